Background: an optimization exercise with open tools, aiming at a short achievable clock period. Do not read the settings as production practice.
Where RTL was checked, it was by simulation tests only, not by an equivalence proof against the original.
Runs are listed by start time; runs that overlapped did not see each other's results, and the first one shown may already differ from the original design.
The series may have gaps, and a smaller design here may also do less where the tests do not look.
For run 1, only the layout was checked, not whether the RTL still works.
Power and IR drop assume default switching activity.

### design/flow/config.mk
export PLATFORM = sky130hd
export DESIGN_NAME = R_triadic
export DESIGN_NICKNAME = R_triadic
export VERILOG_FILES = /design/flow/design.v
export SDC_FILE = /design/flow/constraint.sdc
export NUM_CORES = 4
export LEC_CHECK = 0
export CAP_MARGIN = 20
export CORE_MARGIN = 2
export CORE_UTILIZATION = 40
export SLEW_MARGIN = 20
### design/flow/constraint.sdc
create_clock -name core_clock -period 9.0 [get_ports {clk}]
set_input_delay 1.8000 -clock core_clock [delete_from_list [all_inputs] [get_ports {clk}]]
set_output_delay 1.8000 -clock core_clock [all_outputs]
set_load 0.01 [all_outputs]
### design/flow/design.v
`timescale 1ns / 1ps
module ALU(A, B, ALU_ctrl, Y);
input [31:0]A, B;
input [5:0]ALU_ctrl;
output reg [31:0]Y;
reg signed [31:0] AA, BB;
always@* begin
    AA = A; BB = B;
    case(ALU_ctrl)
        1:  Y = A + B;               
        2:  Y = A - B;               
        3:  Y = A & B;               
        4:  Y = A | B;               
        5:  Y = A ^ B;               
        6:  Y = A << B;      
        7:  Y = A >> B;     
        8:  Y = A >>> B;    
        9:  Y = {A[30:0],A[31]};     
        10: Y = {A[0], A[31:1]};     
        11: Y = (A[31])? ( (B[31])? (A>B): 1) : ( (B[31])? 0: (A>B) );           
        12: Y = (AA>BB)? 1:0;                                                    
        13: Y = (AA<=BB)? 1:0;                                                   
        14: Y = ~( (A[31])? ( (B[31])? (A>B): 1) : ( (B[31])? 0: (A>B) ) );      
        15:  Y = (A>B)? 1:0;         
        16:  Y = (A<B)? 1:0;         
        17:  Y = (A>=B)? 1:0;        
        18:  Y = (A<=B)? 1:0;        
        default: Y = 32'd0;
    endcase
end
endmodule
`timescale 1ns / 1ps
module Reg_File(WE, RD, RS1, RS2, Din, Dout_1, Dout_2, clk, rst);
input WE;
input clk;
input rst;
input[4:0] RD, RS1, RS2;
input [31:0]Din;
output [31:0] Dout_1, Dout_2;
reg [31:0] RFile[31:0];
integer i;
    assign Dout_1 = RFile[RS1];
    assign Dout_2 = RFile[RS2];
    always@(posedge clk)
    begin
        if(rst == 1'b1)
            begin
                for (i = 0; i < 32; i = i + 1)
                    RFile[i] <= i;
            end
        else if(WE == 1'b1)
            begin
                RFile[RD] <= Din;
            end
    end
endmodule
`timescale 1ns / 1ps
module R_triadic(P, OUT, temp, clk, rst, p5);
input clk,rst,p5;
input[3:0]P;
reg [31:0] IR;
output reg [15:0] OUT;
 wire [31:0]Y;
input [7:0]temp;
wire [31:0] dout1, dout2;
always @(posedge clk)
    begin
    if (rst) begin
        IR <= 32'd0;
    end
    else if (P[0]) begin
        IR[7:0] <= temp;
    end
    else if (P[1]) begin
        IR[15:8] <= temp;
    end
    else if (P[2]) begin
        IR[23:16] <= temp;
    end
    else if (P[3]) begin
        IR[31:24] <= temp;
    end
    end
always @*
    begin
    if (p5) begin
      OUT = Y[15:0];
      end
    else begin
      OUT = Y[31:16];
    end
    end
Reg_File reg_32_32( .WE(1'b1),.RD(IR[15:11]), .RS1(IR[25:21]), .RS2(IR[20:16]), .Dout_1(dout1), .Dout_2(dout2), .clk(clk), .rst(rst), .Din(Y) );
ALU Alu(.A(dout1),  .B(dout2), .ALU_ctrl(IR[5:0]), .Y(Y) );
endmodule
### design/flow/run.sh
#!/bin/bash
# synth_recipe.tcl (not shown) runs the flow's synth.tcl, then flattens the netlist and writes it again
# the make line also repeats each setting of config.mk as NAME=value (left out here)
make -C /OpenROAD-flow-scripts/flow DESIGN_CONFIG=/design/flow/config.mk WORK_HOME=/design/flow/orfs CLKGATE_MAP_FILE= SYNTH_SCRIPT=/design/flow/synth_recipe.tcl finish
==> results of run 1 <==
[how the worst max path moves through the flow]
stage                     cells after the start      end      start  slack (ns)
after floorplan                              25   OUT[0]  flip-flop        1.58
after global placement                       21  OUT[13]  flip-flop        0.19
after detailed placement                     21  OUT[13]  flip-flop        0.26
after CTS                                    19   OUT[0]     IR[22]      0.0003
after global routing                         23   OUT[0]  flip-flop       0.007
final                                        24   OUT[0]  flip-flop        0.10
[cell type report]
cell class	instances	area, sq um
fillers	14100	84900
clock inverters	60	652
diodes	5	12.5
repair buffers	419	3690
multi-input cells	3767	29400
flip-flops and latches	1050	31300
clock buffers	150	3000
well taps	2058	2570
inverters	94	353
[report_power, final]
group          total (mW)  internal [mW]  switching [mW]
sequential           5.71           5.58           0.137
clock                4.67           2.59            2.09
combinational        5.03           1.51            3.52
[worst max-delay path, stage by stage, from the launching register on]
cell             delay [ns]
dfxtp_4                0.45
buf_16                 0.21
buf_4                  0.21
nor2_1                 0.51
buf_4                  0.27
nand3_1                0.10
nand4_1                0.12
buf_4                  0.21
ha_1                   0.20
inv_1                  0.06
fa_1                   0.46
nor3b_1                0.18
o31ai_2                0.31
a31oi_1                0.18
nor3_1                 0.21
o21ai_1                0.15
buf_4                  0.18
a21oi_1                0.23
o21a_1                 0.21
mux2_2                 0.35
a211o_1                0.30
a2111oi_4              0.31
buf_4                  0.20
mux2i_1                0.14
clkdlybuf4s50_1        0.54
[kinds of logic after synthesis]
| family | after synthesis | share of synthesized area |
|---|---|---|
| compound gates | 903 | 0.104 |
| xor+xnor | 8 | 0.00112 |
| fa+ha+maj | 100 | 0.0202 |
| buf+inv | 608 | 0.0428 |
| flops | 1050 | 0.500 |
| mux | 973 | 0.208 |
| simple gates | 1783 | 0.124 |
[state kept, by name, summed over array words and instances (netlist names), named ones only]
name	count
Alu.ALU_ctrl	6
IR	15
reg_32_32.RFile	1024
[cells in the mapped netlist, types with 10 or more instances]
cell type     n  area share
a211oi_1     22      0.0026
a21o_1       36      0.0043
a21oi_1     121      0.0097
a221o_1      36      0.0058
a221oi_1     45      0.0063
a22oi_1     324       0.039
a31oi_1      17      0.0017
and2_1       13      0.0013
and3_1       14      0.0014
buf_1        27      0.0016
buf_2       193       0.015
buf_4        21      0.0025
buf_6        10      0.0018
clkbuf_1    263       0.016
dfxtp_1      26      0.0083
edfxtp_1   1024        0.49
ha_1         98       0.020
inv_1        89      0.0053
mux2_2       38      0.0068
mux2i_1     676        0.11
mux4_2      259       0.093
nand2_1     235       0.014
nand2b_1     27      0.0027
nand3_1     107      0.0086
nand4_1      67      0.0067
nor2_1     1134       0.068
nor2b_1      30      0.0030
nor3_1       45      0.0036
nor3b_1      15      0.0018
nor4_1       16      0.0016
o211ai_1     26      0.0031
o21ai_0      86      0.0069
o21bai_1     23      0.0028
o221ai_1     17      0.0024
o22ai_1      34      0.0034
o31ai_1      14      0.0017
or3_1        16      0.0016
[stage by stage]
stage	hold slack [ns]	power (mW)	util	std cells	instance area (sq um)
4_1_cts	0.515	15.2	0.452	7565	70500
3_3_place_gp	0.481	10.6	0.427	7340	66600
6_report	0.518	15.4	0.455	7603	71000
3_5_place_dp	0.502	10.6	0.427	7340	66600
2_1_floorplan	0.463	8.47	-	5425	62600
5_1_grt	0.547	15.8	0.455	7598	70900
[routing by layer]
metal  up-vias  GRT usage
met2      4669      0.511
met3      1021      0.118
met5         -          0
met4        16      0.202
li1      20700          -
met1     26100      0.467
[cells in the final DEF (no fill, tap or decap), drive strengths merged, types with 26 or more instances in the layout]
cell,netlist,layout
dfxtp,26,26
nor2b,30,30
nor3,45,45
mux2i,676,676
nand4,67,67
a221oi,46,46
clkdlybuf4s50,0,28
a22oi,324,324
mux4,259,259
nand3,107,107
clkbuf,263,152
mux2,38,38
nand2b,27,27
a21o,36,36
a221o,36,36
o21ai,90,90
a21oi,121,121
o22ai,34,34
buf,251,389
o211ai,26,26
inv,90,93
clkinv,4,47
nand2,235,235
ha,98,98
nor2,1135,1135
edfxtp,1024,1024
[what timing repair did]
action / CTS / global route
gates resized for setup: 17 / 38
pin swaps: 4 / 7
buffers inserted: 15 / 31
setup endpoints to repair: 13 / 11
cloned: 0 / 2
==> results_dict.tcl, run 1 <==
set metrics [dict create \
    finalCritPeriodShare 0.988 \
    antenna_found_initial 12 \
    numCtsBuffers 114 \
    dieWidth_um 400 \
    fin_tns_setup_ns 0 \
    syn2layout_area_growth_pct 13.3 \
    clock_skew_ns 0.0785 \
    async_reset_ff_frac 0 \
    avgSynthCellArea_sq_um 11.5 \
    syn_inst 5425 \
    port_buffers 30 \
    core_sq_um 156000 \
    pwr_density_cell_nw_per_um2 217 \
    drcViolationCount 0 \
    wl_met1_um 106000 \
    hold_buffers 0 \
    via_per_inst 6.90 \
    maxCapViolations 0 \
    tightest_slew_ns 1.15 \
    wl_per_cell_um 38.1 \
    insertion_delay_ns 0.81 \
    hold_start "IR[19]" \
    cts_max_level 3 \
    clock_sinks 1050 \
    required_ns 7.20 \
    grt_max_degree 67 \
    gp_congestion 0.979 \
    final_antenna_net_count 0 \
    met2_wirelength_um 121000 \
    yosys_warnings 3 \
    std_cell_rows 145 \
    yosysSeqAreaShare 0.500 \
    fp.dieH_um 400 \
    final_nets 5561 \
    first_pass_iters 9 \
    cts.path.max_buffers 3 \
    vias 52400 \
    setup_viol 0 \
    relSlewSlack 0.234 \
    synth_cell_types 88 \
    cts_tree "yes" \
    clk_pin_slew_worst_paths_ns 0.06 \
    status "finished clean" \
    timing.fmax_mhz 112 \
    endpoint_kind "output port" \
    critPathMaxFanout 12 \
    critPathArrivalTime_ns 7.10 \
    grt_pass1_wl_um 396000 \
    wl_met3_um 42500 \
    synth_seq_cells 1050 \
    grt.total_usage 0.355 \
    critical_path.startpoint_type "flip-flop" \
    fin_ws_ns 0.105 \
    holdPathStages 2 \
    drtIter0Drc 9371 \
    post-place-ws_ns 0.257 \
    hold_path_class "flip-flop to flip-flop" \
    wl_um 290000 \
    root_buffer "clkbuf_16" \
    drive_above_1_share 0.185 \
    maxUsedRoutingLayer "met5" \
    period_needed_ns 8.90 \
    reg2reg_depth 24 \
    vdd_drop_max_v 0.000187 \
    syn_area_sq_um 62600 \
    p_leak_nw 23.5 \
    crit_type "flip-flop to output port" \
    hold_viol_final 0 \
    regToRegEndpoint "reg_32_32.RFile[3][0]" \
    synth_edf_count 1024 \
    start_util 0.402 \
    rsz0062_at_grt "no" \
    ys_dominant_reg_cell "edfxtp_1" \
    overflow 0 \
    ios 31 \
    hold_path_end "IR[19]" \
    rrSetupSlack_ns 2.46 \
    slew_viol_final 0 \
    grt_pass1_vias 49900 \
    floorplan.die_area_sq_um 160000 \
    place_hpwl_um 187000 \
]
==> run 2, diff against run 1 <==
==> design/flow/design.v (replaced) <==
`timescale 1ns / 1ps
module KSAdd(a, b, cin, s, co);
parameter N = 16;
input [N-1:0] a, b;
input cin;
output [N-1:0] s;
output co;
localparam L = (N < 2) ? 1 : (N < 4) ? 2 : (N < 8) ? 3 : (N < 16) ? 4 : (N < 32) ? 5 : 6;
wire [N-1:0] p = a ^ b;
wire [N:0] g [0:L];
wire [N:0] q [0:L];
assign g[0] = {a & b, cin};
assign q[0] = {p, 1'b0};
genvar k, i;
generate
    for (k = 0; k < L; k = k + 1) begin : g_lvl
        for (i = 0; i <= N; i = i + 1) begin : g_pos
            if (i >= (1 << k)) begin : g_cmb
                assign g[k+1][i] = g[k][i] | (q[k][i] & g[k][i - (1 << k)]);
                assign q[k+1][i] = q[k][i] & q[k][i - (1 << k)];
            end else begin : g_cpy
                assign g[k+1][i] = g[k][i];
                assign q[k+1][i] = q[k][i];
            end
        end
    end
endgenerate
assign s = p ^ g[L][N-1:0];
assign co = g[L][N];
endmodule
module ALU(A, B, ALU_ctrl, kill, yc, al, sl, ah0, ah1, sh0, sh1,
           s_al, s_sl, s_ah0, s_ah1, s_sh0, s_sh1,
           shl, shr, sl0, sl1, sr0, sr1, cs, ch0, ch1, kc, x1, x0);
input [31:0] A, B;
input [5:0] ALU_ctrl;
input kill;
output [31:0] yc;
output [15:0] al, sl, ah0, ah1, sh0, sh1;
output s_al, s_sl, s_ah0, s_ah1, s_sh0, s_sh1;
output [31:0] shl, shr;
output sl0, sl1, sr0, sr1;
output cs, ch0, ch1, kc, x1, x0;
wire [18:0] o;
genvar n;
generate
    for (n = 0; n < 19; n = n + 1) begin : g_dec
        assign o[n] = ~kill & (ALU_ctrl == n);
    end
endgenerate
wire [31:0] nB = ~B;
wire add_c, add_c0, add_c1, sub_c1;
KSAdd #(16) u_al(.a(A[15:0]), .b(B[15:0]), .cin(1'b0), .s(al), .co(add_c));
KSAdd #(16) u_sl(.a(A[15:0]), .b(nB[15:0]), .cin(1'b1), .s(sl), .co(cs));
KSAdd #(16) u_ah0(.a(A[31:16]), .b(B[31:16]), .cin(1'b0), .s(ah0), .co(add_c0));
KSAdd #(16) u_ah1(.a(A[31:16]), .b(B[31:16]), .cin(1'b1), .s(ah1), .co(add_c1));
KSAdd #(16) u_sh0(.a(A[31:16]), .b(nB[31:16]), .cin(1'b0), .s(sh0), .co(ch0));
KSAdd #(16) u_sh1(.a(A[31:16]), .b(nB[31:16]), .cin(1'b1), .s(sh1), .co(ch1));
assign s_al = o[1];
assign s_sl = o[2];
assign s_ah0 = o[1] & ~add_c;
assign s_ah1 = o[1] & add_c;
assign s_sh0 = o[2] & ~cs;
assign s_sh1 = o[2] & cs;
assign yc = {32{o[3]}} & (A & B)
          | {32{o[4]}} & (A | B)
          | {32{o[5]}} & (A ^ B)
          | {32{o[9]}} & {A[30:0], A[31]}
          | {32{o[10]}} & {A[0], A[31:1]}
          | {32{o[14]}} & 32'hFFFFFFFE;
wire eq = (A == B);
wire sd = A[31] ^ B[31];
wire s_ugt = o[11] | o[15] | (o[12] & ~sd);
wire s_nugt = o[14] | o[18] | (o[13] & ~sd);
assign kc = (o[12] & sd & B[31]) | (o[13] & sd & ~B[31]) | (s_nugt & eq);
assign x1 = (s_ugt & ~eq) | o[17];
assign x0 = s_nugt | o[16];
wire big = |B[31:5];
assign shl = A << B[3:0];
assign shr = A >> B[3:0];
assign sl0 = o[6] & ~big & ~B[4];
assign sl1 = o[6] & ~big & B[4];
assign sr0 = (o[7] | o[8]) & ~big & ~B[4];
assign sr1 = (o[7] | o[8]) & ~big & B[4];
endmodule
module ALU_fin(yc, al, sl, ah0, ah1, sh0, sh1, s_al, s_sl, s_ah0, s_ah1, s_sh0, s_sh1,
               shl, shr, sl0, sl1, sr0, sr1, cs, ch0, ch1, kc, x1, x0, Y);
input [31:0] yc;
input [15:0] al, sl, ah0, ah1, sh0, sh1;
input s_al, s_sl, s_ah0, s_ah1, s_sh0, s_sh1;
input [31:0] shl, shr;
input sl0, sl1, sr0, sr1;
input cs, ch0, ch1, kc, x1, x0;
output [31:0] Y;
wire ge = cs ? ch1 : ch0;
wire cmp = kc | (ge ? x1 : x0);
wire [31:0] ysh = {32{sl0}} & shl | {32{sl1}} & {shl[15:0], 16'd0}
                | {32{sr0}} & shr | {32{sr1}} & {16'd0, shr[31:16]};
wire [15:0] yadd_l = {16{s_al}} & al | {16{s_sl}} & sl;
wire [15:0] yadd_h = {16{s_ah0}} & ah0 | {16{s_ah1}} & ah1
                   | {16{s_sh0}} & sh0 | {16{s_sh1}} & sh1;
assign Y = yc | ysh | {yadd_h, yadd_l[15:1], yadd_l[0] | cmp};
endmodule
`timescale 1ns / 1ps
module Reg_File(sel, data, dout);
parameter N = 32;
parameter W = 32;
input [N-1:0] sel;
input [N*W-1:0] data;
output [W-1:0] dout;
genvar b, j;
generate
    for (b = 0; b < W; b = b + 1) begin : g_bit
        wire [N-1:0] t;
        for (j = 0; j < N; j = j + 1) begin : g_term
            assign t[j] = sel[j] & data[W*j + b];
        end
        assign dout[b] = |t;
    end
endgenerate
endmodule
`timescale 1ns / 1ps
module R_triadic(P, OUT, temp, clk, rst, p5);
input clk, rst, p5;
input [3:0] P;
input [7:0] temp;
output [15:0] OUT;
reg [31:0] IR;
reg [31:0] rd_oh, nrd, rs1_nf, rs2_nf, m2, m3;
reg f_a, f_b, e_a2, e_a3;
reg [31:0] RFile [31:0];
reg [31:0] yc;
reg [15:0] al, sl, ah0, ah1, sh0, sh1;
reg s_al, s_sl, s_ah0, s_ah1, s_sh0, s_sh1;
reg [31:0] shl, shr;
reg sl0, sl1, sr0, sr1;
reg cs, ch0, ch1, kc, x1, x0;
wire [31:0] Y, Yo;
ALU_fin fin_y(.yc(yc), .al(al), .sl(sl), .ah0(ah0), .ah1(ah1), .sh0(sh0), .sh1(sh1),
              .s_al(s_al), .s_sl(s_sl), .s_ah0(s_ah0), .s_ah1(s_ah1), .s_sh0(s_sh0), .s_sh1(s_sh1),
              .shl(shl), .shr(shr), .sl0(sl0), .sl1(sl1), .sr0(sr0), .sr1(sr1),
              .cs(cs), .ch0(ch0), .ch1(ch1), .kc(kc), .x1(x1), .x0(x0), .Y(Y));
ALU_fin fin_o(.yc(yc), .al(al), .sl(sl), .ah0(ah0), .ah1(ah1), .sh0(sh0), .sh1(sh1),
              .s_al(s_al), .s_sl(s_sl), .s_ah0(s_ah0), .s_ah1(s_ah1), .s_sh0(s_sh0), .s_sh1(s_sh1),
              .shl(shl), .shr(shr), .sl0(sl0), .sl1(sl1), .sr0(sr0), .sr1(sr1),
              .cs(cs), .ch0(ch0), .ch1(ch1), .kc(kc), .x1(x1), .x0(x0), .Y(Yo));
assign OUT = p5 ? Yo[15:0] : Yo[31:16];
reg [31:0] IR_n;
always @* begin
    IR_n = IR;
    if (rst)
        IR_n = 32'd0;
    else if (P[0])
        IR_n[7:0] = temp;
    else if (P[1])
        IR_n[15:8] = temp;
    else if (P[2])
        IR_n[23:16] = temp;
    else if (P[3])
        IR_n[31:24] = temp;
end
wire [1023:0] Rc;
genvar j;
generate
    for (j = 0; j < 32; j = j + 1) begin : g_rf
        assign Rc[32*j +: 32] = RFile[j];
        always @(posedge clk) begin
            if (rst)
                RFile[j] <= j;
            else if (rd_oh[j])
                RFile[j] <= Y;
        end
    end
endgenerate
wire ld2 = ~P[0] & ~P[1] & P[2];
wire ld3 = ~P[0] & ~P[1] & ~P[2] & P[3];
wire ldn = ~ld2 & ~ld3;
wire [31:0] g32 = {32{ld2}} & (32'd1 << temp[4:0]);
wire [7:0] g8 = {8{ld2}} & (8'd1 << temp[7:5]);
wire [3:0] g4 = {4{ld3}} & (4'd1 << temp[1:0]);
wire fwd_a = ldn & f_a | ld2 & e_a2 & (temp[7:5] == IR[13:11])
           | ld3 & e_a3 & (temp[1:0] == IR[15:14]);
wire fwd_b = ~ld2 & f_b | ld2 & (temp[4:0] == IR[15:11]);
wire [31:0] sel_a, sel_b;
generate
    for (j = 0; j < 32; j = j + 1) begin : g_sel
        assign sel_a[j] = (ldn & rs1_nf[j]) | (g8[j % 8] & m2[j]) | (g4[j / 8] & m3[j]);
        assign sel_b[j] = (~ld2 & rs2_nf[j]) | (g32[j] & nrd[j]);
    end
endgenerate
wire [31:0] A_n, B_n;
Reg_File #(33, 32) rd_a(.sel({fwd_a, sel_a}), .data({Y, Rc}), .dout(A_n));
Reg_File #(33, 32) rd_b(.sel({fwd_b, sel_b}), .data({Y, Rc}), .dout(B_n));
wire [5:0] op_n = P[0] ? temp[5:0] : IR[5:0];
wire [31:0] yc_n, shl_n, shr_n;
wire [15:0] al_n, sl_n, ah0_n, ah1_n, sh0_n, sh1_n;
wire s_al_n, s_sl_n, s_ah0_n, s_ah1_n, s_sh0_n, s_sh1_n;
wire sl0_n, sl1_n, sr0_n, sr1_n, cs_n, ch0_n, ch1_n, kc_n, x1_n, x0_n;
ALU Alu(.A(A_n), .B(B_n), .ALU_ctrl(op_n), .kill(rst),
        .yc(yc_n), .al(al_n), .sl(sl_n), .ah0(ah0_n), .ah1(ah1_n), .sh0(sh0_n), .sh1(sh1_n),
        .s_al(s_al_n), .s_sl(s_sl_n), .s_ah0(s_ah0_n), .s_ah1(s_ah1_n),
        .s_sh0(s_sh0_n), .s_sh1(s_sh1_n),
        .shl(shl_n), .shr(shr_n), .sl0(sl0_n), .sl1(sl1_n), .sr0(sr0_n), .sr1(sr1_n),
        .cs(cs_n), .ch0(ch0_n), .ch1(ch1_n), .kc(kc_n), .x1(x1_n), .x0(x0_n));
generate
    for (j = 0; j < 32; j = j + 1) begin : g_oh
        always @(posedge clk) begin
            rd_oh[j] <= (IR_n[15:11] == j);
            nrd[j] <= (IR_n[15:11] != j);
            rs1_nf[j] <= (IR_n[25:21] == j) & (IR_n[15:11] != j);
            rs2_nf[j] <= (IR_n[20:16] == j) & (IR_n[15:11] != j);
            m2[j] <= (IR_n[25:24] == j / 8) & (IR_n[15:11] != j);
            m3[j] <= (IR_n[23:21] == j % 8) & (IR_n[15:11] != j);
        end
    end
endgenerate
always @(posedge clk) begin
    IR <= IR_n;
    f_a <= (IR_n[25:21] == IR_n[15:11]);
    f_b <= (IR_n[20:16] == IR_n[15:11]);
    e_a2 <= (IR_n[25:24] == IR_n[15:14]);
    e_a3 <= (IR_n[23:21] == IR_n[13:11]);
    yc <= yc_n;
    al <= al_n;
    sl <= sl_n;
    ah0 <= ah0_n;
    ah1 <= ah1_n;
    sh0 <= sh0_n;
    sh1 <= sh1_n;
    s_al <= s_al_n;
    s_sl <= s_sl_n;
    s_ah0 <= s_ah0_n;
    s_ah1 <= s_ah1_n;
    s_sh0 <= s_sh0_n;
    s_sh1 <= s_sh1_n;
    shl <= shl_n;
    shr <= shr_n;
    sl0 <= sl0_n;
    sl1 <= sl1_n;
    sr0 <= sr0_n;
    sr1 <= sr1_n;
    cs <= cs_n;
    ch0 <= ch0_n;
    ch1 <= ch1_n;
    kc <= kc_n;
    x1 <= x1_n;
    x0 <= x0_n;
end
endmodule
--- a/design/flow/config.mk
+++ b/design/flow/config.mk
@@ -7,5 +7,9 @@
 export LEC_CHECK = 0
+export ABC_CLOCK_PERIOD_IN_PS = 100
 export CAP_MARGIN = 20
 export CORE_MARGIN = 2
-export CORE_UTILIZATION = 40
+export CORE_UTILIZATION = 30
+export PLACE_DENSITY = 0.45
+export SETUP_SLACK_MARGIN = 5
 export SLEW_MARGIN = 20
+export SYNTH_HIERARCHICAL = 1
==> run 2 against run 1 <==
Sequential cell count increased by 399. Highest routed layer unchanged. Critical endpoint is now x1. Combinational power decreased by 39%. Die area increased by 53%. Via count increased by 39%. Worst hold slack got worse by 0.013 ns. Critical path depth increased by 3. Clock skew decreased by 0.0082 ns. Non-clock buffer count increased by 600. First-iteration DRC count increased by 16%. Utilization decreased by 5.0 points.
==> results_dict.tcl, run 2 <==
set metrics [dict create \
    r2r-start "sl1" \
    relSlewSlack 0.121 \
    insertion_delay_ns 0.89 \
    grt_pass1_wl_um 577000 \
    seqCellArea_sq_um 29100 \
    wl_um 432000 \
    critPathLaunch "P[0]" \
    clock_skew_ns 0.0703 \
    endpoint_kind "flip-flop" \
    placed_cell_area_sq_um 77500 \
    avgSynthCellArea_sq_um 9.31 \
    start_util 0.302 \
    overflow 0 \
    dieWidth_um 494 \
    rrSetupSlack_ns 3.95 \
    wl_per_cell_um 37.3 \
    grt_max_degree 226 \
    core_sq_um 238000 \
    critPathMaxFanout 7 \
    hold_path_class "flip-flop to flip-flop" \
    critical_path.startpoint_type "primary input" \
    antenna_found_initial 28 \
    drive_above_1_share 0.284 \
    path_depth 27 \
    critPathArrivalTime_ns 6.77 \
    status "finished clean" \
    rsz0062_at_grt "yes" \
    first_pass_iters 10 \
    finalCritPeriodShare 0.668 \
    vias 72900 \
    dp_cells 10500 \
    post-place-ws_ns 0.480 \
    reg2reg_depth 16 \
    tightest_slew_ns 1.32 \
    hold_viol_final 0 \
    timing.fmax_mhz 166 \
    cp_slowest_cell "nand4_1" \
    clk_pin_slew_worst_paths_ns 0.06 \
    maxCapViolations 0 \
    path_buf_inv 15 \
    drtIter0Drc 10900 \
    grt_pass1_vias 67100 \
    endpoint "x1" \
    crit_family "buffers and inverters" \
    stdcell_area_sq_um 96400 \
    required_ns 9.75 \
    setup_viol 0 \
    fp.dieH_um 494 \
    cts.path.max_buffers 3 \
    crit_path_frequent_cell "buf_6" \
    via_per_inst 6.30 \
    slew_viol_final 0 \
    drcViolationCount 0 \
    port_buffers 30 \
    fin_ws_ns 2.99 \
    holdPathStages 2 \
    final_antenna_net_count 0 \
    gp_congestion 0.921 \
    fin_util 0.405 \
    cts_tree "yes" \
    vdd_drop_max_v 0.000194 \
    syn2layout_area_growth_pct 34.1 \
    fin_tns_setup_ns 0 \
    largest_reg_flops 1024 \
    final_nets 8417 \
    cts_max_level 4 \
    std_cell_rows 179 \
    numCtsBuffers 167 \
    yosys_warnings 9 \
    crit_type "primary input to flip-flop" \
    ios 31 \
    place_hpwl_um 242000 \
    slowest_delay_ns 0.43 \
    syn_inst 7726 \
    hold_ws_ns 0.505 \
    period_needed_ns 6.01 \
    multiInputGateArea_sq_um 45700 \
    clock_sinks 1449 \
    regToRegEndpoint "ah1[12]" \
    final_cell_mix "dfxtp_1, nor2_1, mux2i_1" \
    floorplan.die_area_sq_um 244000 \
    instances_no_fill 11600 \
    syn_area_sq_um 71900 \
    power_mw 17.4 \
    pwr_density_cell_nw_per_um2 181 \
    fillers 23000 \
    regMostFlops "RFile" \
    root_buffer "clkbuf_16" \
    grt.total_usage 0.340 \
    p_leak_nw 34.2 \
    final_common_cell "dfxtp_1" \
]
run 2: cell count changes in the layout (fill, tap and decap cells not counted), moves of 145 or more:
cell,before,now
nand4_1,67,212
mux2i_1,676,1074
buf_6,4,200
dfxtp_1,18,1412
buf_4,350,589
a22oi_2,0,165
mux4_2,259,12
edfxtp_1,1024,0
a22oi_1,324,970
run 2: worst min path at each step:
stage / startpoint / to
2_1_floorplan: RFile[20][2] / RFile[20][2]
3_3_place_gp: RFile[29][3] / RFile[29][3]
3_5_place_dp: RFile[31][3] / RFile[31][3]
4_1_cts: RFile[31][3] / RFile[31][3]
5_1_grt: RFile[15][0] / RFile[15][0]
6_report: RFile[31][3] / RFile[31][3]
run 2: area by class of cell:
cell class,instances,share of cell area
clock inverter,73,0.00928
clock buffer,241,0.0508
sequential,1449,0.302
antenna,17,0.000441
inverter,117,0.00649
timing repair inverter,1,0.000208
tap,3167,0.0411
multi-input combinational,5480,0.474
timing repair buffer,1019,0.116
run 2: power breakdown:
group | switching, mW | internal, mW | total, mW
registers | 0.351 | 6.66 | 7.01
clock network | 3.11 | 4.24 | 7.35
logic | 1.79 | 1.25 | 3.05
total | 5.26 | 12.2 | 17.4
run 2: worst register-to-register path, cell delays in order, from the launching register on:
cell	delay [ns]
dfxtp_1	0.30
buf_6	0.18
a22o_1	0.31
a221oi_2	0.20
nand3_2	0.58
a22oi_1	0.40
nand4_1	0.19
nor4_4	0.74
nand2_1	0.20
buf_8	0.20
ha_4	0.29
a21oi_4	0.13
nand2_1	0.07
or3_4	0.38
o21a_1	0.23
or4_1	0.42
nand4_1	0.15
run 2: routing by layer:
metal  share of wire  GRT usage  vias up
met1            0.37      0.406    36200
met4           0.095      0.260       14
li1                -          -    29800
met2            0.42      0.503     5186
met3            0.11      0.111     1637
met5         0.00022          0        -
run 2: what timing repair did:
action	CTS	global route
gates resized for setup	1040	348
setup endpoints to repair	379	443
pin swaps	355	253
hold buffers	0	0
buffers inserted	515	140
cloned	43	2
==> run 3, diff against run 2 <==
==> design/flow/design.v (replaced) <==
`timescale 1ns / 1ps
module KSPre(a, b, cin, p, G, P);
parameter N = 32;
parameter LV = 3;
input [N-1:0] a, b;
input cin;
output [N-1:0] p;
output [N:0] G, P;
assign p = a ^ b;
wire [N:0] g [0:LV];
wire [N:0] q [0:LV];
assign g[0] = {a & b, cin};
assign q[0] = {p, 1'b0};
genvar k, i;
generate
    for (k = 0; k < LV; k = k + 1) begin : g_lvl
        for (i = 0; i <= N; i = i + 1) begin : g_pos
            if (i >= (1 << k)) begin : g_cmb
                assign g[k+1][i] = g[k][i] | (q[k][i] & g[k][i - (1 << k)]);
                assign q[k+1][i] = q[k][i] & q[k][i - (1 << k)];
            end else begin : g_cpy
                assign g[k+1][i] = g[k][i];
                assign q[k+1][i] = q[k][i];
            end
        end
    end
endgenerate
assign G = g[LV];
assign P = q[LV];
endmodule
module KSPost(p, G, P, s, co);
parameter N = 32;
parameter LV = 3;    
parameter L = 6;     
input [N-1:0] p;
input [N:0] G, P;
output [N-1:0] s;
output co;
wire [N:0] g [LV:L];
wire [N:0] q [LV:L];
assign g[LV] = G;
assign q[LV] = P;
genvar k, i;
generate
    for (k = LV; k < L; k = k + 1) begin : g_lvl
        for (i = 0; i <= N; i = i + 1) begin : g_pos
            if (i >= (1 << k)) begin : g_cmb
                assign g[k+1][i] = g[k][i] | (q[k][i] & g[k][i - (1 << k)]);
                assign q[k+1][i] = q[k][i] & q[k][i - (1 << k)];
            end else begin : g_cpy
                assign g[k+1][i] = g[k][i];
                assign q[k+1][i] = q[k][i];
            end
        end
    end
endgenerate
assign s = p ^ g[L][N-1:0];
assign co = g[L][N];
endmodule
module OpSel(sa, sb, Yf, a_cur, na_l2, na_l3, b_cur, b_l2, A, B);
input [3:0] sa;      
input [2:0] sb;      
input [31:0] Yf, a_cur, na_l2, na_l3, b_cur, b_l2;
output [31:0] A, B;
wire [31:0] ta0, ta1, ta2, ta3, tb0, tb1, tb2;
GND2 #(32) u_ta0(.a({32{sa[0]}}), .b(Yf), .y(ta0));
GND2 #(32) u_ta1(.a({32{sa[1]}}), .b(a_cur), .y(ta1));
GORNB #(32) u_ta2(.a(na_l2), .b({32{sa[2]}}), .y(ta2));
GORNB #(32) u_ta3(.a(na_l3), .b({32{sa[3]}}), .y(ta3));
GND4 #(32) u_a(.a(ta0), .b(ta1), .c(ta2), .d(ta3), .y(A));
GND2 #(32) u_tb0(.a({32{sb[0]}}), .b(Yf), .y(tb0));
GND2 #(32) u_tb1(.a({32{sb[1]}}), .b(b_cur), .y(tb1));
GND2 #(32) u_tb2(.a({32{sb[2]}}), .b(b_l2), .y(tb2));
GND3 #(32) u_b(.a(tb0), .b(tb1), .c(tb2), .y(B));
endmodule
module ALU(a_cur, na_l2, na_l3, b_cur, b_l2, Yf, sa, sb, ALU_ctrl, kill,
           yc, pa, Ga, Pa, ps, Gs, Ps, s_add, s_sub,
           shl, shr, sl0, sl1, sr0, sr1, kc, x1, x0);
input [31:0] a_cur, na_l2, na_l3, b_cur, b_l2, Yf;    
input [3:0] sa;      
input [2:0] sb;      
input [5:0] ALU_ctrl;
input kill;
output [31:0] yc;
output [31:0] pa, ps;
output [32:0] Ga, Pa, Gs, Ps;
output s_add, s_sub;
output [31:0] shl, shr;
output sl0, sl1, sr0, sr1;
output kc, x1, x0;
wire [31:0] A, B, Ax, Bx;
OpSel u_opa(.sa(sa), .sb(sb), .Yf(Yf), .a_cur(a_cur), .na_l2(na_l2), .na_l3(na_l3),
            .b_cur(b_cur), .b_l2(b_l2), .A(Ax), .B(Bx));
OpSel u_opb(.sa(sa), .sb(sb), .Yf(Yf), .a_cur(a_cur), .na_l2(na_l2), .na_l3(na_l3),
            .b_cur(b_cur), .b_l2(b_l2), .A(A), .B(B));
wire [18:0] o;
genvar n;
generate
    for (n = 0; n < 19; n = n + 1) begin : g_dec
        assign o[n] = ~kill & (ALU_ctrl == n);
    end
endgenerate
KSPre #(32, 3) u_add(.a(Ax), .b(Bx), .cin(1'b0), .p(pa), .G(Ga), .P(Pa));
KSPre #(32, 3) u_sub(.a(Ax), .b(~Bx), .cin(1'b1), .p(ps), .G(Gs), .P(Ps));
assign s_add = o[1];
assign s_sub = o[2];
assign yc = {32{o[3]}} & (A & B)
          | {32{o[4]}} & (A | B)
          | {32{o[5]}} & (A ^ B)
          | {32{o[9]}} & {A[30:0], A[31]}
          | {32{o[10]}} & {A[0], A[31:1]}
          | {32{o[14]}} & 32'hFFFFFFFE;
wire eq = (A == B);
wire sd = A[31] ^ B[31];
wire s_ugt = o[11] | o[15] | (o[12] & ~sd);
wire s_nugt = o[14] | o[18] | (o[13] & ~sd);
assign kc = (o[12] & sd & B[31]) | (o[13] & sd & ~B[31]) | (s_nugt & eq);
assign x1 = (s_ugt & ~eq) | o[17];
assign x0 = s_nugt | o[16];
wire [2:0] bigc = {|b_l2[31:5], |b_cur[31:5], |Yf[31:5]};
wire big = |(sb & bigc);
assign shl = A << B[3:0];
assign shr = A >> B[3:0];
assign sl0 = o[6] & ~big & ~B[4];
assign sl1 = o[6] & ~big & B[4];
assign sr0 = (o[7] | o[8]) & ~big & ~B[4];
assign sr1 = (o[7] | o[8]) & ~big & B[4];
endmodule
module ALU_fin(yc, pa, Ga, Pa, ps, Gs, Ps, s_add, s_sub,
               shl, shr, sl0, sl1, sr0, sr1, kc, x1, x0, Y);
input [31:0] yc;
input [31:0] pa, ps;
input [32:0] Ga, Pa, Gs, Ps;
input s_add, s_sub;
input [31:0] shl, shr;
input sl0, sl1, sr0, sr1;
input kc, x1, x0;
output [31:0] Y;
wire [31:0] sum, dif;
wire co_add, ge;
KSPost #(32, 3, 6) u_add(.p(pa), .G(Ga), .P(Pa), .s(sum), .co(co_add));
KSPost #(32, 3, 6) u_sub(.p(ps), .G(Gs), .P(Ps), .s(dif), .co(ge));
wire cmp = kc | (ge ? x1 : x0);
wire [31:0] ysh = {32{sl0}} & shl | {32{sl1}} & {shl[15:0], 16'd0}
                | {32{sr0}} & shr | {32{sr1}} & {16'd0, shr[31:16]};
assign Y = yc | ysh | {32{s_add}} & sum | {32{s_sub}} & dif | {31'd0, cmp};
endmodule
`timescale 1ns / 1ps
module Reg_File(sel, data, dout);
parameter N = 32;
parameter W = 32;
parameter INV = 0;
input [N-1:0] sel;
input [N*W-1:0] data;
output [W-1:0] dout;
wire [W*N/2-1:0] t1;
genvar i;
generate
    for (i = 0; i < N / 2; i = i + 1) begin : g_t1
        GA22OI #(W) u(.a({W{sel[2*i]}}), .b(data[W*(2*i) +: W]),
                      .c({W{sel[2*i+1]}}), .d(data[W*(2*i+1) +: W]), .y(t1[W*i +: W]));
    end
    if (N == 32) begin : g_n32
        wire [4*W-1:0] t2;
        for (i = 0; i < 4; i = i + 1) begin : g_t2
            GND4 #(W) u(.a(t1[W*(4*i) +: W]), .b(t1[W*(4*i+1) +: W]),
                        .c(t1[W*(4*i+2) +: W]), .d(t1[W*(4*i+3) +: W]), .y(t2[W*i +: W]));
        end
        if (INV) begin : g_inv
            GNR4 #(W) u(.a(t2[0 +: W]), .b(t2[W +: W]), .c(t2[2*W +: W]), .d(t2[3*W +: W]), .y(dout));
        end else begin : g_true
            wire [2*W-1:0] t3;
            GNR2 #(W) u0(.a(t2[0 +: W]), .b(t2[W +: W]), .y(t3[0 +: W]));
            GNR2 #(W) u1(.a(t2[2*W +: W]), .b(t2[3*W +: W]), .y(t3[W +: W]));
            GND2 #(W) u2(.a(t3[0 +: W]), .b(t3[W +: W]), .y(dout));
        end
    end else if (N == 8) begin : g_n8
        if (INV) begin : g_inv
            wire [2*W-1:0] t2;
            GND2 #(W) u0(.a(t1[0 +: W]), .b(t1[W +: W]), .y(t2[0 +: W]));
            GND2 #(W) u1(.a(t1[2*W +: W]), .b(t1[3*W +: W]), .y(t2[W +: W]));
            GNR2 #(W) u2(.a(t2[0 +: W]), .b(t2[W +: W]), .y(dout));
        end else begin : g_true
            GND4 #(W) u(.a(t1[0 +: W]), .b(t1[W +: W]), .c(t1[2*W +: W]), .d(t1[3*W +: W]), .y(dout));
        end
    end else begin : g_n4
        if (INV) begin : g_inv
            GAN2 #(W) u(.a(t1[0 +: W]), .b(t1[W +: W]), .y(dout));
        end else begin : g_true
            GND2 #(W) u(.a(t1[0 +: W]), .b(t1[W +: W]), .y(dout));
        end
    end
endgenerate
endmodule
module GA22OI(a, b, c, d, y);
parameter W = 32;
input [W-1:0] a, b, c, d;
output [W-1:0] y;
assign y = ~((a & b) | (c & d));
endmodule
module GND2(a, b, y);
parameter W = 32;
input [W-1:0] a, b;
output [W-1:0] y;
assign y = ~(a & b);
endmodule
module GND3(a, b, c, y);
parameter W = 32;
input [W-1:0] a, b, c;
output [W-1:0] y;
assign y = ~(a & b & c);
endmodule
module GND4(a, b, c, d, y);
parameter W = 32;
input [W-1:0] a, b, c, d;
output [W-1:0] y;
assign y = ~(a & b & c & d);
endmodule
module GNR2(a, b, y);
parameter W = 32;
input [W-1:0] a, b;
output [W-1:0] y;
assign y = ~(a | b);
endmodule
module GNR4(a, b, c, d, y);
parameter W = 32;
input [W-1:0] a, b, c, d;
output [W-1:0] y;
assign y = ~(a | b | c | d);
endmodule
module GAN2(a, b, y);
parameter W = 32;
input [W-1:0] a, b;
output [W-1:0] y;
assign y = a & b;
endmodule
module GORNB(a, b, y);
parameter W = 32;
input [W-1:0] a, b;
output [W-1:0] y;
assign y = a | ~b;
endmodule
`timescale 1ns / 1ps
module R_triadic(P, OUT, temp, clk, rst, p5);
input clk, rst, p5;
input [3:0] P;
input [7:0] temp;
output [15:0] OUT;
reg [31:0] IR;
reg [31:0] rs1_oh, rs2_oh, rd_oh;
reg [3:0] rs1_hi;    
reg [7:0] rs1_lo;    
reg f_a, f_b, e_a2, e_a3;
reg [31:0] RFile [31:0];
reg [31:0] yc;
reg [31:0] pa, ps;
reg [32:0] Ga, Pa, Gs, Ps;
reg s_add, s_sub;
reg [31:0] shl, shr;
reg sl0, sl1, sr0, sr1;
reg kc, x1, x0;
wire [31:0] Y, Yo;
ALU_fin fin_y(.yc(yc), .pa(pa), .Ga(Ga), .Pa(Pa), .ps(ps), .Gs(Gs), .Ps(Ps),
              .s_add(s_add), .s_sub(s_sub),
              .shl(shl), .shr(shr), .sl0(sl0), .sl1(sl1), .sr0(sr0), .sr1(sr1),
              .kc(kc), .x1(x1), .x0(x0), .Y(Y));
ALU_fin fin_o(.yc(yc), .pa(pa), .Ga(Ga), .Pa(Pa), .ps(ps), .Gs(Gs), .Ps(Ps),
              .s_add(s_add), .s_sub(s_sub),
              .shl(shl), .shr(shr), .sl0(sl0), .sl1(sl1), .sr0(sr0), .sr1(sr1),
              .kc(kc), .x1(x1), .x0(x0), .Y(Yo));
wire [15:0] o_lo, o_hi;
GND2 #(16) u_olo(.a({16{p5}}), .b(Yo[15:0]), .y(o_lo));      
GORNB #(16) u_ohi(.a({16{p5}}), .b(Yo[31:16]), .y(o_hi));    
GND2 #(16) u_out(.a(o_lo), .b(o_hi), .y(OUT));
reg [31:0] IR_n;
always @* begin
    IR_n = IR;
    if (rst)
        IR_n = 32'd0;
    else if (P[0])
        IR_n[7:0] = temp;
    else if (P[1])
        IR_n[15:8] = temp;
    else if (P[2])
        IR_n[23:16] = temp;
    else if (P[3])
        IR_n[31:24] = temp;
end
wire [1023:0] Rc;
genvar j;
generate
    for (j = 0; j < 32; j = j + 1) begin : g_rf
        assign Rc[32*j +: 32] = RFile[j];
        always @(posedge clk) begin
            if (rst)
                RFile[j] <= j;
            else if (rd_oh[j])
                RFile[j] <= Y;
        end
    end
endgenerate
wire ld2 = ~P[0] & ~P[1] & P[2];
wire ld3 = ~P[0] & ~P[1] & ~P[2] & P[3];
wire ldn = ~ld2 & ~ld3;
wire [31:0] t32 = 32'd1 << temp[4:0];
wire [7:0] t8 = 8'd1 << temp[7:5];
wire [3:0] t4 = 4'd1 << temp[1:0];
wire [31:0] a_cur, b_cur, b_l2, na_l2, na_l3;
Reg_File #(32, 32, 0) rd_a(.sel(rs1_oh), .data(Rc), .dout(a_cur));
Reg_File #(32, 32, 0) rd_b(.sel(rs2_oh), .data(Rc), .dout(b_cur));
Reg_File #(32, 32, 0) rd_bl(.sel(t32), .data(Rc), .dout(b_l2));
wire [255:0] a8;
wire [127:0] a4;
genvar k;
generate
    for (k = 0; k < 8; k = k + 1) begin : g_a8
        Reg_File #(4, 32, 0) rd(.sel(rs1_hi),
            .data({Rc[32*(24+k) +: 32], Rc[32*(16+k) +: 32], Rc[32*(8+k) +: 32], Rc[32*k +: 32]}),
            .dout(a8[32*k +: 32]));
    end
    for (k = 0; k < 4; k = k + 1) begin : g_a4
        Reg_File #(8, 32, 0) rd(.sel(rs1_lo), .data(Rc[256*k +: 256]), .dout(a4[32*k +: 32]));
    end
endgenerate
Reg_File #(8, 32, 1) rd_al2(.sel(t8), .data(a8), .dout(na_l2));
Reg_File #(4, 32, 1) rd_al3(.sel(t4), .data(a4), .dout(na_l3));
wire fwd_a = ldn & f_a | ld2 & e_a2 & (temp[7:5] == IR[13:11])
           | ld3 & e_a3 & (temp[1:0] == IR[15:14]);
wire fwd_b = ~ld2 & f_b | ld2 & (temp[4:0] == IR[15:11]);
wire [5:0] op_n = P[0] ? temp[5:0] : IR[5:0];
wire [31:0] yc_n, shl_n, shr_n, pa_n, ps_n;
wire [32:0] Ga_n, Pa_n, Gs_n, Ps_n;
wire s_add_n, s_sub_n, sl0_n, sl1_n, sr0_n, sr1_n, kc_n, x1_n, x0_n;
ALU Alu(.a_cur(a_cur), .na_l2(na_l2), .na_l3(na_l3), .b_cur(b_cur), .b_l2(b_l2), .Yf(Y),
        .sa({ld3 & ~fwd_a, ld2 & ~fwd_a, ldn & ~fwd_a, fwd_a}),
        .sb({ld2 & ~fwd_b, ~ld2 & ~fwd_b, fwd_b}), .ALU_ctrl(op_n), .kill(rst),
        .yc(yc_n), .pa(pa_n), .Ga(Ga_n), .Pa(Pa_n), .ps(ps_n), .Gs(Gs_n), .Ps(Ps_n),
        .s_add(s_add_n), .s_sub(s_sub_n),
        .shl(shl_n), .shr(shr_n), .sl0(sl0_n), .sl1(sl1_n), .sr0(sr0_n), .sr1(sr1_n),
        .kc(kc_n), .x1(x1_n), .x0(x0_n));
generate
    for (j = 0; j < 32; j = j + 1) begin : g_oh
        always @(posedge clk) begin
            rd_oh[j] <= (IR_n[15:11] == j);
            rs1_oh[j] <= (IR_n[25:21] == j);
            rs2_oh[j] <= (IR_n[20:16] == j);
        end
    end
endgenerate
always @(posedge clk) begin
    IR <= IR_n;
    rs1_hi <= 4'd1 << IR_n[25:24];
    rs1_lo <= 8'd1 << IR_n[23:21];
    f_a <= (IR_n[25:21] == IR_n[15:11]);
    f_b <= (IR_n[20:16] == IR_n[15:11]);
    e_a2 <= (IR_n[25:24] == IR_n[15:14]);
    e_a3 <= (IR_n[23:21] == IR_n[13:11]);
    yc <= yc_n;
    pa <= pa_n;
    Ga <= Ga_n;
    Pa <= Pa_n;
    ps <= ps_n;
    Gs <= Gs_n;
    Ps <= Ps_n;
    s_add <= s_add_n;
    s_sub <= s_sub_n;
    shl <= shl_n;
    shr <= shr_n;
    sl0 <= sl0_n;
    sl1 <= sl1_n;
    sr0 <= sr0_n;
    sr1 <= sr1_n;
    kc <= kc_n;
    x1 <= x1_n;
    x0 <= x0_n;
end
endmodule
--- a/design/flow/config.mk
+++ b/design/flow/config.mk
@@ -7,4 +7,6 @@
 export LEC_CHECK = 0
-export ABC_CLOCK_PERIOD_IN_PS = 100
+export ABC_CLOCK_PERIOD_IN_PS = 4000
 export CAP_MARGIN = 20
+export CELL_PAD_IN_SITES_DETAIL_PLACEMENT = 1
+export CELL_PAD_IN_SITES_GLOBAL_PLACEMENT = 1
 export CORE_MARGIN = 2
==> run 3 against run 2 <==
Still clean on timing, DRC and antenna. Clock-buffer cell count up 29. Sequential cell count shrank 9. Register-to-register slack gained 0.27 ns. Sequential power about the same. Total power is 11% higher. Clock skew shrank 0.0077 ns. Worst setup slack better by 1.2 ns.
==> results_dict.tcl, run 3 <==
set metrics [dict create \
    critPathArrivalTime_ns 5.62 \
    finalCritPeriodShare 0.532 \
    clk_pin_slew_worst_paths_ns 0.06 \
    tightest_slew_ns 1.34 \
    slew_viol_final 0 \
    place_hpwl_um 499000 \
    final_common_cell "a22oi_2" \
    setup_viol 0 \
    core_sq_um 337000 \
    vdd_drop_max_v 0.000148 \
    syn_area_sq_um 102000 \
    endpoint_kind "flip-flop" \
    fp.dieH_um 586 \
    drive_above_1_share 0.451 \
    floorplan.die_area_sq_um 343000 \
    fin_util 0.384 \
    grt.total_usage 0.443 \
    placed_cell_area_sq_um 111000 \
    port_buffers 30 \
    maxCapViolations 0 \
    final_cell_mix "a22oi_2, dfxtp_1, nor2_1" \
    via_per_inst 6.90 \
    crit_type "flip-flop to flip-flop" \
    clock_sinks 1440 \
    dieWidth_um 586 \
    wl_per_cell_um 50.1 \
    grt_max_degree 168 \
    stdcell_area_sq_um 129000 \
    drtIter0Drc 13900 \
    gp_congestion 0.968 \
    grt_pass1_vias 105000 \
    wl_um 789000 \
    critPathMaxFanout 72 \
    start_util 0.302 \
    regMostFlops "RFile" \
    relSlewSlack 0.106 \
    hold_path_class "flip-flop to flip-flop" \
    rsz0062_at_grt "yes" \
    vias 109000 \
    avgSynthCellArea_sq_um 9.79 \
    numCtsBuffers 191 \
    critical_path.startpoint_type "flip-flop" \
    first_pass_iters 9 \
    root_buffer "clkbuf_16" \
    final_antenna_net_count 0 \
    grt_pass1_wl_um 1030000 \
    clock_skew_ns 0.0626 \
    timing.fmax_mhz 209 \
    largest_reg_flops 1024 \
    status "finished clean" \
    yosys_warnings 10 \
    std_cell_rows 213 \
    pwr_density_cell_nw_per_um2 150 \
    overflow 0 \
    fin_tns_setup_ns 0 \
    final_nets 11200 \
    insertion_delay_ns 0.97 \
    hold_ws_ns 0.595 \
    syn_inst 10400 \
    required_ns 9.84 \
    cts_max_level 4 \
    ios 31 \
    period_needed_ns 4.78 \
    syn2layout_area_growth_pct 27.3 \
    hold_viol_final 0 \
    antenna_found_initial 43 \
    power_mw 19.4 \
    cts.path.max_buffers 4 \
    p_leak_nw 40.8 \
    drcViolationCount 0 \
    cts_tree "yes" \
]
-- run 3: through the flow --
step                cells  setup slack, ns
finish              15800             4.22
global route        15700             4.43
CTS                 15600             4.44
detailed placement  14800            0.481
global placement    14800            0.598
floorplan           10400             3.29
-- run 3: path summary, 6_finish.rpt --
path	startpoint	endpoint	slack (ns)	depth (start not counted)
worst min-delay path	IR[17]	IR[17]	0.59	2
worst max register to register	rs1_lo[2]	x1	4.22	14
worst max-delay path	rs1_lo[2]	x1	4.22	14
worst min register to register	IR[17]	IR[17]	0.59	2
-- run 3: cell type report --
type                            count  area [sq um]
Fill cell                       36900        207000
Multi-Input combinational cell   8326         75400
Sequential cell                  1440         29400
Timing Repair Buffer              965         11600
Tap cell                         4515          5650
Clock buffer                      270          5490
Clock inverter                     80          1140
Inverter                          132           538
Antenna cell                       39          97.6
Timing Repair inverter              2          17.5
-- run 3: report_power, final --
part           total [mW]  internal, mW  switching [mW]
registers            6.98          6.56           0.419
logic                3.96          1.32            2.64
clock network        8.44          4.90            3.54
-- run 3: per-layer routing --
layer / track usage / routed length (um)
met5: 0.00364 / 359
met4: 0.339 / 72200
met3: 0.175 / 94300
met2: 0.616 / 314000
met1: 0.541 / 309000
-- run 3: repair_timing --
action                                  CTS  global route
buffers inserted                        366           173
cloned                                   32             7
resized for setup                       888           446
endpoints found under the setup margin  297           225
pin swaps                               314           418
hold buffers                              0             0
-- run 3: critical path, stage by stage, from the launching register on --
cell and delay [ns]:
dfxtp_4 0.52, buf_12 0.26, a22oi_2 0.42, nand4_1 0.13, a22oi_2 0.27, and2_1 0.25, nand2b_1 0.14, nand4_1 0.28
buf_12 0.24, inv_1 0.09, ha_4 0.25, nor4_4 0.56, nand4_1 0.36, nor2_4 0.32, o32ai_2 0.13
==> run 4, diff against run 3 <==
--- a/design/flow/design.v
+++ b/design/flow/design.v
@@ -59,6 +59,6 @@
 endmodule
-module OpSel(sa, sb, Yf, a_cur, na_l2, na_l3, b_cur, b_l2, A, B);
+module OpSel(sa, sb, Yf, na_cur, na_l2, na_l3, nb_cur, nb_l2, A, B);
 input [3:0] sa;      
 input [2:0] sb;      
-input [31:0] Yf, a_cur, na_l2, na_l3, b_cur, b_l2;
+input [31:0] Yf, na_cur, na_l2, na_l3, nb_cur, nb_l2;
 output [31:0] A, B;
@@ -66,3 +66,3 @@
 GND2 #(32) u_ta0(.a({32{sa[0]}}), .b(Yf), .y(ta0));
-GND2 #(32) u_ta1(.a({32{sa[1]}}), .b(a_cur), .y(ta1));
+GORNB #(32) u_ta1(.a(na_cur), .b({32{sa[1]}}), .y(ta1));
 GORNB #(32) u_ta2(.a(na_l2), .b({32{sa[2]}}), .y(ta2));
@@ -71,10 +71,10 @@
 GND2 #(32) u_tb0(.a({32{sb[0]}}), .b(Yf), .y(tb0));
-GND2 #(32) u_tb1(.a({32{sb[1]}}), .b(b_cur), .y(tb1));
-GND2 #(32) u_tb2(.a({32{sb[2]}}), .b(b_l2), .y(tb2));
+GORNB #(32) u_tb1(.a(nb_cur), .b({32{sb[1]}}), .y(tb1));
+GORNB #(32) u_tb2(.a(nb_l2), .b({32{sb[2]}}), .y(tb2));
 GND3 #(32) u_b(.a(tb0), .b(tb1), .c(tb2), .y(B));
 endmodule
-module ALU(a_cur, na_l2, na_l3, b_cur, b_l2, Yf, sa, sb, ALU_ctrl, kill,
+module ALU(na_cur, na_l2, na_l3, nb_cur, nb_l2, Yf, sa, sb, ALU_ctrl, kill,
            yc, pa, Ga, Pa, ps, Gs, Ps, s_add, s_sub,
            shl, shr, sl0, sl1, sr0, sr1, kc, x1, x0);
-input [31:0] a_cur, na_l2, na_l3, b_cur, b_l2, Yf;    
+input [31:0] na_cur, na_l2, na_l3, nb_cur, nb_l2, Yf;    
 input [3:0] sa;      
@@ -91,6 +91,6 @@
 wire [31:0] A, B, Ax, Bx;
-OpSel u_opa(.sa(sa), .sb(sb), .Yf(Yf), .a_cur(a_cur), .na_l2(na_l2), .na_l3(na_l3),
-            .b_cur(b_cur), .b_l2(b_l2), .A(Ax), .B(Bx));
-OpSel u_opb(.sa(sa), .sb(sb), .Yf(Yf), .a_cur(a_cur), .na_l2(na_l2), .na_l3(na_l3),
-            .b_cur(b_cur), .b_l2(b_l2), .A(A), .B(B));
+OpSel u_opa(.sa(sa), .sb(sb), .Yf(Yf), .na_cur(na_cur), .na_l2(na_l2), .na_l3(na_l3),
+            .nb_cur(nb_cur), .nb_l2(nb_l2), .A(Ax), .B(Bx));
+OpSel u_opb(.sa(sa), .sb(sb), .Yf(Yf), .na_cur(na_cur), .na_l2(na_l2), .na_l3(na_l3),
+            .nb_cur(nb_cur), .nb_l2(nb_l2), .A(A), .B(B));
 wire [18:0] o;
@@ -119,3 +119,3 @@
 assign x0 = s_nugt | o[16];
-wire [2:0] bigc = {|b_l2[31:5], |b_cur[31:5], |Yf[31:5]};
+wire [2:0] bigc = {~&nb_l2[31:5], ~&nb_cur[31:5], |Yf[31:5]};
 wire big = |(sb & bigc);
@@ -171,6 +171,3 @@
         end else begin : g_true
-            wire [2*W-1:0] t3;
-            GNR2 #(W) u0(.a(t2[0 +: W]), .b(t2[W +: W]), .y(t3[0 +: W]));
-            GNR2 #(W) u1(.a(t2[2*W +: W]), .b(t2[3*W +: W]), .y(t3[W +: W]));
-            GND2 #(W) u2(.a(t3[0 +: W]), .b(t3[W +: W]), .y(dout));
+            GOR4 #(W) u(.a(t2[0 +: W]), .b(t2[W +: W]), .c(t2[2*W +: W]), .d(t2[3*W +: W]), .y(dout));
         end
@@ -230,2 +227,8 @@
 endmodule
+module GOR4(a, b, c, d, y);
+parameter W = 32;
+input [W-1:0] a, b, c, d;
+output [W-1:0] y;
+assign y = a | b | c | d;
+endmodule
 module GAN2(a, b, y);
@@ -270,6 +273,3 @@
               .kc(kc), .x1(x1), .x0(x0), .Y(Yo));
-wire [15:0] o_lo, o_hi;
-GND2 #(16) u_olo(.a({16{p5}}), .b(Yo[15:0]), .y(o_lo));      
-GORNB #(16) u_ohi(.a({16{p5}}), .b(Yo[31:16]), .y(o_hi));    
-GND2 #(16) u_out(.a(o_lo), .b(o_hi), .y(OUT));
+assign OUT = p5 ? Yo[15:0] : Yo[31:16];
 reg [31:0] IR_n;
@@ -307,6 +307,6 @@
 wire [3:0] t4 = 4'd1 << temp[1:0];
-wire [31:0] a_cur, b_cur, b_l2, na_l2, na_l3;
-Reg_File #(32, 32, 0) rd_a(.sel(rs1_oh), .data(Rc), .dout(a_cur));
-Reg_File #(32, 32, 0) rd_b(.sel(rs2_oh), .data(Rc), .dout(b_cur));
-Reg_File #(32, 32, 0) rd_bl(.sel(t32), .data(Rc), .dout(b_l2));
+wire [31:0] na_cur, nb_cur, nb_l2, na_l2, na_l3;
+Reg_File #(32, 32, 1) rd_a(.sel(rs1_oh), .data(Rc), .dout(na_cur));
+Reg_File #(32, 32, 1) rd_b(.sel(rs2_oh), .data(Rc), .dout(nb_cur));
+Reg_File #(32, 32, 1) rd_bl(.sel(t32), .data(Rc), .dout(nb_l2));
 wire [255:0] a8;
@@ -333,3 +333,3 @@
 wire s_add_n, s_sub_n, sl0_n, sl1_n, sr0_n, sr1_n, kc_n, x1_n, x0_n;
-ALU Alu(.a_cur(a_cur), .na_l2(na_l2), .na_l3(na_l3), .b_cur(b_cur), .b_l2(b_l2), .Yf(Y),
+ALU Alu(.na_cur(na_cur), .na_l2(na_l2), .na_l3(na_l3), .nb_cur(nb_cur), .nb_l2(nb_l2), .Yf(Y),
         .sa({ld3 & ~fwd_a, ld2 & ~fwd_a, ldn & ~fwd_a, fwd_a}),
--- a/design/flow/config.mk
+++ b/design/flow/config.mk
@@ -8,3 +8,3 @@
 export ABC_CLOCK_PERIOD_IN_PS = 4000
-export CAP_MARGIN = 20
+export CAP_MARGIN = 40
 export CELL_PAD_IN_SITES_DETAIL_PLACEMENT = 1
@@ -15,3 +15,3 @@
 export SETUP_SLACK_MARGIN = 5
-export SLEW_MARGIN = 20
+export SLEW_MARGIN = 40
 export SYNTH_HIERARCHICAL = 1
==> run 4 against run 3 <==
Still clean on timing, DRC and antenna. Sequential share of layout area decreased by 0.27 points. Maximum frequency up 2.4%. Worst hold slack better by 0.054 ns. Worst setup slack better by 0.11 ns. Utilization rose by 0.15 points. Die area increased by 0.56%. Global-route usage down 0.51 points. Highest routed layer unchanged.
==> results_dict.tcl, run 4 <==
set metrics [dict create \
    place_hpwl_um 512000 \
    first_pass_iters 9 \
    stdcell_area_sq_um 131000 \
    endpoint_kind "flip-flop" \
    timing.fmax_mhz 214 \
    ios 31 \
    numCtsBuffers 190 \
    final_common_cell "a22oi_2" \
    hold_ws_ns 0.649 \
    floorplan.die_area_sq_um 345000 \
    cts.path.max_buffers 4 \
    p_leak_nw 41.1 \
    via_per_inst 6.98 \
    maxCapViolations 0 \
    fin_ws_ns 4.33 \
    clock_skew_ns 0.0630 \
    critPathMaxFanout 28 \
    syn_inst 10200 \
    syn2layout_area_growth_pct 28.1 \
    final_nets 11000 \
    fp.dieH_um 587 \
    r2r-start "rs1_lo[0]" \
    placed_cell_area_sq_um 113000 \
    final_cell_mix "a22oi_2, dfxtp_1, nor2_1" \
    grt_pass1_wl_um 1030000 \
    overflow 0 \
    post-place-ws_ns 1.39 \
    hold_start "RFile[27][31]" \
    largest_reg_flops 1024 \
    grt.total_usage 0.437 \
    start_util 0.301 \
    port_buffers 30 \
    setup_viol 0 \
    grt_pass1_vias 105000 \
    yosys_warnings 10 \
    hold_viol_final 0 \
    period_needed_ns 4.67 \
    critical_path.startpoint_type "flip-flop" \
    critPathArrivalTime_ns 5.38 \
    drive_above_1_share 0.468 \
    finalCritPeriodShare 0.519 \
    required_ns 9.70 \
    fillers 36900 \
    cts_max_level 4 \
    crit_type "flip-flop to flip-flop" \
    regMostFlops "RFile" \
    std_cell_rows 214 \
    wl_per_cell_um 50.7 \
    final_antenna_net_count 0 \
    slew_viol_final 0 \
    status "finished clean" \
    root_buffer "clkbuf_16" \
    fin_tns_setup_ns 0 \
    vias 109000 \
    pwr_density_cell_nw_per_um2 146 \
    syn_area_sq_um 102000 \
    instances_no_fill 15600 \
    tightest_slew_ns 1.02 \
    antenna_found_initial 35 \
    insertion_delay_ns 1.00 \
    hold_path_class "flip-flop to flip-flop" \
    critPathLaunch "rs1_lo[0]" \
    avgSynthCellArea_sq_um 10.1 \
    vdd_drop_max_v 0.000150 \
    dieWidth_um 587 \
    dp_cells 14600 \
    wl_um 791000 \
    grt_max_degree 173 \
    drcViolationCount 0 \
    clock_sinks 1440 \
    core_sq_um 339000 \
    relSlewSlack 0.317 \
    rsz0062_at_grt "yes" \
    cts_tree "yes" \
    clk_pin_slew_worst_paths_ns 0.06 \
    gp_congestion 0.980 \
    drtIter0Drc 14600 \
]
[run 4: timing repair]
action	in CTS	in global routing
cloned	40	5
endpoints found under the setup margin	403	561
hold buffers	0	0
setup buffers	380	147
pin swaps	430	303
gates resized for setup	981	243
[run 4: cell type report]
class | instances | area, sq um | share of cell area
Multi-Input combinational cell | 8099 | 75900 | 0.581
Sequential cell | 1440 | 29300 | 0.224
Clock inverter | 96 | 1480 | 0.0113
Timing Repair Buffer | 1017 | 12300 | 0.0944
Clock buffer | 253 | 5340 | 0.0409
Tap cell | 4536 | 5680 | 0.0434
Inverter | 132 | 558 | 0.00427
Antenna cell | 32 | 80.1 | 0.000612
Timing Repair inverter | 2 | 17.5 | 0.000134
[run 4: routing by layer]
metal | wire length (um) | track usage | share of wire | up-vias
met3 | 91900 | 0.168 | 0.12 | 2677
met2 | 318000 | 0.618 | 0.40 | 8124
met4 | 66400 | 0.304 | 0.084 | 29
li1 | - | - | - | 41600
met1 | 314000 | 0.543 | 0.40 | 56500
met5 | 923 | 0.00274 | 0.0012 | -
[run 4: final timing paths]
path | slack, ns | cells after the start | end
setup / recovery | 4.33 | 13 | yc[12]
hold / removal | 0.65 | 2 | RFile[27][31]
setup reg to reg | 4.33 | 13 | yc[12]
hold reg to reg | 0.65 | 2 | RFile[27][31]
[run 4: report_power, final]
| part | leakage, nW | switching [mW] | total [mW] | internal [mW] |
|---|---|---|---|---|
| clock network | 3.32 | 3.54 | 8.66 | 5.12 |
| registers | 11.7 | 0.397 | 6.95 | 6.55 |
| logic | 26.0 | 2.26 | 3.48 | 1.23 |
[run 4: critical path: stages, from the launching register on]
cell       delay, ns
dfxtp_4         0.80
buf_6           0.44
buf_8           0.48
a22oi_2         0.16
nand4_1         0.33
a22oi_2         0.19
and2_1          0.23
nand2b_1        0.15
nand4_1         0.10
buf_4           0.28
inv_1           0.12
ha_4            0.26
a222oi_1        0.32
o2111ai_2       0.39
[run 4: metrics by stage]
stage | total power [mW] | util
after floorplan | 8.43 | -
after CTS | 18.9 | 0.378
final | 19.1 | 0.385
after detailed placement | 9.72 | 0.332
after global placement | 9.68 | 0.329
after global routing | 19.5 | 0.385
==> run 5, diff against run 4 <==
--- a/design/flow/design.v
+++ b/design/flow/design.v
@@ -59,6 +59,32 @@
 endmodule
-module OpSel(sa, sb, Yf, na_cur, na_l2, na_l3, nb_cur, nb_l2, A, B);
+module KSCo(G, P, co);
+parameter N = 32;
+parameter LV = 3;
+parameter L = 6;
+input [N:0] G, P;
+output co;
+wire [N:0] g [LV:L];
+wire [N:0] q [LV:L];
+assign g[LV] = G;
+assign q[LV] = P;
+genvar k, i;
+generate
+    for (k = LV; k < L; k = k + 1) begin : g_lvl
+        for (i = 0; i <= N; i = i + 1) begin : g_pos
+            if (i >= (1 << k)) begin : g_cmb
+                assign g[k+1][i] = g[k][i] | (q[k][i] & g[k][i - (1 << k)]);
+                assign q[k+1][i] = q[k][i] & q[k][i - (1 << k)];
+            end else begin : g_cpy
+                assign g[k+1][i] = g[k][i];
+                assign q[k+1][i] = q[k][i];
+            end
+        end
+    end
+endgenerate
+assign co = g[L][N];
+endmodule
+module OpSel(sa, sb, Yf, a_cur, na_l2, na_l3, b_cur, b_l2, A, B);
 input [3:0] sa;      
 input [2:0] sb;      
-input [31:0] Yf, na_cur, na_l2, na_l3, nb_cur, nb_l2;
+input [31:0] Yf, a_cur, na_l2, na_l3, b_cur, b_l2;
 output [31:0] A, B;
@@ -66,3 +92,3 @@
 GND2 #(32) u_ta0(.a({32{sa[0]}}), .b(Yf), .y(ta0));
-GORNB #(32) u_ta1(.a(na_cur), .b({32{sa[1]}}), .y(ta1));
+GND2 #(32) u_ta1(.a({32{sa[1]}}), .b(a_cur), .y(ta1));
 GORNB #(32) u_ta2(.a(na_l2), .b({32{sa[2]}}), .y(ta2));
@@ -71,10 +97,11 @@
 GND2 #(32) u_tb0(.a({32{sb[0]}}), .b(Yf), .y(tb0));
-GORNB #(32) u_tb1(.a(nb_cur), .b({32{sb[1]}}), .y(tb1));
-GORNB #(32) u_tb2(.a(nb_l2), .b({32{sb[2]}}), .y(tb2));
+GND2 #(32) u_tb1(.a({32{sb[1]}}), .b(b_cur), .y(tb1));
+GND2 #(32) u_tb2(.a({32{sb[2]}}), .b(b_l2), .y(tb2));
 GND3 #(32) u_b(.a(tb0), .b(tb1), .c(tb2), .y(B));
 endmodule
-module ALU(na_cur, na_l2, na_l3, nb_cur, nb_l2, Yf, sa, sb, ALU_ctrl, kill,
-           yc, pa, Ga, Pa, ps, Gs, Ps, s_add, s_sub,
-           shl, shr, sl0, sl1, sr0, sr1, kc, x1, x0);
-input [31:0] na_cur, na_l2, na_l3, nb_cur, nb_l2, Yf;    
+module ALU(a_cur, na_l2, na_l3, b_cur, b_l2, Yf, sa, sb, big_cur, big_l2, ALU_ctrl, kill,
+           yc, pa, Ga, Pa, ps, Gs, Ps, Gr, Pr, s_add, s_sub,
+           shl, shr, sl0, sl1, sr0, sr1, kc, su, sn, o16, o17);
+input [31:0] a_cur, na_l2, na_l3, b_cur, b_l2, Yf;    
+input big_cur, big_l2;
 input [3:0] sa;      
@@ -85,3 +112,3 @@
 output [31:0] pa, ps;
-output [32:0] Ga, Pa, Gs, Ps;
+output [32:0] Ga, Pa, Gs, Ps, Gr, Pr;
 output s_add, s_sub;
@@ -89,8 +116,8 @@
 output sl0, sl1, sr0, sr1;
-output kc, x1, x0;
+output kc, su, sn, o16, o17;
 wire [31:0] A, B, Ax, Bx;
-OpSel u_opa(.sa(sa), .sb(sb), .Yf(Yf), .na_cur(na_cur), .na_l2(na_l2), .na_l3(na_l3),
-            .nb_cur(nb_cur), .nb_l2(nb_l2), .A(Ax), .B(Bx));
-OpSel u_opb(.sa(sa), .sb(sb), .Yf(Yf), .na_cur(na_cur), .na_l2(na_l2), .na_l3(na_l3),
-            .nb_cur(nb_cur), .nb_l2(nb_l2), .A(A), .B(B));
+OpSel u_opa(.sa(sa), .sb(sb), .Yf(Yf), .a_cur(a_cur), .na_l2(na_l2), .na_l3(na_l3),
+            .b_cur(b_cur), .b_l2(b_l2), .A(Ax), .B(Bx));
+OpSel u_opb(.sa(sa), .sb(sb), .Yf(Yf), .a_cur(a_cur), .na_l2(na_l2), .na_l3(na_l3),
+            .b_cur(b_cur), .b_l2(b_l2), .A(A), .B(B));
 wire [18:0] o;
@@ -104,2 +131,4 @@
 KSPre #(32, 3) u_sub(.a(Ax), .b(~Bx), .cin(1'b1), .p(ps), .G(Gs), .P(Ps));
+wire [31:0] pr;
+KSPre #(32, 3) u_rev(.a(Bx), .b(~Ax), .cin(1'b1), .p(pr), .G(Gr), .P(Pr));
 assign s_add = o[1];
@@ -112,10 +141,9 @@
           | {32{o[14]}} & 32'hFFFFFFFE;
-wire eq = (A == B);
 wire sd = A[31] ^ B[31];
-wire s_ugt = o[11] | o[15] | (o[12] & ~sd);
-wire s_nugt = o[14] | o[18] | (o[13] & ~sd);
-assign kc = (o[12] & sd & B[31]) | (o[13] & sd & ~B[31]) | (s_nugt & eq);
-assign x1 = (s_ugt & ~eq) | o[17];
-assign x0 = s_nugt | o[16];
-wire [2:0] bigc = {~&nb_l2[31:5], ~&nb_cur[31:5], |Yf[31:5]};
+assign su = o[11] | o[15] | (o[12] & ~sd);
+assign sn = o[14] | o[18] | (o[13] & ~sd);
+assign kc = (o[12] & sd & B[31]) | (o[13] & sd & ~B[31]);
+assign o16 = o[16];
+assign o17 = o[17];
+wire [2:0] bigc = {big_l2, big_cur, |Yf[31:5]};
 wire big = |(sb & bigc);
@@ -128,7 +156,7 @@
 endmodule
-module ALU_fin(yc, pa, Ga, Pa, ps, Gs, Ps, s_add, s_sub,
-               shl, shr, sl0, sl1, sr0, sr1, kc, x1, x0, Y);
+module ALU_fin(yc, pa, Ga, Pa, ps, Gs, Ps, Gr, Pr, s_add, s_sub,
+               shl, shr, sl0, sl1, sr0, sr1, kc, su, sn, o16, o17, Y);
 input [31:0] yc;
 input [31:0] pa, ps;
-input [32:0] Ga, Pa, Gs, Ps;
+input [32:0] Ga, Pa, Gs, Ps, Gr, Pr;
 input s_add, s_sub;
@@ -136,3 +164,3 @@
 input sl0, sl1, sr0, sr1;
-input kc, x1, x0;
+input kc, su, sn, o16, o17;
 output [31:0] Y;
@@ -142,3 +170,5 @@
 KSPost #(32, 3, 6) u_sub(.p(ps), .G(Gs), .P(Ps), .s(dif), .co(ge));
-wire cmp = kc | (ge ? x1 : x0);
+wire le;
+KSCo #(32, 3, 6) u_rev(.G(Gr), .P(Pr), .co(le));
+wire cmp = kc | (le ? sn : su) | (ge ? o17 : o16);
 wire [31:0] ysh = {32{sl0}} & shl | {32{sl1}} & {shl[15:0], 16'd0}
@@ -171,3 +201,6 @@
         end else begin : g_true
-            GOR4 #(W) u(.a(t2[0 +: W]), .b(t2[W +: W]), .c(t2[2*W +: W]), .d(t2[3*W +: W]), .y(dout));
+            wire [2*W-1:0] t3;
+            GNR2 #(W) u0(.a(t2[0 +: W]), .b(t2[W +: W]), .y(t3[0 +: W]));
+            GNR2 #(W) u1(.a(t2[2*W +: W]), .b(t2[3*W +: W]), .y(t3[W +: W]));
+            GND2 #(W) u2(.a(t3[0 +: W]), .b(t3[W +: W]), .y(dout));
         end
@@ -227,8 +260,2 @@
 endmodule
-module GOR4(a, b, c, d, y);
-parameter W = 32;
-input [W-1:0] a, b, c, d;
-output [W-1:0] y;
-assign y = a | b | c | d;
-endmodule
 module GAN2(a, b, y);
@@ -257,2 +284,3 @@
 reg [31:0] RFile [31:0];
+reg [31:0] bigR;
 reg [31:0] yc;
@@ -263,3 +291,4 @@
 reg sl0, sl1, sr0, sr1;
-reg kc, x1, x0;
+reg [32:0] Gr, Pr;
+reg kc, su, sn, o16, o17;
 wire [31:0] Y, Yo;
@@ -268,3 +297,3 @@
               .shl(shl), .shr(shr), .sl0(sl0), .sl1(sl1), .sr0(sr0), .sr1(sr1),
-              .kc(kc), .x1(x1), .x0(x0), .Y(Y));
+              .Gr(Gr), .Pr(Pr), .kc(kc), .su(su), .sn(sn), .o16(o16), .o17(o17), .Y(Y));
 ALU_fin fin_o(.yc(yc), .pa(pa), .Ga(Ga), .Pa(Pa), .ps(ps), .Gs(Gs), .Ps(Ps),
@@ -272,4 +301,7 @@
               .shl(shl), .shr(shr), .sl0(sl0), .sl1(sl1), .sr0(sr0), .sr1(sr1),
-              .kc(kc), .x1(x1), .x0(x0), .Y(Yo));
-assign OUT = p5 ? Yo[15:0] : Yo[31:16];
+              .Gr(Gr), .Pr(Pr), .kc(kc), .su(su), .sn(sn), .o16(o16), .o17(o17), .Y(Yo));
+wire [15:0] o_lo, o_hi;
+GND2 #(16) u_olo(.a({16{p5}}), .b(Yo[15:0]), .y(o_lo));      
+GORNB #(16) u_ohi(.a({16{p5}}), .b(Yo[31:16]), .y(o_hi));    
+GND2 #(16) u_out(.a(o_lo), .b(o_hi), .y(OUT));
 reg [31:0] IR_n;
@@ -299,2 +331,8 @@
         end
+        always @(posedge clk) begin
+            if (rst)
+                bigR[j] <= 1'b0;
+            else if (rd_oh[j])
+                bigR[j] <= |Y[31:5];
+        end
     end
@@ -307,6 +345,6 @@
 wire [3:0] t4 = 4'd1 << temp[1:0];
-wire [31:0] na_cur, nb_cur, nb_l2, na_l2, na_l3;
-Reg_File #(32, 32, 1) rd_a(.sel(rs1_oh), .data(Rc), .dout(na_cur));
-Reg_File #(32, 32, 1) rd_b(.sel(rs2_oh), .data(Rc), .dout(nb_cur));
-Reg_File #(32, 32, 1) rd_bl(.sel(t32), .data(Rc), .dout(nb_l2));
+wire [31:0] a_cur, b_cur, b_l2, na_l2, na_l3;
+Reg_File #(32, 32, 0) rd_a(.sel(rs1_oh), .data(Rc), .dout(a_cur));
+Reg_File #(32, 32, 0) rd_b(.sel(rs2_oh), .data(Rc), .dout(b_cur));
+Reg_File #(32, 32, 0) rd_bl(.sel(t32), .data(Rc), .dout(b_l2));
 wire [255:0] a8;
@@ -326,2 +364,4 @@
 Reg_File #(4, 32, 1) rd_al3(.sel(t4), .data(a4), .dout(na_l3));
+wire big_cur = |(rs2_oh & bigR);
+wire big_l2 = |(t32 & bigR);
 wire fwd_a = ldn & f_a | ld2 & e_a2 & (temp[7:5] == IR[13:11])
@@ -332,6 +372,7 @@
 wire [32:0] Ga_n, Pa_n, Gs_n, Ps_n;
-wire s_add_n, s_sub_n, sl0_n, sl1_n, sr0_n, sr1_n, kc_n, x1_n, x0_n;
-ALU Alu(.na_cur(na_cur), .na_l2(na_l2), .na_l3(na_l3), .nb_cur(nb_cur), .nb_l2(nb_l2), .Yf(Y),
+wire [32:0] Gr_n, Pr_n;
+wire s_add_n, s_sub_n, sl0_n, sl1_n, sr0_n, sr1_n, kc_n, su_n, sn_n, o16_n, o17_n;
+ALU Alu(.a_cur(a_cur), .na_l2(na_l2), .na_l3(na_l3), .b_cur(b_cur), .b_l2(b_l2), .Yf(Y),
         .sa({ld3 & ~fwd_a, ld2 & ~fwd_a, ldn & ~fwd_a, fwd_a}),
-        .sb({ld2 & ~fwd_b, ~ld2 & ~fwd_b, fwd_b}), .ALU_ctrl(op_n), .kill(rst),
+        .sb({ld2 & ~fwd_b, ~ld2 & ~fwd_b, fwd_b}), .big_cur(big_cur), .big_l2(big_l2), .ALU_ctrl(op_n), .kill(rst),
         .yc(yc_n), .pa(pa_n), .Ga(Ga_n), .Pa(Pa_n), .ps(ps_n), .Gs(Gs_n), .Ps(Ps_n),
@@ -339,3 +380,3 @@
         .shl(shl_n), .shr(shr_n), .sl0(sl0_n), .sl1(sl1_n), .sr0(sr0_n), .sr1(sr1_n),
-        .kc(kc_n), .x1(x1_n), .x0(x0_n));
+        .Gr(Gr_n), .Pr(Pr_n), .kc(kc_n), .su(su_n), .sn(sn_n), .o16(o16_n), .o17(o17_n));
 generate
@@ -372,5 +413,9 @@
     sr1 <= sr1_n;
+    Gr <= Gr_n;
+    Pr <= Pr_n;
     kc <= kc_n;
-    x1 <= x1_n;
-    x0 <= x0_n;
+    su <= su_n;
+    sn <= sn_n;
+    o16 <= o16_n;
+    o17 <= o17_n;
 end
==> run 5 against run 4 <==
Clock skew rose by 0.030 ns. Cell count up 6.0%. Clock power down 0.9%. Synthesized cell count increased by 6.7%. Die area is 2.2% higher. Critical endpoint is now OUT[0]. Largest cell class unchanged.
==> results_dict.tcl, run 5 <==
set metrics [dict create \
    reg2reg_depth 13 \
    switching_power_mw 7.31 \
    gp_congestion 0.984 \
    rsz0062_at_grt "yes" \
    regMostFlops "RFile" \
    overflow 0 \
    critPathMaxFanout 2 \
    r2r-start "rs1_lo[5]" \
    insertion_delay_ns 1.01 \
    grt.total_usage 0.449 \
    p_leak_nw 44.1 \
    endpoint_kind "output port" \
    drtIter0Drc 15700 \
    setup_viol 0 \
    power_switching_share 0.352 \
    crit_type "flip-flop to output port" \
    seqCellArea_sq_um 30300 \
    critical_path.startpoint_type "flip-flop" \
    regToRegEndpoint "shr[7]" \
    critPathLaunch "Gr[0]" \
    grt_max_degree 182 \
    syn_area_sq_um 104000 \
    clk_pin_slew_worst_paths_ns 0.07 \
    required_ns 7.20 \
    endpoint "OUT[0]" \
    fin_util 0.396 \
    fillers 37600 \
    final_nets 11900 \
    place_hpwl_um 546000 \
    clock_sinks 1483 \
    combPwrFrac 0.236 \
    power_frac_seq 0.351 \
    wl_um 835000 \
    status "finished clean" \
    port_buffers 30 \
    grt_pass1_wl_um 1080000 \
    floorplan.die_area_sq_um 353000 \
    ios 31 \
    vias 115000 \
    via_per_inst 6.96 \
    avgSynthCellArea_sq_um 9.64 \
    fin_tns_setup_ns 0 \
    critPathArrivalTime_ns 3.00 \
    syn_inst 10800 \
    multiInputGateArea_sq_um 78400 \
    relSlewSlack 0.311 \
    intPower_mw 13.5 \
    antenna_found_initial 43 \
    maxCapViolations 0 \
    first_pass_iters 9 \
    core_sq_um 346000 \
    finalCritPeriodShare 0.533 \
    fp.dieH_um 594 \
    hold_viol_final 0 \
    pwr_density_cell_nw_per_um2 151 \
    numCtsBuffers 196 \
    cts_tree "yes" \
    cts.path.max_buffers 4 \
    drcViolationCount 0 \
    root_buffer "clkbuf_16" \
    wl_per_cell_um 50.5 \
    rrSetupSlack_ns 4.62 \
    period_needed_ns 4.80 \
    clock_skew_ns 0.0929 \
    std_cell_rows 216 \
    hold_path_class "flip-flop to flip-flop" \
    pwr-share-clk 0.413 \
    dieWidth_um 594 \
    grt_pass1_vias 110000 \
    timing.fmax_mhz 208 \
    slew_viol_final 0 \
    cts_max_level 4 \
    syn2layout_area_growth_pct 31.5 \
    final_common_cell "a22oi_2" \
    yosys_warnings 11 \
    drive_above_1_share 0.464 \
    start_util 0.302 \
    final_antenna_net_count 0 \
    final_cell_mix "a22oi_2, dfxtp_1, nor2_1" \
    largest_reg_flops 1024 \
    vdd_drop_max_v 0.000137 \
    tightest_slew_ns 1.03 \
]
[run 5: how the worst min path moves through the flow]
stage / cells after the start / endpoint / start / slack [ns]
floorplan: 2 / bigR[20] / bigR[20] / 0.47
global placement: 2 / bigR[12] / bigR[12] / 0.49
detailed placement: 2 / bigR[12] / bigR[12] / 0.50
CTS: 2 / bigR[12] / bigR[12] / 0.51
global route: 2 / bigR[27] / bigR[27] / 0.53
finish: 2 / bigR[23] / bigR[23] / 0.52
[run 5: metal layers]
| metal | up-vias | GRT usage | routed length, um |
|---|---|---|---|
| met4 | 20 | 0.334 | 75600 |
| li1 | 44000 | - | - |
| met3 | 2700 | 0.159 | 101000 |
| met2 | 8612 | 0.622 | 327000 |
| met1 | 59700 | 0.568 | 330000 |
| met5 | - | 0 | 432 |
[run 5: cell type report]
cell class,count,share of cell area
diodes,40,0.000729
repair buffers,1235,0.111
clock buffers,276,0.0412
flip-flops and latches,1483,0.221
repair inverters,1,0.0000638
well taps,4578,0.0417
multi-input cells,8681,0.572
inverters,166,0.00557
clock inverters,82,0.00770
[run 5: metrics by stage]
| stage | instances | area (sq um) | power, mW | hold slack, ns | setup WS, ns |
|---|---|---|---|---|---|
| finish | 16500 | 137000 | 20.8 | 0.517 | 4.20 |
| global route | 16500 | 137000 | 21.1 | 0.532 | 4.23 |
| CTS | 16200 | 132000 | 20.2 | 0.509 | 4.12 |
| detailed placement | 15400 | 115000 | 10.8 | 0.501 | 1.59 |
| global placement | 15300 | 114000 | 10.7 | 0.490 | 1.44 |
| floorplan | 10800 | 106000 | 8.88 | 0.471 | 2.29 |
[run 5: critical path, stage by stage, from the launching register on]
cell	delay, ns
dfxtp_1	0.34
a21o_1	0.12
a21oi_1	0.06
o21ai_1	0.59
mux2i_1	0.42
nand3_1	0.18
nand2_1	0.12
nand2_2	0.07
buf_6	0.12
[run 5: power by group through the flow]
stage               registers [mW]  logic [mW]  clock network, mW
detailed placement            7.38        3.39                  0
global placement              7.39        3.35                  0
finish                        7.28        4.90               8.58
CTS                           7.24        4.26               8.65
floorplan                     7.22        1.66                  0
global route                  7.28        4.91               8.90
[run 5: timing repair]
action	in CTS	in global routing
pin swaps	445	512
cloned	40	13
resized for setup	1227	595
endpoints found under the setup margin	315	234
endpoints found under the hold margin	0	0
hold buffers	0	0
buffers inserted	479	249
==> run 6, diff against run 5 <==
--- a/design/flow/config.mk
+++ b/design/flow/config.mk
@@ -12,4 +12,4 @@
 export CORE_MARGIN = 2
-export CORE_UTILIZATION = 30
-export PLACE_DENSITY = 0.45
+export CORE_UTILIZATION = 40
+export PLACE_DENSITY = 0.55
 export SETUP_SLACK_MARGIN = 5
==> run 6 against run 5 <==
Still clean on timing, DRC and antenna. Clock power grew 1%. Global-route usage grew 11 points. Cell count shrank 6.8%. Clock skew shrank 0.016 ns. Maximum frequency is essentially flat. Combinational power shrank 3%. Utilization grew 13 points. Non-clock buffer count grew 71. Highest routed layer unchanged.
==> results_dict.tcl, run 6 <==
set metrics [dict create \
    floorplan.die_area_sq_um 265000 \
    rrSetupSlack_ns 4.54 \
    seqCellArea_sq_um 30200 \
    cts_tree "yes" \
    final_antenna_net_count 0 \
    drcViolationCount 0 \
    critPathArrivalTime_ns 2.99 \
    fillers 27600 \
    final_cell_mix "a22oi_2, dfxtp_1, nor2_1" \
    gp_congestion 1.00 \
    cts_max_level 4 \
    syn_inst 10800 \
    cp_slowest_cell "xnor2_1" \
    p_leak_nw 44.5 \
    critPathMaxFanout 5 \
    rsz0062_at_grt "yes" \
    vdd_drop_max_v 0.000179 \
    yosys_warnings 11 \
    grt.total_usage 0.559 \
    maxCapViolations 0 \
    tightest_slew_ns 1.17 \
    hold_path_class "flip-flop to flip-flop" \
    endpoint_kind "output port" \
    multiInputGateArea_sq_um 78100 \
    dieWidth_um 515 \
    final_common_cell "a22oi_2" \
    via_per_inst 7.79 \
    core_sq_um 259000 \
    clk_pin_slew_worst_paths_ns 0.06 \
    final_nets 12000 \
    finalCritPeriodShare 0.533 \
    crit_type "flip-flop to output port" \
    hold_viol_final 0 \
    grt_pass1_vias 113000 \
    std_cell_rows 187 \
    critical_path.startpoint_type "flip-flop" \
    cts.path.max_buffers 4 \
    syn_area_sq_um 104000 \
    drtIter0Drc 19300 \
    grt_max_degree 144 \
    insertion_delay_ns 0.98 \
    slowest_delay_ns 0.62 \
    power_mw 20.7 \
    setup_viol 0 \
    place_hpwl_um 464000 \
    hold_buffers 0 \
    crit_chain "buf_4 > a21o_1 > a21oi_2 > xnor2_1 > a22oi_1 > nand3_1 > nand2b_1 > nand2_4 > buf_6" \
    clock_skew_ns 0.0768 \
    period_needed_ns 4.79 \
    fin_tns_setup_ns 0 \
    status "finished clean" \
    clock_sinks 1483 \
    ios 31 \
    first_pass_iters 10 \
    syn2layout_area_growth_pct 30.8 \
    port_buffers 30 \
    largest_reg_flops 1024 \
    wl_per_cell_um 51.2 \
    numCtsBuffers 194 \
    required_ns 7.20 \
    timing.fmax_mhz 209 \
    wl_um 789000 \
    root_buffer "clkbuf_16" \
    regMostFlops "RFile" \
    vias 120000 \
    antenna_found_initial 51 \
    drive_above_1_share 0.467 \
    slew_viol_final 0 \
    overflow 0 \
    start_util 0.402 \
    avgSynthCellArea_sq_um 9.64 \
    grt_pass1_wl_um 1020000 \
    relSlewSlack 0.223 \
    fp.dieH_um 515 \
    pwr_density_cell_nw_per_um2 152 \
]
run 6: area by class of cell:
type | count | area share
multi-input combinational | 8683 | 0.572
sequential | 1483 | 0.221
timing repair buffer | 1306 | 0.119
clock buffer | 261 | 0.0405
tap | 3402 | 0.0312
clock inverter | 82 | 0.00924
inverter | 166 | 0.00568
antenna | 37 | 0.000678
timing repair inverter | 1 | 0.0000641
run 6: power by group:
group	switching, mW	leakage [nW]	total (mW)	internal [mW]
clock network	3.50	3.33	8.68	5.18
logic	3.09	29.1	4.77	1.67
registers	0.460	12.1	7.26	6.80
run 6: critical path, delay by kind of cell, from the launching register on:
| family | cells | cell delay [ns] |
|---|---|---|
| AO/OA/AOI/OAI | 3 | 0.49 |
| XOR/XNOR | 1 | 0.62 |
| buffers and inverters | 2 | 0.29 |
| flip-flops | 1 | 0.34 |
| AND/OR/NAND/NOR | 3 | 0.33 |
run 6: metrics by stage:
stage / hold slack (ns) / std cells / setup WS (ns) / util / area [sq um]
2_1_floorplan: 0.471 / 10800 / 2.29 / - / 106000
3_3_place_gp: 0.485 / 14100 / 1.78 / 0.432 / 112000
3_5_place_dp: 0.496 / 14100 / 1.92 / 0.434 / 113000
4_1_cts: 0.504 / 15100 / 4.30 / 0.503 / 130000
5_1_grt: 0.531 / 15400 / 4.20 / 0.526 / 136000
6_report: 0.511 / 15400 / 4.21 / 0.526 / 137000
run 6: timing repair:
item | CTS | global route
endpoints found under the setup margin | 395 | 292
gates cloned | 50 | 21
pin swaps | 321 | 481
buffers inserted | 543 | 281
gates resized for setup | 1179 | 659
run 6: routing by layer:
layer	global-route usage	share of wire	vias to the layer above
met4	0.481	0.11	58
li1	-	-	44100
met2	0.733	0.37	11400
met5	0.0396	0.0023	-
met1	0.650	0.36	60100
met3	0.298	0.16	4414
run 6: path summary, 6_finish.rpt:
kind / start / endpoint / cells past startpoint
worst max-delay path: Gs[0] / OUT[0] / 9
worst min-delay path: bigR[12] / bigR[12] / 2
worst max register to register: rs1_lo[1] / yc[4] / 14
worst min register to register: bigR[12] / bigR[12] / 2

==> port drivers added, routing unchanged <==
In the flow no input, the clock included, has a driving cell. The finished layouts below were timed again as built, in two steps.
Step 1 (the two cells are an assumption about what drives the block):
set clk [get_ports {clk}]
set_driving_cell -lib_cell sky130_fd_sc_hd__clkbuf_16 $clk
set_driving_cell -lib_cell sky130_fd_sc_hd__buf_2 [delete_from_list [all_inputs] $clk]
Step 2, shift: input delay + t, output delay - t, t = (earliest + latest rising clock arrival at the registers) / 2. This alone moves slack from input paths to output paths.
a / b / c = ideal ports / drivers / drivers and shift; a / b = the first two.
| run | t (ns) | slack for setup (ns) | worst setup path after step 2 | worst data-port slew with drivers (ns) |
|---|---|---|---|---|
| run 1 | 0.831 | 0.105 / 0.044 / 0.875 | register to output | 0.05 |
| run 2 | 0.952 | 2.987 / 3.055 / 2.103 | input to register | 0.05 |
| run 3 | 1.057 | 4.216 / 4.216 / 3.227 | input to register | 0.08 |
| run 4 | 1.070 | 4.326 / 4.326 / 3.331 | input to register | 0.08 |
| run 5 | 1.089 | 4.203 / 4.077 / 3.628 | input to register | 0.08 |
| run 6 | 1.052 | 4.205 / 4.090 / 3.484 | input to register | 0.21 |
After both steps setup and hold are still met in every run listed. The setup slack of run 4, which loses most, moves by 0.000 ns with the drivers and by -0.995 ns with both steps.
